Context: an optimization exercise on an open-source flow, tuned for small area. The choices shown serve that exercise and are no tape-out recipe. Where RTL was checked, it was by simulation tests only, not by an equivalence proof against the original. Runs are listed by start time; runs that overlapped did not see each other's results, and the first one shown may already differ from the original design. Some runs may be left out. An edit can pass the tests and still lose a function that they never use. No functional check of the RTL was part of run 2. In runs 9 to 13 the design's own scripts or RTL, not TritonCTS, make the clock network. The flow treats the clock pin as an ideal source. Dropping or thinning the clock tree relies on that and would not hold on a real chip. Power and IR drop assume default switching activity.

**design/flow/design.v**
```verilog
module cache(reset, seletorVia, habilita, clock, endereco, entradaDeDados, saidaDeDados, hit, miss, lru1, lru2, dirty1, dirty2, valid1, valid2);
input seletorVia;
input habilita;
input clock;
input reset;
input [2:0] endereco;
input [7:0] entradaDeDados;
output reg [7:0] saidaDeDados;
output reg dirty1, dirty2, lru1, lru2, hit, miss;
output valid1, valid2;
reg [7:0] dado1 [0:7];   
reg [7:0] ff1;           
reg [7:0] ff2;           
assign valid1 = 1'b1;
assign valid2 = 1'b1;
wire acc  = seletorVia | habilita;           
wire wr1  = ~seletorVia & habilita;          
wire lru10 = ~reset & lru1 & ~lru2;          
wire wr2  = seletorVia & habilita & lru10;   
wire din_ff = &entradaDeDados;
wire ff1_a = reset | ff1[endereco];
wire ff2_a = reset | ff2[endereco];
wire eq1   = ~ff1[endereco] & (dado1[endereco] == entradaDeDados);
wire cmp_hit = ff1_a ? din_ff : eq1;
integer i;
always @(posedge clock) begin
  for (i = 0; i < 8; i = i + 1)
    if (acc && endereco == i)
      dado1[i] <= entradaDeDados;
  for (i = 0; i < 8; i = i + 1) begin
    if (acc && endereco == i)
      ff1[i] <= din_ff;
    else if (reset)
      ff1[i] <= 1'b1;
    if (wr2 && endereco == i)
      ff2[i] <= din_ff;
    else if (reset)
      ff2[i] <= 1'b1;
  end
  if (acc)
    saidaDeDados <= entradaDeDados;
  else if (reset)
    saidaDeDados <= 8'h00;
  if (wr1) begin
    hit  <= ~ff1_a;
    miss <= ff1_a;
  end else if (wr2) begin
    hit  <= ~ff2_a;
    miss <= ff2_a;
  end else if (seletorVia) begin
    hit  <= cmp_hit;
    miss <= ~cmp_hit;
  end else if (reset) begin
    hit  <= 1'b0;
    miss <= 1'b0;
  end
  if (wr1)
    dirty1 <= 1'b1;
  else if (reset)
    dirty1 <= 1'b0;
  if (wr2)
    dirty2 <= 1'b1;
  else if (reset)
    dirty2 <= 1'b0;
  if (wr2) begin
    lru1 <= 1'b0;
    lru2 <= 1'b1;
  end else if (acc) begin
    lru1 <= 1'b1;
    lru2 <= 1'b0;
  end else if (reset) begin
    lru1 <= 1'b0;
    lru2 <= 1'b0;
  end
end
endmodule
```
**design/flow/config.mk**
```make
export PLATFORM = sky130hd
export DESIGN_NAME = cache
export DESIGN_NICKNAME = cache
export VERILOG_FILES = /design/flow/design.v
export SDC_FILE = /design/flow/constraint.sdc
export NUM_CORES = 4
export LEC_CHECK = 0
export CAP_MARGIN = 20
export CORE_MARGIN = 2
export CORE_UTILIZATION = 40
export SLEW_MARGIN = 20
```
**design/flow/run.sh**
```bash
#!/bin/bash
# synth_recipe.tcl (not shown) runs the flow's synth.tcl, then flattens the netlist and writes it again
# the make line also repeats each setting of config.mk as NAME=value (left out here)
make -C /OpenROAD-flow-scripts/flow DESIGN_CONFIG=/design/flow/config.mk WORK_HOME=/design/flow/orfs CLKGATE_MAP_FILE= SYNTH_SCRIPT=/design/flow/synth_recipe.tcl finish
```
**design/flow/constraint.sdc**
```tcl
create_clock -name core_clock -period 5.0 [get_ports {clock}]
set_input_delay 1.0000 -clock core_clock [delete_from_list [all_inputs] [get_ports {clock}]]
set_output_delay 1.0000 -clock core_clock [all_outputs]
set_load 0.01 [all_outputs]
```
==> impl_metrics.csv, run 1 <==
group,metric,value,unit
global_route,track_usage,17.7,%
synthesis,yosysUniqueCellTypes,54,
timing,timing.final.crit_period,3.30,ns
pwr,p_sw_share,23.8,%
synthesis,yosys_most_used_dff,"edfxtp_1",
synthesis,synth.avg_cell_area,13.5,um^2
critical_path,end_kind,"flip-flop",
clock_tree,cts_num_sinks,94,
job,maxCapViolations,0,
worst_hold_path,hold_class,"reg -> reg",
critical_path,slowest_delay,0.64,ns
placement,place_area,4640,um^2
placement,post-dp-hpwl,6230,um
critical_path,critPathKind,"in -> reg",
finish,num-fill-cells,894,
finish,diodes,0,
finish,multi_input_area,1270,um^2
floorplan,die_area,11300,um^2
clock_tree,insertion_delay,0.36,ns
floorplan,core,10200,um^2
placement,post-place-cells,469,
pwr,seq_power_share,57.5,%
drt,drc_errors,0,
global_route,antenna_found_initial,0,
drt,routed_wl,9510,um
synthesis,async_reset_ff_share,0,%
floorplan,die_h,106,um
drt,antenna_left,0,
placement,gp_congestion,0.864,
finish,nets,359,
clock_tree,htree_levels,3,
timing,slew_viol_final,0,
clock_tree,ctsHoldBuffers,0,
clock_tree,clk_pin_slew,0.09,ns
drt,initialDrtViolationCount,224,
floorplan,core.rowCount,37,
clock_tree,root_buffer,"clkbuf_8",
global_route,gr-total-overflow,0,
timing,rsz0062_at_grt,"no",
pwr,finalPower,1590,uW
synthesis,synthCells,310,
pwr,vdd_drop_max,0.159,mV
clock_tree,cts_setup_buffers,0,
clock_tree,cts_made_buffers,9,
floorplan,ios,31,
timing,max_freq,303,MHz
synthesis,synth_top_area_cell,"edfxtp_1",
timing,hold_violations,0,
finish,stdcell_area,4830,um^2
global_route,grt_pass1_vias,2597,
clock_tree,cts_tree,"yes",
finish,register_area,2780,um^2
pwr,comb_power_share,11.2,%
synthesis,yosysMostFrequentCell,"edfxtp_1",
timing,timing.final.crit_share,66.1,%
pwr,internal_power,1220,uW
global_route,grt_pass1_wl,14600,um
synthesis,yosysWarningCount,2,
timing,setup_viol,0,
global_route,grt_max_degree,28,
clock_tree,clockBufferDepth,2,
pwr,p_switching,379,uW
pwr,leakage,0.00167,uW
drt,wl_per_cell,19.6,um
floorplan,start_util,40.9,%
critical_path,critical_path.cell_chain,"clkdlybuf4s50_1 -> mux2_1 -> mux4_2 -> or2_1 -> a2111o_1 -> nor4_2 -> a31oi_1",
pwr,cellPowerDensity,330,nW/um^2
clock_tree,cts_resized,0,
timing,tns,0,ns
drt,dr.pass1.iters,5,
pwr,p_clk_share,31.3,%
synthesis,ys_ff_latch,94,
synthesis,synth_top_area_share,64.5,%
finish,drive_above_1_share,12.6,%
finish,finalNonFillerCells,485,
critical_path,crit_required,5.12,ns
finish,syn_to_final_growth,15.4,%
drt,drt-vias-per-instance,5.47,
critical_path,crit_path_top_delay_cell,"clkdlybuf4s50_1",
timing,max_slew_margin,37.2,%
critical_path,cp.arrival,3.42,ns
synthesis,yosysSeqAreaShare,66.4,%
synthesis,synthTopCellsByArea,"edfxtp_1, mux2i_1, nor2_1",
status,outcome,"finished clean",
synthesis,synth_commonest_cells,"edfxtp_1, nor2_1, nand2_1",
drt,vias,2651,
critical_path,cp_max_fo,6,
placement,io_buffers,28,
floorplan,die_x,106,um
synthesis,syn-cell-area,4190,um^2
critical_path,cp-start-kind,"input port",
timing,tightest_slew,0.935,ns
synthesis,synth-edff-count,90,
timing,fin_skew,0.0131,ns
power groups by stage:
stage          Clock, uW  Combinational [uW]  Sequential, uW
2_1_floorplan          0                98.1             937
3_3_place_gp           0                 177             933
3_5_place_dp           0                 177             935
4_1_cts              504                 178             917
5_1_grt              541                 194             921
6_report             500                 178             917
stage by stage:
step	hold WS (ns)	setup WS (ns)	utilization [%]
6_report	0.462	1.70	47.2
3_5_place_dp	0.454	1.28	45.4
5_1_grt	0.502	1.53	47.2
3_3_place_gp	0.447	1.33	45.4
2_1_floorplan	0.474	1.99	-
4_1_cts	0.468	1.69	47.2
final timing paths:
kind,start,end,slack (ns),cells past startpoint
hold reg to reg,dirty1,dirty1,0.46,2
setup reg to reg,ff1[3],miss,2.64,6
hold / removal,dirty1,dirty1,0.46,2
setup / recovery,endereco[0],miss,1.70,7
cells by family (layout without fill, tap and decap cells):
group | count (synthesis) | in the layout | share of synthesized area (%)
and+or+nand+nor | 104 | 104 | 12.9
AOI/OAI and AO/OA | 52 | 52 | 9.44
DFF | 94 | 94 | 66.4
buffers and inverters | 30 | 68 | 3.23
muxes | 25 | 25 | 7.02
xor gates and xnor gates | 4 | 4 | 0.837
other | 1 | 2 | 0.0895
critical path: cells and delay by family:
family | cells | cell delay (ns)
compound gates | 2 | 0.43
buf+inv | 1 | 0.64
mux | 2 | 0.82
simple gates | 2 | 0.53
area by class of cell:
cell class | count | share of cell area [%]
Clock inverter | 5 | 1.22
Tap cell | 136 | 3.52
Clock buffer | 11 | 2.72
Inverter | 11 | 0.855
Multi-Input combinational cell | 187 | 26.4
Timing Repair Buffer | 41 | 7.72
Sequential cell | 94 | 57.6
placed cells by master (no fill, tap or decap), drive strengths merged, types with 6 or more instances in the layout:
master and instances:
buf 14, clkbuf 11, clkdlybuf4s50 27, edfxtp 90, inv 12, mux2 6
mux2i 17, nand2 20, nand2b 10, nand3 7, nor2 23, nor2b 13
or2 11
state kept, by name (all words and copies together) (netlist names):
name,cells
hit,1
dirty1,1
lru1,1
lru2,1
dado1,64
saidaDeDados,8
miss,1
ff1,8
ff2,8
dirty2,1
metal layers:
metal / track usage (%) / up-vias / part of all wire, %
li1: - / 1230 / -
met1: 24.6 / 1318 / 46
met2: 27.6 / 93 / 47
met3: 4.05 / 10 / 5.6
met4: 5.55 / 0 / 1.3
met5: 0 / - / 0
==> inputs of run 2 (changes only) <==
==> design/flow/design.v (replaced) <==
module cache(reset, seletorVia, habilita, clock, endereco, entradaDeDados, saidaDeDados, hit, miss, lru1, lru2, dirty1, dirty2, valid1, valid2);
input seletorVia;
input habilita;
input clock;
input reset;
input [2:0] endereco;
input [7:0] entradaDeDados;
output reg [7:0] saidaDeDados;
output reg dirty1, dirty2, lru1, lru2, hit, miss;
output valid1, valid2;
reg [7:0] dado1 [0:7];   
reg [7:0] e1;            
reg [7:0] ff2;           
assign valid1 = 1'b1;
assign valid2 = 1'b1;
wire acc  = seletorVia | habilita;           
wire wr1  = ~seletorVia & habilita;          
wire lru10 = ~reset & lru1 & ~lru2;          
wire wr2  = seletorVia & habilita & lru10;   
wire din_ff = &entradaDeDados;
wire hold = ~acc & ~reset;                   
wire [7:0] dec = 8'd1 << endereco;
wire [7:0] we1 = {8{acc}} & dec;
wire [7:0] we2 = {8{wr2}} & dec;
reg [7:0] rd;
integer j;
always @(*) begin
  rd = 8'd0;
  for (j = 0; j < 8; j = j + 1)
    rd = rd | ({8{dec[j]}} & dado1[j]);
end
wire e1_a  = reset | |(dec & e1);
wire ff2_a = |(dec & ff2);
wire ff1_a = e1_a | &rd;
wire cmp_hit = e1_a ? din_ff : (rd == entradaDeDados);
wire hit_n  = (wr1 & ~ff1_a) | (wr2 & ~ff2_a) | (seletorVia & ~wr2 & cmp_hit) | (hold & hit);
wire miss_n = (wr1 & ff1_a) | (wr2 & ff2_a) | (seletorVia & ~wr2 & ~cmp_hit) | (hold & miss);
integer i;
always @(posedge clock) begin
  for (i = 0; i < 8; i = i + 1)
    dado1[i] <= ({8{we1[i]}} & entradaDeDados) | ({8{~we1[i]}} & dado1[i]);
  e1  <= ~we1 & (e1 | {8{reset}});
  ff2 <= (we2 & {8{din_ff}}) | (~we2 & ff2) | {8{reset}};
  saidaDeDados <= ({8{acc}} & entradaDeDados) | ({8{hold}} & saidaDeDados);
  hit  <= hit_n;
  miss <= miss_n;
  dirty1 <= wr1 | (dirty1 & ~reset);
  dirty2 <= wr2 | (dirty2 & ~reset);
  lru1 <= (acc & ~wr2) | (hold & lru1);
  lru2 <= wr2 | (hold & lru2);
end
endmodule
==> design/flow/flow/run.sh (new file) <==
#!/bin/bash
# The standard layout (standard.sh) with area-oriented knobs:
#  - synthesis: synth_recipe.tcl with an area-oriented ABC mapping script (synth_area.tcl)
#  - port buffers of the smallest buffer cell
#  - no dummy loads in the clock tree
#  - after CTS, downsize cells on paths with slack to spare (post_cts.tcl)
set -euo pipefail
here=$(pwd)
bash standard.sh \
  "SYNTH_SCRIPT=$here/flow/synth_area.tcl" \
  "BUFFER_PORTS_ARGS=-buffer_cell sky130_fd_sc_hd__buf_1" \
  "CTS_ARGS=-sink_clustering_enable -repair_clock_nets -dont_use_dummy_load" \
  "POST_CTS_TCL=$here/flow/post_cts.tcl" \
  finish > make_finish.log 2>&1
==> design/flow/flow/area.abc (new file) <==
strash
&get -n
&dch -f
&nf -R 1000
&put
strash
&get -n
&dch -f
&nf -R 1000
&put
topo
==> design/flow/flow/post_cts.tcl (new file) <==
# Recover area: downsize cells on paths that have slack to spare, then re-legalise.
estimate_parasitics -placement
repair_timing -recover_power 100 -verbose
detailed_placement
check_placement -verbose
==> design/flow/flow/synth_area.tcl (new file) <==
# The standard synthesis (synth_recipe.tcl), with the final technology mapping done by an
# area-oriented ABC script instead of ORFS's delay-oriented one. Registers are untouched: abc
# maps only the combinational logic, so register names and cell types are the standard ones.
set area_abc_script [file join [file dirname [file normalize [info script]]] area.abc]
proc abc {args} {
  set i [lsearch -exact $args -script]
  if { $i >= 0 } { lset args [expr { $i + 1 }] $::area_abc_script }
  yosys abc {*}$args
}
source [file join [pwd] synth_recipe.tcl]
==> design/flow/standard.sh (new file) <==
#!/bin/bash
# synth_recipe.tcl (not shown) runs the flow's synth.tcl, then flattens the netlist and writes it again
# the make line also repeats each setting of config.mk as NAME=value (left out here)
make -C /OpenROAD-flow-scripts/flow DESIGN_CONFIG=/design/flow/config.mk WORK_HOME=/design/flow/orfs CLKGATE_MAP_FILE= SYNTH_SCRIPT=/design/flow/synth_recipe.tcl "${@:-finish}"
--- a/design/flow/config.mk
+++ b/design/flow/config.mk
@@ -10,2 +10,3 @@
 export CORE_UTILIZATION = 40
+export GPL_TIMING_DRIVEN = 0
 export SLEW_MARGIN = 20
removed: design/flow/run.sh
==> impl_metrics.csv, run 2 <==
group,metric,value,unit
status,outcome,"stopped before the end",
status,tool.error,"ERROR: TCL interpreter returned an error: couldn't read file \"/OpenROAD-flow-scripts/flow/synth_recipe.tcl\": no such file or directory",
status,lastStage,"synthesis",
synthesis,yosysWarningCount,2,
==> inputs of run 3 (changes only) <==
--- a/design/flow/design.v
+++ b/design/flow/design.v
@@ -40,3 +40,4 @@
   for (i = 0; i < 8; i = i + 1)
-    dado1[i] <= ({8{we1[i]}} & entradaDeDados) | ({8{~we1[i]}} & dado1[i]);
+    if (we1[i])
+      dado1[i] <= entradaDeDados;
   e1  <= ~we1 & (e1 | {8{reset}});
--- a/design/flow/flow/synth_area.tcl
+++ b/design/flow/flow/synth_area.tcl
@@ -3,3 +3,4 @@
 # maps only the combinational logic, so register names and cell types are the standard ones.
-set area_abc_script [file join [file dirname [file normalize [info script]]] area.abc]
+set area_flow_dir [file dirname [file normalize [info script]]]
+set area_abc_script [file join $area_flow_dir area.abc]
 proc abc {args} {
@@ -9,2 +10,2 @@
 }
-source [file join [pwd] synth_recipe.tcl]
+source [file join [file dirname $area_flow_dir] synth_recipe.tcl]
==> impl_metrics.csv, run 3 <==
group,metric,value,unit
status,outcome,"finished clean",
drt,wl_per_cell,20.1,um
drt,drc_errors,0,
floorplan,die_x,97.9,um
global_route,antenna_found_initial,0,
global_route,grt_pass1_vias,2267,
drt,dr.pass1.iters,4,
critical_path,crit_required,5.23,ns
synthesis,yosysWarningCount,2,
critical_path,rrSetupSlack,2.76,ns
synthesis,yosysSeqAreaShare,71.5,%
finish,nets,325,
synthesis,synth.avg_cell_area,13.1,um^2
synthesis,synth_top_area_share,54.4,%
synthesis,yosys_most_used_dff,"edfxtp_1",
synthesis,async_reset_ff_share,0,%
synthesis,synth_commonest_cells,"edfxtp_1, nor2_1, dfxtp_1",
synthesis,synthTopCellsByArea,"edfxtp_1, dfxtp_1, nor2_1",
finish,largest_reg_flops,64,
synthesis,yosysUniqueCellTypes,27,
placement,pre_cts_ws,1.03,ns
drt,vias,2338,
global_route,grt.busiest_layer,"met2",
global_route,grt_use_met2,28.7,%
pwr,finalPower,1390,uW
drt,drt-vias-per-instance,5.62,
timing,rsz0062_at_grt,"no",
placement,post-dp-hpwl,5230,um
finish,layout_common_cells,"edfxtp_1, nor2_1, dfxtp_1",
clock_tree,insertion_delay,0.36,ns
pwr,p_sw_share,22.9,%
global_route,gr-usage-met1,25.4,%
global_route,gr-total-overflow,0,
drt,antenna_left,0,
synthesis,synth_top_area_cell,"edfxtp_1",
clock_tree,clk_pin_slew,0.09,ns
critical_path,cp_max_fo,13,
pwr,internal_power,1070,uW
finish,diodes,0,
synthesis,yosysMostFrequentCell,"edfxtp_1",
global_route,grt_max_degree,22,
timing,setup_viol,0,
critical_path,cp-startpoint,"endereco[2]",
pwr,comb_power_share,8.6,%
finish,syn_to_final_growth,11.1,%
timing,tightest_slew,1.14,ns
synthesis,synthCells,269,
synthesis,syn-cell-area,3530,um^2
finish,final_common_cell,"edfxtp_1",
worst_hold_path,hold_depth,2,
critical_path,cp.arrival,3.84,ns
timing,fin_ws,1.39,ns
critical_path,worstReg2RegStart,"dado1[4][5]",
global_route,track_usage,18.3,%
timing,fin_skew,0.0242,ns
pwr,vdd_drop_max,0.201,mV
timing,max_slew_margin,24.0,%
timing,tns,0,ns
pwr,p_switching,317,uW
floorplan,die_area,9590,um^2
finish,final_util,45.4,%
finish,drive_above_1_share,5.19,%
job,maxCapViolations,0,
critical_path,critPathCapture,"miss",
worst_hold_path,hold_class,"reg -> reg",
global_route,gr-usage-met3,3.36,%
timing,slew_viol_final,0,
timing,hold_violations,0,
pwr,seq_power_share,63.7,%
critical_path,reg2reg_to,"miss",
floorplan,start_util,40.9,%
floorplan,die_h,97.9,um
pwr,cellPowerDensity,354,nW/um^2
drt,routed_wl,8360,um
floorplan,ios,31,
synthesis,ys_ff_latch,94,
placement,io_buffers,28,
timing,timing.final.crit_period,3.61,ns
finish,top_register,"dado1",
placement,place_area,3790,um^2
clock_tree,cts_num_sinks,94,
placement,gp_congestion,0.825,
drt,initialDrtViolationCount,261,
floorplan,core.rowCount,34,
critical_path,r2r_cells,8,
critical_path,cp-start-kind,"input port",
finish,stdcell_area,3920,um^2
global_route,grt_pass1_wl,13000,um
timing,max_freq,277,MHz
floorplan,core,8640,um^2
critical_path,end_kind,"flip-flop",
synthesis,synth-edff-count,64,
clock_tree,cts_tree,"yes",
pwr,leakage,0.00127,uW
critical_path,critPathKind,"in -> reg",
pwr,p_clk_share,27.7,%
timing,timing.final.crit_share,72.1,%
-- run 3: cells by family (layout without fill, tap and decap cells) --
group | count (synthesis) | in the layout | share of synthesized area, %
AND/OR/NAND/NOR | 97 | 97 | 12.4
flip-flops | 94 | 94 | 71.5
AO/OA/AOI/OAI | 68 | 68 | 14.1
XOR/XNOR | 5 | 5 | 1.24
buffers and inverters | 4 | 42 | 0.638
other | 1 | 2 | 0.106
-- run 3: layout make-up --
cell class | count | area [um^2]
inverter | 2 | 7.51
fill | 807 | 4720
tap | 108 | 135
timing repair buffer | 29 | 113
multi-input combinational | 172 | 1000
sequential | 94 | 2520
buffer | 2 | 15.0
clock buffer | 9 | 124
-- run 3: per-layer routing --
layer | share of wire (%) | vias up
met5 | 0 | -
met4 | 0.86 | 0
met3 | 8.4 | 7
met2 | 49 | 85
met1 | 42 | 1126
li1 | - | 1120
-- run 3: worst max-delay path: stages --
cell and delay (ns):
clkbuf_1 0.37, nor2_1 0.12, and2_0 0.45, a222oi_1 0.47
nand2_1 0.09, a221oi_1 0.42, nor2_1 0.08, nor3_1 0.18
nand4_1 0.12, o21ai_0 0.34, o221ai_1 0.18
-- run 3: through the flow --
step           std cells  hold slack (ns)
6_report             416            0.452
5_1_grt              416            0.496
3_5_place_dp         407            0.444
3_3_place_gp         406            0.441
2_1_floorplan        270            0.431
-- run 3: how the worst min path moves through the flow --
stage | slack (ns) | start | end
2_1_floorplan | 0.43 | ff2[3] | ff2[3]
5_1_grt | 0.50 | dirty2 | dirty2
3_5_place_dp | 0.44 | dirty2 | dirty2
3_3_place_gp | 0.44 | dirty2 | dirty2
6_report | 0.45 | dirty2 | dirty2
-- run 3: power groups by stage --
stage | sequential [uW] | clock, uW | combinational, uW
2_1_floorplan | 902 | 0 | 63.7
3_3_place_gp | 899 | 0 | 117
3_5_place_dp | 900 | 0 | 120
5_1_grt | 886 | 424 | 133
6_report | 883 | 384 | 119
==> inputs of run 4 (changes only) <==
--- a/design/flow/flow/run.sh
+++ b/design/flow/flow/run.sh
@@ -11,3 +11,3 @@
   "BUFFER_PORTS_ARGS=-buffer_cell sky130_fd_sc_hd__buf_1" \
-  "CTS_ARGS=-sink_clustering_enable -repair_clock_nets -dont_use_dummy_load" \
+  "CTS_ARGS=-sink_clustering_enable -repair_clock_nets -dont_use_dummy_load -root_buf sky130_fd_sc_hd__clkbuf_8 -buf_list sky130_fd_sc_hd__clkbuf_4" \
   "POST_CTS_TCL=$here/flow/post_cts.tcl" \
==> impl_metrics.csv, run 4 <==
group,metric,value,unit
drt,drt-vias-per-instance,5.62,
worst_hold_path,hold_class,"reg -> reg",
critical_path,end_kind,"flip-flop",
placement,post-dp-hpwl,5230,um
synthesis,synth.avg_cell_area,13.1,um^2
critical_path,cp-start-kind,"input port",
synthesis,synthCells,269,
clock_tree,cts_num_sinks,94,
synthesis,synth-edff-count,64,
timing,hold_violations,0,
drt,wl_per_cell,20.1,um
timing,setup_viol,0,
drt,initialDrtViolationCount,261,
clock_tree,clk_pin_slew,0.09,ns
finish,top_register,"dado1",
critical_path,cp-startpoint,"endereco[2]",
floorplan,die_h,97.9,um
synthesis,yosysWarningCount,2,
pwr,cellPowerDensity,354,nW/um^2
global_route,gr-total-overflow,0,
synthesis,ys_ff_latch,94,
timing,fin_skew,0.0242,ns
critical_path,worstReg2RegStart,"dado1[4][5]",
drt,drc_errors,0,
synthesis,yosysSeqAreaShare,71.5,%
timing,tns,0,ns
drt,vias,2338,
floorplan,die_x,97.9,um
synthesis,synth_top_area_cell,"edfxtp_1",
floorplan,die_area,9590,um^2
synthesis,syn-cell-area,3530,um^2
floorplan,start_util,40.9,%
pwr,vdd_drop_max,0.201,mV
global_route,grt_pass1_wl,13000,um
clock_tree,cts_tree,"yes",
drt,antenna_left,0,
finish,drive_above_1_share,5.19,%
synthesis,synth_commonest_cells,"edfxtp_1, nor2_1, dfxtp_1",
placement,post-place-cells,407,
timing,timing.final.crit_period,3.61,ns
timing,rsz0062_at_grt,"no",
finish,diodes,0,
floorplan,core,8640,um^2
synthesis,synthTopCellsByArea,"edfxtp_1, dfxtp_1, nor2_1",
worst_hold_path,hp-start,"dirty2",
global_route,grt_max_degree,22,
synthesis,yosysMostFrequentCell,"edfxtp_1",
timing,max_freq,277,MHz
critical_path,crit_required,5.23,ns
drt,routed_wl,8360,um
critical_path,cp.arrival,3.84,ns
pwr,leakage,0.00127,uW
synthesis,async_reset_ff_share,0,%
floorplan,core.rowCount,34,
finish,nets,325,
placement,gp_congestion,0.825,
synthesis,synth_top_area_share,54.4,%
critical_path,cp_max_fo,13,
finish,finalNonFillerCells,416,
timing,slew_viol_final,0,
synthesis,yosysUniqueCellTypes,27,
placement,io_buffers,28,
job,maxCapViolations,0,
finish,largest_reg_flops,64,
timing,tightest_slew,1.14,ns
status,outcome,"finished clean",
timing,max_slew_margin,24.0,%
global_route,track_usage,18.3,%
global_route,grt_pass1_vias,2267,
critical_path,critPathKind,"in -> reg",
timing,timing.final.crit_share,72.1,%
pwr,finalPower,1390,uW
floorplan,ios,31,
synthesis,yosys_most_used_dff,"edfxtp_1",
drt,dr.pass1.iters,4,
finish,syn_to_final_growth,11.1,%
clock_tree,insertion_delay,0.36,ns
finish,layout_common_cells,"edfxtp_1, nor2_1, dfxtp_1",
finish,final_common_cell,"edfxtp_1",
global_route,antenna_found_initial,0,
-- run 4: cell counts after synthesis --
No cell type changed its count.
-- run 4: cells by family after synthesis --
kind of cell,count (synthesis),share of synthesized area (%)
DFF,94,71.5
other,1,0.106
buffers and inverters,4,0.638
and+or+nand+nor,97,12.4
AOI/OAI and AO/OA,68,14.1
xor gates and xnor gates,5,1.24
-- run 4: worst max-delay path, stage by stage --
cell      delay (ns)
clkbuf_1        0.37
nor2_1          0.12
and2_0          0.45
a222oi_1        0.47
nand2_1         0.09
a221oi_1        0.42
nor2_1          0.08
nor3_1          0.18
nand4_1         0.12
o21ai_0         0.34
o221ai_1        0.18
-- run 4: path summary, 6_finish.rpt --
check,endpoint,slack [ns],cells after the start
hold reg to reg,dirty2,0.45,2
hold / removal,dirty2,0.45,2
setup / recovery,miss,1.39,11
setup reg to reg,miss,2.76,8
-- run 4: final cells by class --
| type | instances | area, um^2 |
|---|---|---|
| multi-input cells | 172 | 1000 |
| clock buffers | 9 | 124 |
| flip-flops and latches | 94 | 2520 |
| inverters | 2 | 7.51 |
| fillers | 807 | 4720 |
| plain buffers | 2 | 15.0 |
| repair buffers | 29 | 113 |
| well taps | 108 | 135 |
-- run 4: routing by layer --
metal | global-route usage [%] | up-vias | share of wire, %
li1 | - | 1120 | -
met1 | 25.4 | 1126 | 42
met2 | 28.7 | 85 | 49
met3 | 3.36 | 7 | 8.4
met4 | 7.16 | 0 | 0.86
met5 | 0 | - | 0
-- run 4: report_power, final --
group	total [uW]	switching [uW]	internal, uW
clock network	384	223	162
registers	883	13.3	869
logic	119	80.7	38.3
total	1390	317	1070
-- run 4: stage by stage --
step           utilization (%)  hold slack [ns]  cell area (um^2)  setup slack, ns
2_1_floorplan                -            0.431              3530             2.16
3_3_place_gp              43.7            0.441              3770            0.993
3_5_place_dp              43.9            0.444              3790             1.03
5_1_grt                   45.4            0.496              3920             1.09
6_report                  45.4            0.452              3920             1.39
==> inputs of run 5 (changes only) <==
--- a/design/flow/design.v
+++ b/design/flow/design.v
@@ -43,3 +43,7 @@
   e1  <= ~we1 & (e1 | {8{reset}});
-  ff2 <= (we2 & {8{din_ff}}) | (~we2 & ff2) | {8{reset}};
+  for (i = 0; i < 8; i = i + 1)
+    if (reset)
+      ff2[i] <= 1'b1;
+    else if (we2[i])
+      ff2[i] <= din_ff;
   saidaDeDados <= ({8{acc}} & entradaDeDados) | ({8{hold}} & saidaDeDados);
==> design/flow/flow/run.sh (replaced) <==
#!/bin/bash
# The standard layout (standard.sh) with area-oriented knobs:
#  - synthesis: synth_recipe.tcl with an area-oriented ABC mapping script (synth_area.tcl)
#  - port buffers (and synthesis pass-through buffers) of the smallest buffer cell
#  - no dummy loads in the clock tree
#  - after CTS, downsize cells on paths with slack to spare (post_cts.tcl)
set -euo pipefail
here=$(pwd)
bash standard.sh \
  "SYNTH_SCRIPT=$here/flow/synth_area.tcl" \
  "BUFFER_PORTS_ARGS=-buffer_cell sky130_fd_sc_hd__buf_1" \
  "CTS_ARGS=-sink_clustering_enable -repair_clock_nets -dont_use_dummy_load" \
  "POST_CTS_TCL=$here/flow/post_cts.tcl" \
  "MIN_BUF_CELL_AND_PORTS=sky130_fd_sc_hd__buf_1 A X" \
  finish > make_finish.log 2>&1
==> impl_metrics.csv, run 5 <==
group,metric,value,unit
status,outcome,"finished clean",
global_route,track_usage,17.6,%
timing,fin_ws,1.31,ns
global_route,grt_pass1_wl,12500,um
synthesis,synth-edff-count,64,
job,maxCapViolations,0,
synthesis,yosysSeqAreaShare,72.6,%
synthesis,synth-compound-area-share,14.7,%
timing,max_freq,271,MHz
finish,largest_reg_flops,64,
synthesis,synth-simple-area-share,10.8,%
synthesis,synth.avg_cell_area,14.1,um^2
synthesis,syn-cell-area,3480,um^2
pwr,internal_power,1070,uW
synthesis,yosys_most_used_dff,"edfxtp_1",
pwr,cellPowerDensity,355,nW/um^2
synthesis,synthAdderAreaFrac,0,%
floorplan,core.rowCount,34,
drt,routed_wl,8010,um
synthesis,synth_top_area_cell,"edfxtp_1",
pwr,finalPower,1390,uW
pwr,p_sw_share,22.9,%
timing,whs,0.464,ns
synthesis,synth_top_area_share,55.3,%
timing,max_slew_margin,30.6,%
drt,vias,2276,
floorplan,die_x,97.2,um
floorplan,ios,31,
critical_path,cp_max_fo,11,
synthesis,synth_xor_xnor_area_share,1.51,%
timing,timing.final.crit_share,73.7,%
drt,wl_per_cell,20.1,um
clock_tree,cts_num_sinks,94,
critical_path,slowest_delay,0.80,ns
pwr,p_clk_share,28.0,%
placement,post-place-cells,390,
timing,timing.final.crit_period,3.69,ns
floorplan,start_util,40.6,%
timing,slew_viol_final,0,
synthesis,yosysMostFrequentCell,"edfxtp_1",
pwr,comb_power_share,8.4,%
critical_path,critical_path.cell_chain,"clkbuf_1 -> nand2_1 -> nor2_1 -> a22oi_1 -> nand3_1 -> xor2_1 -> a2111oi_0 -> nand4_1 -> nor4_1 -> a21oi_1 -> a311o_1",
clock_tree,cts_tree,"yes",
synthesis,synthCells,247,
placement,post-dp-hpwl,5200,um
timing,tns,0,ns
finish,drive_above_1_share,6.19,%
placement,gp_congestion,0.771,
synthesis,async_reset_ff_share,0,%
drt,drc_errors,0,
critical_path,path_delay_family,"simple AND/OR/NAND/NOR gates",
synthesis,ys_ff_latch,94,
pwr,leakage,0.00127,uW
synthesis,yosysWarningCount,2,
placement,pre_cts_ws,0.919,ns
synthesis,synth_mux_area_share,0,%
worst_hold_path,hold_class,"reg -> reg",
critical_path,crit_required,5.25,ns
global_route,grt_pass1_vias,2207,
critical_path,cp.arrival,3.94,ns
global_route,antenna_found_initial,0,
finish,final_common_cell,"edfxtp_1",
drt,antenna_left,0,
synthesis,synthTopCellsByArea,"edfxtp_1, dfxtp_1, a222oi_1",
pwr,p_switching,317,uW
timing,tightest_slew,1.04,ns
drt,drt-vias-per-instance,5.70,
critical_path,crit_path_top_delay_cell,"nor2_1",
timing,rsz0062_at_grt,"no",
placement,io_buffers,28,
timing,fin_skew,0.0124,ns
finish,layout_common_cells,"edfxtp_1, dfxtp_1, nor2_1",
critical_path,end_kind,"flip-flop",
synthesis,yosysUniqueCellTypes,30,
finish,syn_to_final_growth,12.4,%
finish,finalNonFillerCells,399,
clock_tree,clk_pin_slew,0.08,ns
critical_path,cp_num_buf_inv,1,
synthesis,synth_top_family_by_area,"compound AO/OA/AOI/OAI gates",
floorplan,die_area,9450,um^2
finish,diodes,0,
critical_path,critPathKind,"in -> reg",
drt,initialDrtViolationCount,225,
finish,top_register,"dado1",
synthesis,synth_commonest_cells,"edfxtp_1, dfxtp_1, nor2_1",
finish,num-fill-cells,774,
pwr,seq_power_share,63.6,%
floorplan,die_h,97.2,um
clock_tree,insertion_delay,0.35,ns
timing,setup_viol,0,
global_route,grt_max_degree,20,
global_route,gr-total-overflow,0,
timing,hold_violations,0,
drt,dr.pass1.iters,7,
floorplan,core,8550,um^2
pwr,vdd_drop_max,0.189,mV
critical_path,cp-start-kind,"input port",
finish,nets,308,
-- run 5: changes by cell type in the layout (fill, tap and decap cells not counted), sizes merged, moves of 2 or more --
cell    delta
nor2      -15
nand2      -9
a222oi     +7
a22oi      -5
a221oi     -4
and2       +4
buf        +4
nor2b      +3
nor3b      +3
a21o       +2
nand2b     -2
nand4      -2
-- run 5: final cells by class --
type,count,area [um^2],area share [%]
Multi-Input combinational cell,151,968,24.8
Inverter,1,3.75,0.0961
Buffer,2,7.51,0.192
Timing Repair Buffer,34,146,3.75
Clock buffer,9,124,3.17
Tap cell,108,135,3.46
Sequential cell,94,2520,64.6
-- run 5: metrics by stage --
step	area, um^2	util (%)
final	3910	45.7
after global routing	3910	45.7
after detailed placement	3790	44.3
after global placement	3720	43.5
after floorplan	3480	-
-- run 5: path summary, 6_finish.rpt --
kind | startpoint | endpoint | slack [ns] | cells past startpoint
worst max-delay path | endereco[0] | miss | 1.31 | 11
worst min-delay path | dirty2 | dirty2 | 0.46 | 1
worst max register to register | dado1[6][4] | miss | 2.61 | 8
worst min register to register | dirty2 | dirty2 | 0.46 | 1
-- run 5: cell families (layout without fill, tap and decap cells) --
| family | after synthesis | in the layout |
|---|---|---|
| other cells | 1 | 2 |
| compound gates | 67 | 67 |
| buf+inv | 3 | 46 |
| flops | 94 | 94 |
| simple gates | 76 | 76 |
| xor+xnor | 6 | 6 |
-- run 5: power by group through the flow --
| stage | clock [uW] | combinational [uW] | sequential [uW] |
|---|---|---|---|
| final | 388 | 117 | 883 |
| after global routing | 421 | 129 | 887 |
| after detailed placement | 0 | 117 | 900 |
| after global placement | 0 | 111 | 899 |
| after floorplan | 0 | 60.9 | 902 |
-- run 5: layer usage --
layer / GRT usage (%) / part of all wire [%]
met1: 23.5 / 46
met2: 27.9 / 47
met3: 3.02 / 4.7
met4: 9.08 / 2.9
met5: 0 / 0
==> inputs of run 6 (changes only) <==
--- a/design/flow/config.mk
+++ b/design/flow/config.mk
@@ -7,3 +7,3 @@
 export LEC_CHECK = 0
-export CAP_MARGIN = 20
+export CAP_MARGIN = 0
 export CORE_MARGIN = 2
@@ -11,2 +11,2 @@
 export GPL_TIMING_DRIVEN = 0
-export SLEW_MARGIN = 20
+export SLEW_MARGIN = 0
==> impl_metrics.csv, run 6 <==
group,metric,value,unit
finish,diodes,0,
clock_tree,insertion_delay,0.35,ns
placement,pre_cts_ws,0.953,ns
timing,setup_viol,0,
finish,largest_reg_flops,64,
status,outcome,"finished clean",
drt,drc_errors,0,
synthesis,synth_top_area_cell,"edfxtp_1",
synthesis,ys_ff_latch,94,
timing,timing.final.crit_period,3.67,ns
synthesis,async_reset_ff_share,0,%
clock_tree,cts_tree,"yes",
placement,post-dp-hpwl,4960,um
synthesis,syn-cell-area,3480,um^2
pwr,cellPowerDensity,356,nW/um^2
timing,fin_ws,1.33,ns
critical_path,crit_required,5.24,ns
global_route,gr-total-overflow,0,
finish,top_register,"dado1",
synthesis,synth-edff-count,64,
global_route,grt_pass1_wl,12200,um
placement,gp_congestion,0.771,
finish,final_util,45.4,%
finish,drive_above_1_share,5.24,%
finish,num-fill-cells,790,
timing,slew_viol_final,0,
floorplan,die_h,97.2,um
pwr,vdd_drop_max,0.211,mV
synthesis,yosys_most_used_dff,"edfxtp_1",
drt,dr.pass1.iters,5,
drt,antenna_left,0,
floorplan,core.rowCount,34,
floorplan,start_util,40.6,%
drt,vias,2254,
placement,io_buffers,28,
finish,final_common_cell,"edfxtp_1",
critical_path,critPathKind,"in -> reg",
finish,nets,303,
synthesis,yosysUniqueCellTypes,30,
timing,max_freq,272,MHz
floorplan,core,8550,um^2
drt,routed_wl,7930,um
critical_path,cp.arrival,3.91,ns
critical_path,cp-start-kind,"input port",
synthesis,synth.avg_cell_area,14.1,um^2
worst_hold_path,hold_class,"reg -> reg",
critical_path,end_kind,"flip-flop",
finish,layout_common_cells,"edfxtp_1, dfxtp_1, nor2_1",
global_route,grt_pass1_vias,2156,
clock_tree,cts_num_sinks,94,
pwr,finalPower,1380,uW
finish,syn_to_final_growth,11.6,%
finish,finalNonFillerCells,394,
synthesis,synthCells,247,
synthesis,synthTopCellsByArea,"edfxtp_1, dfxtp_1, a222oi_1",
global_route,track_usage,17.2,%
timing,tightest_slew,1.16,ns
timing,hold_violations,0,
synthesis,synth_top_area_share,55.3,%
floorplan,ios,31,
timing,fin_skew,0.0224,ns
timing,rsz0062_at_grt,"no",
timing,max_slew_margin,22.0,%
global_route,antenna_found_initial,0,
synthesis,yosysWarningCount,2,
synthesis,yosysSeqAreaShare,72.6,%
global_route,grt_max_degree,20,
pwr,leakage,0.00126,uW
drt,initialDrtViolationCount,191,
synthesis,synth_commonest_cells,"edfxtp_1, dfxtp_1, nor2_1",
job,maxCapViolations,0,
drt,wl_per_cell,20.1,um
clock_tree,clk_pin_slew,0.08,ns
synthesis,yosysMostFrequentCell,"edfxtp_1",
timing,timing.final.crit_share,73.5,%
critical_path,cp_max_fo,11,
placement,post-place-cells,385,
floorplan,die_area,9450,um^2
timing,tns,0,ns
drt,drt-vias-per-instance,5.72,
floorplan,die_x,97.2,um
run 6: cell counts after synthesis:
No cell type changed its count.
run 6: worst max-delay path, stage by stage:
cell and delay (ns):
clkbuf_1 0.29, nand2_1 0.14, nor2_1 0.78, a22oi_1 0.23
nand3_1 0.18, xor2_1 0.08, a2111oi_0 0.36, nand4_1 0.14
nor4_1 0.28, a21oi_1 0.11, a311o_1 0.32
run 6: path summary, 6_finish.rpt:
check | endpoint | cells past startpoint | startpoint | slack, ns
min reg2reg | dirty2 | 1 | dirty2 | 0.47
max reg2reg | miss | 8 | dado1[2][0] | 2.56
max | miss | 11 | endereco[1] | 1.33
min | dirty2 | 1 | dirty2 | 0.47
run 6: power by group:
part | leakage [uW] | internal (uW) | total [uW] | switching, uW
logic | 0.000359 | 38.1 | 114 | 75.8
registers | 0.000833 | 869 | 883 | 13.9
clock network | 0.0000647 | 162 | 384 | 222
total | 0.00126 | 1070 | 1380 | 312
run 6: per-layer routing:
metal	GRT usage (%)	vias to the layer above	wire length, um
li1	-	1068	-
met1	23.5	1110	3670
met2	26.9	58	3680
met3	3.17	18	370
met4	7.69	0	206
met5	0	-	0
run 6: area by class of cell:
class	instances	area, um^2	share of cell area [%]
inverter	1	3.75	0.0967
sequential	94	2520	65.0
multi-input combinational	151	971	25.0
clock buffer	9	124	3.19
timing repair buffer	29	116	3.00
buffer	2	7.51	0.193
tap	108	135	3.48
run 6: cell families after synthesis:
kind of cell           after synthesis  share of synthesized area (%)
flip-flops                          94                           72.6
AND/OR/NAND/NOR                     76                           10.8
buffers and inverters                3                          0.324
AO/OA/AOI/OAI                       67                           14.7
XOR/XNOR                             6                           1.51
other                                1                          0.108
run 6: per-stage QoR:
stage	hold slack, ns	instance area [um^2]
after detailed placement	0.446	3760
after global placement	0.439	3720
after floorplan	0.431	3480
after global routing	0.486	3880
final	0.467	3880
==> inputs of run 7 (changes only) <==
--- a/design/flow/config.mk
+++ b/design/flow/config.mk
@@ -9,3 +9,3 @@
 export CORE_MARGIN = 2
-export CORE_UTILIZATION = 40
+export CORE_UTILIZATION = 60
 export GPL_TIMING_DRIVEN = 0
==> impl_metrics.csv, run 7 <==
group,metric,value,unit
synthesis,synth-edff-count,64,
pwr,cellPowerDensity,358,nW/um^2
critical_path,cp_max_fo,12,
synthesis,synth-simple-area-share,10.8,%
job,maxCapViolations,0,
floorplan,ios,31,
pwr,vdd_drop_max,0.251,mV
finish,syn_to_final_growth,10.3,%
synthesis,yosys_most_used_dff,"edfxtp_1",
timing,hold_violations,0,
timing,whs,0.468,ns
synthesis,synthAdderAreaFrac,0,%
floorplan,start_util,62.7,%
finish,nets,304,
global_route,antenna_found_initial,0,
floorplan,die_x,80.1,um
clock_tree,cts_tree,"yes",
clock_tree,insertion_delay,0.34,ns
placement,gp_congestion,0.729,
finish,top_register,"dado1",
floorplan,die_h,80.1,um
finish,largest_reg_flops,64,
finish,diodes,0,
synthesis,ys_ff_latch,94,
floorplan,core,5540,um^2
global_route,grt_pass1_vias,2106,
synthesis,synth-compound-area-share,14.7,%
worst_hold_path,hold_class,"reg -> reg",
timing,timing.final.crit_share,75.5,%
synthesis,syn-cell-area,3480,um^2
critical_path,crit_required,5.24,ns
critical_path,cp.arrival,4.01,ns
drt,routed_wl,7610,um
pwr,internal_power,1070,uW
timing,timing.final.crit_period,3.77,ns
floorplan,die_area,6420,um^2
timing,max_slew_margin,23.9,%
drt,drt-vias-per-instance,6.38,
finish,num-fill-cells,422,
drt,wl_per_cell,21.2,um
synthesis,yosysMostFrequentCell,"edfxtp_1",
clock_tree,clk_pin_slew,0.09,ns
status,outcome,"finished clean",
drt,initialDrtViolationCount,295,
synthesis,synth.avg_cell_area,14.1,um^2
finish,final_common_cell,"edfxtp_1",
pwr,leakage,0.00126,uW
critical_path,cp-start-kind,"input port",
clock_tree,cts_num_sinks,94,
synthesis,synth_top_area_share,55.3,%
timing,slew_viol_final,0,
placement,io_buffers,28,
placement,pre_cts_ws,0.933,ns
critical_path,critPathKind,"in -> reg",
finish,layout_common_cells,"edfxtp_1, dfxtp_1, nor2_1",
timing,rsz0062_at_grt,"no",
pwr,p_clk_share,27.3,%
timing,setup_viol,0,
synthesis,async_reset_ff_share,0,%
drt,antenna_left,0,
finish,drive_above_1_share,4.88,%
pwr,comb_power_share,8.3,%
timing,max_freq,265,MHz
global_route,track_usage,25.3,%
finish,finalNonFillerCells,359,
synthesis,yosysWarningCount,2,
timing,fin_ws,1.23,ns
synthesis,synth_top_family_by_area,"compound AO/OA/AOI/OAI gates",
drt,dr.pass1.iters,5,
global_route,grt_max_degree,20,
timing,fin_skew,0.0193,ns
synthesis,synthTopCellsByArea,"edfxtp_1, dfxtp_1, a222oi_1",
timing,tns,0,ns
synthesis,synth_top_area_cell,"edfxtp_1",
pwr,p_switching,302,uW
synthesis,synth_xor_xnor_area_share,1.51,%
global_route,grt_pass1_wl,11500,um
placement,post-dp-hpwl,4780,um
synthesis,yosysUniqueCellTypes,30,
drt,vias,2290,
pwr,finalPower,1370,uW
placement,post-place-cells,349,
critical_path,end_kind,"flip-flop",
pwr,seq_power_share,64.4,%
synthesis,synth_mux_area_share,0,%
pwr,p_sw_share,22.0,%
drt,drc_errors,0,
synthesis,synthCells,247,
floorplan,core.rowCount,27,
timing,tightest_slew,1.13,ns
global_route,gr-total-overflow,0,
synthesis,yosysSeqAreaShare,72.6,%
synthesis,synth_commonest_cells,"edfxtp_1, dfxtp_1, nor2_1",
-- run 7: cell counts after synthesis --
No cell type changed its count.
-- run 7: worst max-delay path, stage by stage --
cell	delay (ns)
buf_1	0.26
nor3b_2	0.91
a222oi_1	0.31
nand3_1	0.21
xor2_1	0.08
a2111oi_0	0.39
nand4_1	0.16
nor4_1	0.28
a21oi_1	0.10
a311o_1	0.32
-- run 7: worst paths after layout --
path	end	slack, ns	start	depth (start not counted)
worst max-delay path	miss	1.23	endereco[1]	10
worst min-delay path	dirty1	0.47	dirty1	1
worst max register to register	miss	2.54	dado1[1][4]	8
worst min register to register	dirty1	0.47	dirty1	1
-- run 7: metrics by stage --
step                      area (um^2)  util, %
final                            3830     69.2
after global routing             3830     69.2
after detailed placement         3710     67.0
after global placement           3670     66.3
after floorplan                  3480        -
-- run 7: layout make-up --
| type | count | area (um^2) | area share (%) |
|---|---|---|---|
| flip-flops and latches | 94 | 2520 | 65.8 |
| multi-input cells | 151 | 966 | 25.2 |
| clock buffers | 9 | 124 | 3.23 |
| repair buffers | 30 | 120 | 3.13 |
| well taps | 72 | 90.1 | 2.35 |
| plain buffers | 2 | 7.51 | 0.196 |
| inverters | 1 | 3.75 | 0.0979 |
-- run 7: logic make-up (layout without fill, tap and decap cells) --
| family | count (synthesis) | after routing |
|---|---|---|
| DFF | 94 | 94 |
| and+or+nand+nor | 76 | 76 |
| AOI/OAI and AO/OA | 67 | 67 |
| xor gates and xnor gates | 6 | 6 |
| buffers and inverters | 3 | 42 |
| other | 1 | 2 |
-- run 7: per-layer routing --
layer	global-route usage, %	share of wire, %	vias to the layer above
met3	3.71	5.5	8
met1	36.6	45	1140
met2	40.3	48	78
met4	7.46	0.87	0
met5	0	0	-
li1	-	-	1064
-- run 7: power by group through the flow --
| stage | Combinational (uW) | Sequential [uW] | Clock [uW] |
|---|---|---|---|
| 2_1_floorplan | 60.9 | 902 | 0 |
| 5_1_grt | 126 | 886 | 407 |
| 3_5_place_dp | 113 | 900 | 0 |
| 3_3_place_gp | 110 | 899 | 0 |
| 6_report | 114 | 883 | 374 |
==> inputs of run 8 (changes only) <==
--- a/design/flow/config.mk
+++ b/design/flow/config.mk
@@ -9,3 +9,3 @@
 export CORE_MARGIN = 2
-export CORE_UTILIZATION = 60
+export CORE_UTILIZATION = 75
 export GPL_TIMING_DRIVEN = 0
==> impl_metrics.csv, run 8 <==
group,metric,value,unit
synthesis,yosys_most_used_dff,"edfxtp_1",
finish,final_common_cell,"edfxtp_1",
synthesis,ys_ff_latch,94,
synthesis,yosysWarningCount,2,
job,maxCapViolations,0,
finish,drive_above_1_share,4.91,%
pwr,internal_power,1070,uW
pwr,vdd_drop_max,0.365,mV
pwr,finalPower,1380,uW
critical_path,cp.arrival,4.11,ns
timing,whs,0.473,ns
drt,wl_per_cell,23.3,um
pwr,p_sw_share,22.5,%
drt,antenna_left,0,
drt,initialDrtViolationCount,341,
critical_path,critPathKind,"in -> reg",
placement,post-dp-hpwl,4930,um
timing,fin_skew,0.0121,ns
floorplan,core,4410,um^2
status,outcome,"finished clean",
floorplan,ios,31,
clock_tree,cts_tree,"yes",
synthesis,yosysSeqAreaShare,72.6,%
synthesis,synth_top_area_share,55.3,%
synthesis,async_reset_ff_share,0,%
critical_path,rrSetupSlack,2.43,ns
placement,io_buffers,28,
critical_path,cp_max_fo,12,
critical_path,crit_path_top_delay_cell,"nor3b_2",
finish,top_register,"dado1",
global_route,grt_pass1_wl,12000,um
timing,setup_viol,0,
critical_path,cpMostUsedCell,"a21oi_1",
pwr,p_clk_share,27.4,%
floorplan,die_h,72.1,um
floorplan,die_x,72.1,um
critical_path,path_delay_family,"simple AND/OR/NAND/NOR gates",
critical_path,cp-start-kind,"input port",
floorplan,core.rowCount,24,
timing,max_slew_margin,22.9,%
pwr,p_switching,310,uW
critical_path,end_kind,"flip-flop",
synthesis,synth_commonest_cells,"edfxtp_1, dfxtp_1, nor2_1",
critical_path,slowest_delay,0.93,ns
synthesis,synth-edff-count,64,
finish,largest_reg_flops,64,
clock_tree,cts_num_sinks,94,
critical_path,cp_num_buf_inv,1,
timing,max_freq,258,MHz
pwr,cellPowerDensity,363,nW/um^2
placement,gp_congestion,0.812,
timing,slew_viol_final,0,
pwr,comb_power_share,8.4,%
drt,vias,2396,
timing,tightest_slew,1.15,ns
clock_tree,insertion_delay,0.35,ns
drt,routed_wl,7850,um
synthesis,synth.avg_cell_area,14.1,um^2
drt,drc_errors,0,
timing,rsz0062_at_grt,"no",
finish,num-fill-cells,212,
pwr,seq_power_share,64.2,%
timing,timing.final.crit_share,77.5,%
critical_path,crit_required,5.24,ns
global_route,gr-total-overflow,0,
synthesis,synth_top_area_cell,"edfxtp_1",
worst_hold_path,hold_class,"reg -> reg",
global_route,track_usage,32.7,%
drt,dr.pass1.iters,6,
clock_tree,clk_pin_slew,0.08,ns
finish,diodes,0,
finish,layout_common_cells,"edfxtp_1, dfxtp_1, nor2_1",
synthesis,synthCells,247,
synthesis,synthTopCellsByArea,"edfxtp_1, dfxtp_1, a222oi_1",
synthesis,syn-cell-area,3480,um^2
timing,tns,0,ns
timing,timing.final.crit_period,3.87,ns
global_route,grt_max_degree,20,
synthesis,yosysMostFrequentCell,"edfxtp_1",
finish,syn_to_final_growth,9.29,%
global_route,grt_pass1_vias,2329,
floorplan,die_area,5190,um^2
drt,drt-vias-per-instance,7.11,
timing,hold_violations,0,
synthesis,yosysUniqueCellTypes,30,
critical_path,critical_path.cell_chain,"clkbuf_1 -> nor3b_2 -> a22oi_1 -> nand3_1 -> a21oi_1 -> a2111oi_0 -> nand4_1 -> nor4_1 -> a21oi_1 -> a311o_1",
global_route,antenna_found_initial,0,
floorplan,start_util,78.7,%
finish,nets,302,
pwr,leakage,0.00125,uW
## run 8: cell counts after synthesis
No cell type changed its count.
## run 8: metrics by stage
stage	instances	utilization, %	area (um^2)	setup WS (ns)
2_1_floorplan	248	-	3480	1.63
3_3_place_gp	328	82.7	3650	0.453
3_5_place_dp	328	83.2	3670	0.817
5_1_grt	337	86.1	3800	1.01
6_report	337	86.1	3800	1.13
## run 8: path summary, 6_finish.rpt
kind,start,endpoint,cells after the start
worst max-delay path,endereco[2],miss,10
worst min-delay path,dirty1,dirty1,1
worst max register to register,dado1[6][4],miss,8
worst min register to register,dirty1,dirty1,1
## run 8: cell families after synthesis
kind of cell,share of synthesized area (%)
AO/OA/AOI/OAI,14.7
buffers and inverters,0.324
AND/OR/NAND/NOR,10.8
flip-flops,72.6
other,0.108
XOR/XNOR,1.51
## run 8: power groups by stage
stage,clock [uW],combinational [uW],sequential (uW)
2_1_floorplan,0,60.9,902
3_3_place_gp,0,108,899
3_5_place_dp,0,114,902
5_1_grt,406,125,888
6_report,378,116,885
## run 8: layout make-up
type                    count  area [um^2]  share of cell area [%]
clock buffers               9          124                    3.26
multi-input cells         151          971                    25.6
well taps                  52         65.1                    1.71
flip-flops and latches     94         2520                    66.4
inverters                   1         3.75                  0.0988
repair buffers             28          105                    2.77
plain buffers               2         7.51                   0.198
## run 8: metal layers
layer / vias up / GRT usage (%) / wire length, um
met2: 161 / 51.2 / 3950
met3: 21 / 9.03 / 806
li1: 1063 / - / -
met4: 0 / 15.3 / 161
met5: - / 0 / 0
met1: 1151 / 43.2 / 2930
==> inputs of run 9 (changes only) <==
--- a/design/flow/flow/run.sh
+++ b/design/flow/flow/run.sh
@@ -4,3 +4,3 @@
 #  - port buffers (and synthesis pass-through buffers) of the smallest buffer cell
-#  - no dummy loads in the clock tree
+#  - clock tree: a single level of clock buffers built by manual_cts.tcl
 #  - after CTS, downsize cells on paths with slack to spare (post_cts.tcl)
@@ -11,3 +11,3 @@
   "BUFFER_PORTS_ARGS=-buffer_cell sky130_fd_sc_hd__buf_1" \
-  "CTS_ARGS=-sink_clustering_enable -repair_clock_nets -dont_use_dummy_load" \
+  "PRE_CTS_TCL=$here/flow/manual_cts.tcl" \
   "POST_CTS_TCL=$here/flow/post_cts.tcl" \
==> design/flow/flow/manual_cts.tcl (new file) <==
set mcts_cell sky130_fd_sc_hd__buf_8
set mcts_groups 4

set block [ord::get_db_block]
set db [ord::get_db]
set master [$db findMaster $mcts_cell]
set clk_net [$block findNet clock]

set sinks {}
foreach it [$clk_net getITerms] {
  if { [$it isInputSignal] || [[$it getMTerm] getSigType] eq "CLOCK" || 1 } {
    set inst [$it getInst]
    set bb [$inst getBBox]
    lappend sinks [list $it [expr { ([$bb xMin] + [$bb xMax]) / 2 }] [expr { ([$bb yMin] + [$bb yMax]) / 2 }]]
  }
}
puts "manual CTS: [llength $sinks] clock sinks, $mcts_groups x $mcts_cell"

proc mcts_split { items n } {
  # split items into n groups of near-equal size: by x first, then by y
  if { $n <= 1 } { return [list $items] }
  set half [expr { $n / 2 }]
  set byx [lsort -integer -index 1 $items]
  set cut [expr { [llength $items] * $half / $n }]
  set a [lrange $byx 0 [expr { $cut - 1 }]]
  set b [lrange $byx $cut end]
  set out {}
  foreach g [list $a $b] k [list $half [expr { $n - $half }]] {
    if { $k <= 1 } { lappend out $g; continue }
    set byy [lsort -integer -index 2 $g]
    set c2 [expr { [llength $g] * ($k / 2) / $k }]
    lappend out [lrange $byy 0 [expr { $c2 - 1 }]] [lrange $byy $c2 end]
  }
  return $out
}

set groups [mcts_split $sinks $mcts_groups]
set k 0
foreach g $groups {
  set inst [odb::dbInst_create $block $master "clkbuf_manual_$k"]
  set net [odb::dbNet_create $block "clknet_manual_$k"]
  $net setSigType CLOCK
  [$inst findITerm A] connect $clk_net
  [$inst findITerm X] connect $net
  set sx 0
  set sy 0
  foreach s $g {
    set it [lindex $s 0]
    $it disconnect
    $it connect $net
    incr sx [lindex $s 1]
    incr sy [lindex $s 2]
  }
  set cx [expr { $sx / [llength $g] }]
  set cy [expr { $sy / [llength $g] }]
  $inst setLocation $cx $cy
  $inst setPlacementStatus PLACED
  puts "manual CTS: clkbuf_manual_$k drives [llength $g] sinks at ($cx, $cy)"
  incr k
}
$clk_net setSigType CLOCK
global_connect

# TritonCTS is not run: the tree above is the clock tree.
proc clock_tree_synthesis { args } {
  puts "manual CTS: clock_tree_synthesis skipped ($args)"
}
set_propagated_clock [all_clocks]
==> impl_metrics.csv, run 9 <==
group,metric,value,unit
critical_path,end_kind,"flip-flop",
timing,rsz0062_at_grt,"no",
floorplan,die_x,72.1,um
global_route,grt_max_degree,25,
synthesis,async_reset_ff_share,0,%
clock_tree,insertion_delay,0.14,ns
synthesis,yosysWarningCount,2,
finish,drive_above_1_share,3.21,%
synthesis,yosysUniqueCellTypes,30,
floorplan,core.rowCount,24,
timing,setup_viol,0,
synthesis,ys_ff_latch,94,
drt,dr.pass1.iters,5,
finish,top_register,"dado1",
critical_path,cp_max_fo,12,
drt,vias,2322,
finish,layout_common_cells,"edfxtp_1, dfxtp_1, nor2_1",
critical_path,reg2reg_to,"miss",
finish,syn_to_final_growth,7.45,%
critical_path,rrSetupSlack,2.36,ns
timing,hold_violations,0,
drt,wl_per_cell,22.9,um
global_route,grt_pass1_wl,11800,um
timing,fin_skew,0.0127,ns
job,maxCapViolations,0,
finish,nets,297,
pwr,leakage,0.00122,uW
drt,antenna_left,0,
pwr,finalPower,1260,uW
drt,drc_errors,0,
synthesis,synth-edff-count,64,
synthesis,synth_top_area_cell,"edfxtp_1",
critical_path,cp-start-kind,"input port",
drt,initialDrtViolationCount,336,
placement,io_buffers,28,
floorplan,core,4410,um^2
timing,tightest_slew,1.11,ns
synthesis,synthTopCellsByArea,"edfxtp_1, dfxtp_1, a222oi_1",
critical_path,r2r_cells,8,
synthesis,yosys_most_used_dff,"edfxtp_1",
critical_path,cp-startpoint,"endereco[2]",
global_route,gr-total-overflow,0,
critical_path,worstReg2RegStart,"dado1[6][4]",
finish,diodes,0,
timing,fin_ws,0.871,ns
finish,final_common_cell,"edfxtp_1",
pwr,vdd_drop_max,0.280,mV
placement,gp_congestion,0.812,
drt,drt-vias-per-instance,6.99,
global_route,track_usage,30.2,%
pwr,cellPowerDensity,338,nW/um^2
synthesis,syn-cell-area,3480,um^2
global_route,grt_pass1_vias,2266,
synthesis,yosysMostFrequentCell,"edfxtp_1",
floorplan,start_util,78.7,%
floorplan,ios,31,
status,outcome,"finished clean",
floorplan,die_area,5190,um^2
drt,routed_wl,7590,um
synthesis,yosysSeqAreaShare,72.6,%
synthesis,synth_commonest_cells,"edfxtp_1, dfxtp_1, nor2_1",
timing,max_slew_margin,25.7,%
critical_path,cp.arrival,4.17,ns
timing,timing.final.crit_period,4.13,ns
clock_tree,clk_pin_slew,0.12,ns
critical_path,critPathCapture,"miss",
critical_path,critPathKind,"in -> reg",
critical_path,crit_required,5.04,ns
finish,largest_reg_flops,64,
worst_hold_path,hold_class,"reg -> reg",
timing,max_freq,242,MHz
placement,post-dp-hpwl,4930,um
synthesis,synth_top_area_share,55.3,%
global_route,antenna_found_initial,0,
synthesis,synthCells,247,
placement,pre_cts_ws,0.817,ns
floorplan,die_h,72.1,um
timing,timing.final.crit_share,82.6,%
timing,slew_viol_final,0,
timing,tns,0,ns
synthesis,synth.avg_cell_area,14.1,um^2
## run 9: cell counts after synthesis
Identical to the previous run, type by type.
## run 9: critical path, stage by stage
cell	delay (ns)
clkbuf_1	0.34
nor3b_2	0.94
a22oi_1	0.21
nand3_1	0.17
a21oi_1	0.09
a2111oi_0	0.54
nand4_1	0.16
nor4_1	0.29
a21oi_1	0.10
a311o_1	0.33
## run 9: kinds of logic after synthesis
| group | after synthesis | share of synthesized area (%) |
|---|---|---|
| other | 1 | 0.108 |
| and+or+nand+nor | 76 | 10.8 |
| buffers and inverters | 3 | 0.324 |
| DFF | 94 | 72.6 |
| xor gates and xnor gates | 6 | 1.51 |
| AOI/OAI and AO/OA | 67 | 14.7 |
## run 9: how the worst min path moves through the flow
stage / from / endpoint / depth (start not counted)
floorplan: ff2[2] / ff2[2] / 2
global placement: dirty2 / dirty2 / 1
detailed placement: dirty1 / dirty1 / 1
global route: dirty1 / dirty1 / 1
finish: dirty1 / dirty1 / 1
## run 9: routing by layer
metal	part of all wire [%]	track usage [%]	vias up
li1	-	-	1059
met1	38	42.4	1107
met2	50	51.4	150
met3	11	6.53	6
met4	0.70	3.35	0
met5	0	0	-
## run 9: stage by stage
step                      hold slack [ns]  util [%]  instances  cell area [um^2]
final                               0.484      84.6        332              3730
after detailed placement            0.451      83.2        328              3670
after global routing                0.497      84.6        332              3730
after global placement              0.438      82.7        328              3650
after floorplan                     0.431         -        248              3480
## run 9: report_power, final
group / total (uW) / switching, uW / internal (uW)
registers: 884 / 15.3 / 869
logic: 115 / 77.5 / 37.6
clock network: 263 / 171 / 91.9
total: 1260 / 264 / 999
## run 9: area by class of cell
type	instances	area, um^2
plain buffers	6	67.6
fillers	223	679
inverters	1	3.75
multi-input cells	151	971
flip-flops and latches	94	2520
well taps	52	65.1
repair buffers	28	105
==> inputs of run 10 (changes only) <==
--- a/design/flow/flow/manual_cts.tcl
+++ b/design/flow/flow/manual_cts.tcl
@@ -1,2 +1,2 @@
-set mcts_cell sky130_fd_sc_hd__buf_8
+set mcts_cell sky130_fd_sc_hd__clkbuf_16
 set mcts_groups 4
==> impl_metrics.csv, run 10 <==
group,metric,value,unit
global_route,grt_max_degree,25,
synthesis,yosysMostFrequentCell,"edfxtp_1",
timing,setup_viol,0,
synthesis,synth_top_area_cell,"edfxtp_1",
floorplan,die_x,72.1,um
critical_path,cp_max_fo,12,
synthesis,synth_commonest_cells,"edfxtp_1, dfxtp_1, nor2_1",
synthesis,synth_top_area_share,55.3,%
synthesis,synth-edff-count,64,
floorplan,core.rowCount,24,
pwr,p_switching,262,uW
critical_path,cp_num_buf_inv,1,
critical_path,reg2reg_to,"miss",
synthesis,synthCells,247,
floorplan,ios,31,
critical_path,r2r_cells,8,
critical_path,rrSetupSlack,2.37,ns
timing,max_freq,245,MHz
status,outcome,"finished clean",
synthesis,yosys_most_used_dff,"edfxtp_1",
worst_hold_path,hold_end,"dirty1",
floorplan,die_h,72.1,um
timing,slew_viol_final,0,
drt,drc_errors,0,
pwr,internal_power,1050,uW
finish,layout_common_cells,"edfxtp_1, dfxtp_1, nor2_1",
finish,final_util,85.5,%
drt,wl_per_cell,22.8,um
timing,max_slew_margin,22.1,%
drt,routed_wl,7580,um
critical_path,crit_required,5.04,ns
finish,top_register,"dado1",
critical_path,slowest_delay,0.91,ns
drt,initialDrtViolationCount,343,
global_route,antenna_found_initial,0,
finish,final_common_cell,"edfxtp_1",
worst_hold_path,hold_class,"reg -> reg",
finish,largest_reg_flops,64,
timing,fin_skew,0.0105,ns
pwr,comb_power_share,8.7,%
synthesis,syn-cell-area,3480,um^2
synthesis,synth.avg_cell_area,14.1,um^2
placement,gp_congestion,0.812,
timing,tightest_slew,1.16,ns
synthesis,synthTopCellsByArea,"edfxtp_1, dfxtp_1, a222oi_1",
critical_path,worstReg2RegStart,"dado1[6][4]",
clock_tree,clk_pin_slew,0.09,ns
finish,diodes,0,
critical_path,cp-startpoint,"endereco[2]",
floorplan,start_util,78.7,%
pwr,seq_power_share,67.3,%
timing,timing.final.crit_share,81.6,%
floorplan,die_area,5190,um^2
clock_tree,insertion_delay,0.15,ns
synthesis,async_reset_ff_share,0,%
global_route,grt_pass1_wl,11800,um
drt,antenna_left,0,
pwr,p_sw_share,19.9,%
timing,rsz0062_at_grt,"no",
critical_path,critical_path.cell_chain,"clkbuf_1 -> nor3b_2 -> a22oi_1 -> nand3_1 -> a21oi_1 -> a2111oi_0 -> nand4_1 -> nor4_1 -> a21oi_1 -> a311o_1",
pwr,p_clk_share,24.0,%
global_route,track_usage,30.3,%
critical_path,path_delay_family,"simple AND/OR/NAND/NOR gates",
timing,timing.final.crit_period,4.08,ns
synthesis,ys_ff_latch,94,
pwr,vdd_drop_max,0.272,mV
placement,post-dp-hpwl,4930,um
critical_path,crit_path_top_delay_cell,"nor3b_2",
drt,drt-vias-per-instance,7.08,
placement,io_buffers,28,
critical_path,cp-start-kind,"input port",
pwr,cellPowerDensity,348,nW/um^2
timing,tns,0,ns
critical_path,critPathKind,"in -> reg",
synthesis,yosysSeqAreaShare,72.6,%
synthesis,yosysWarningCount,2,
job,maxCapViolations,0,
global_route,gr-total-overflow,0,
critical_path,end_kind,"flip-flop",
timing,hold_violations,0,
global_route,grt_pass1_vias,2278,
worst_hold_path,hp-start,"dirty1",
finish,nets,297,
floorplan,core,4410,um^2
worst_hold_path,hold_depth,1,
finish,drive_above_1_share,3.21,%
pwr,leakage,0.00124,uW
critical_path,cp.arrival,4.12,ns
synthesis,yosysUniqueCellTypes,30,
drt,dr.pass1.iters,7,
finish,syn_to_final_growth,8.60,%
critical_path,cpMostUsedCell,"a21oi_1",
drt,vias,2349,
## run 10: cell types whose count changed in the layout (fill, tap and decap cells not counted)
cell,previous run,this run
buf_8,4,0
clkbuf_16,0,4
## run 10: per-layer routing
layer,up-vias,GRT usage (%),part of all wire (%)
met4,0,3.77,0.92
met2,135,51.6,50
met1,1153,43.3,39
met5,-,0,0
li1,1052,-,-
met3,9,5.14,10
## run 10: worst max-delay path by stage
stage / end / slack, ns / depth (start not counted)
finish: miss / 0.92 / 10
global route: miss / 0.74 / 10
detailed placement: miss / 0.82 / 10
global placement: miss / 0.45 / 10
floorplan: miss / 1.63 / 9
## run 10: power by group through the flow
stage	clock network, uW	registers [uW]	logic [uW]
after floorplan	0	902	60.9
after global placement	0	899	108
after detailed placement	0	902	114
after global routing	343	888	125
final	315	885	115
## run 10: kinds of logic (layout without fill, tap and decap cells)
kind of cell | after synthesis | after routing | share of synthesized area, %
AO/OA/AOI/OAI | 67 | 67 | 14.7
XOR/XNOR | 6 | 6 | 1.51
buffers and inverters | 3 | 35 | 0.324
flip-flops | 94 | 94 | 72.6
other | 1 | 2 | 0.108
AND/OR/NAND/NOR | 76 | 76 | 10.8
## run 10: final cells by class
type	instances	area, um^2
buffer	6	108
fill	214	639
inverter	1	3.75
multi-input combinational	151	971
sequential	94	2520
tap	52	65.1
timing repair buffer	28	105
## run 10: worst reg2reg max path: stages (launching register included)
cell and delay [ns]:
edfxtp_1 0.39, a222oi_1 0.42, nand3_1 0.20, xor2_1 0.18, a2111oi_0 0.43, nand4_1 0.16, nor4_1 0.30, a21oi_1 0.10
a311o_1 0.33
## run 10: through the flow
stage / worst slack [ns] / cell area (um^2) / hold slack (ns) / power, uW / std cells
floorplan: 1.63 / 3480 / 0.431 / 963 / 248
finish: 0.921 / 3770 / 0.476 / 1310 / 332
global placement: 0.453 / 3650 / 0.438 / 1010 / 328
detailed placement: 0.817 / 3670 / 0.451 / 1020 / 328
global route: 0.738 / 3770 / 0.489 / 1360 / 332
==> inputs of run 11 (changes only) <==
--- a/design/flow/flow/manual_cts.tcl
+++ b/design/flow/flow/manual_cts.tcl
@@ -1,2 +1,2 @@
-set mcts_cell sky130_fd_sc_hd__clkbuf_16
+set mcts_cell sky130_fd_sc_hd__buf_12
 set mcts_groups 4
==> impl_metrics.csv, run 11 <==
group,metric,value,unit
status,outcome,"finished clean",
synthesis,yosysWarningCount,2,
drt,dr.pass1.iters,6,
timing,tightest_slew,1.09,ns
finish,diodes,0,
synthesis,yosys_most_used_dff,"edfxtp_1",
pwr,p_clk_share,23.0,%
floorplan,die_h,72.1,um
timing,max_slew_margin,26.8,%
critical_path,cp.arrival,4.12,ns
finish,syn_to_final_growth,8.03,%
critical_path,cp-start-kind,"input port",
critical_path,worstReg2RegStart,"dado1[6][4]",
pwr,finalPower,1300,uW
synthesis,async_reset_ff_share,0,%
global_route,grt_pass1_vias,2261,
floorplan,die_area,5190,um^2
drt,vias,2332,
global_route,track_usage,30.2,%
drt,initialDrtViolationCount,369,
timing,hold_violations,0,
synthesis,synth_commonest_cells,"edfxtp_1, dfxtp_1, nor2_1",
synthesis,yosysUniqueCellTypes,30,
synthesis,yosysMostFrequentCell,"edfxtp_1",
pwr,comb_power_share,8.8,%
floorplan,start_util,78.7,%
critical_path,r2r_cells,8,
timing,fin_skew,0.0104,ns
critical_path,slowest_delay,0.94,ns
synthesis,syn-cell-area,3480,um^2
clock_tree,insertion_delay,0.13,ns
timing,whs,0.475,ns
critical_path,reg2reg_to,"miss",
finish,layout_common_cells,"edfxtp_1, dfxtp_1, nor2_1",
finish,nets,297,
finish,final_util,85.1,%
global_route,gr-total-overflow,0,
pwr,seq_power_share,68.1,%
timing,max_freq,243,MHz
timing,timing.final.crit_share,82.2,%
synthesis,synth_top_area_share,55.3,%
critical_path,critPathKind,"in -> reg",
worst_hold_path,hold_depth,2,
placement,post-dp-hpwl,4930,um
synthesis,synthTopCellsByArea,"edfxtp_1, dfxtp_1, a222oi_1",
finish,largest_reg_flops,64,
global_route,grt_max_degree,25,
timing,rsz0062_at_grt,"no",
pwr,cellPowerDensity,346,nW/um^2
critical_path,end_kind,"flip-flop",
synthesis,ys_ff_latch,94,
placement,io_buffers,28,
synthesis,synth_top_area_cell,"edfxtp_1",
placement,post-place-cells,328,
worst_hold_path,hp-start,"e1[1]",
finish,drive_above_1_share,3.21,%
pwr,leakage,0.00122,uW
floorplan,ios,31,
drt,routed_wl,7550,um
worst_hold_path,hold_class,"reg -> reg",
global_route,antenna_found_initial,0,
critical_path,cpMostUsedCell,"a21oi_1",
critical_path,rrSetupSlack,2.43,ns
floorplan,core,4410,um^2
pwr,p_sw_share,20.1,%
floorplan,core.rowCount,24,
clock_tree,clk_pin_slew,0.09,ns
worst_hold_path,hold_end,"e1[1]",
pwr,internal_power,1040,uW
critical_path,crit_required,5.01,ns
critical_path,cp_num_buf_inv,1,
drt,antenna_left,0,
job,maxCapViolations,0,
floorplan,die_x,72.1,um
critical_path,critical_path.cell_chain,"clkbuf_1 -> nor3b_2 -> a22oi_1 -> nand3_1 -> a21oi_1 -> a2111oi_0 -> nand4_1 -> nor4_1 -> a21oi_1 -> a311o_1",
timing,tns,0,ns
critical_path,crit_path_top_delay_cell,"nor3b_2",
critical_path,cp.depth,10,
timing,timing.final.crit_period,4.11,ns
drt,drc_errors,0,
critical_path,cp_max_fo,12,
placement,gp_congestion,0.812,
finish,final_common_cell,"edfxtp_1",
synthesis,synthCells,247,
global_route,grt_pass1_wl,11800,um
synthesis,synth-edff-count,64,
timing,slew_viol_final,0,
critical_path,path_delay_family,"simple AND/OR/NAND/NOR gates",
finish,finalNonFillerCells,332,
synthesis,yosysSeqAreaShare,72.6,%
pwr,vdd_drop_max,0.269,mV
timing,setup_viol,0,
synthesis,synth.avg_cell_area,14.1,um^2
finish,top_register,"dado1",
drt,drt-vias-per-instance,7.02,
pwr,p_switching,262,uW
drt,wl_per_cell,22.8,um
==> run 11: cell counts after synthesis <==
Identical to the previous run, type by type.
==> run 11: cell families (layout without fill, tap and decap cells) <==
kind of cell           Yosys count  count (layout)  synth area share [%]
other                            1               2                 0.108
AND/OR/NAND/NOR                 76              76                  10.8
flip-flops                      94              94                  72.6
buffers and inverters            3              35                 0.324
XOR/XNOR                         6               6                  1.51
AO/OA/AOI/OAI                   67              67                  14.7
==> run 11: how the worst max path moves through the flow <==
stage	to	start
after detailed placement	miss	endereco[2]
after global routing	miss	endereco[2]
after global placement	miss	endereco[1]
after floorplan	miss	endereco[0]
final	miss	endereco[2]
==> run 11: tightest hold or removal path, delay by kind of cell (launching register included) <==
family | cells | cell delay, ns
flip-flops | 1 | 0.32
AND/OR/NAND/NOR | 2 | 0.12
==> run 11: per-stage QoR <==
| step | area [um^2] | setup WS [ns] |
|---|---|---|
| global placement | 3650 | 0.453 |
| global route | 3750 | 0.735 |
| detailed placement | 3670 | 0.817 |
| floorplan | 3480 | 1.63 |
| finish | 3750 | 0.889 |
==> run 11: final cells by class <==
class,count,area [um^2]
sequential,94,2520
multi-input combinational,151,971
fill,220,659
timing repair buffer,28,105
buffer,6,87.6
tap,52,65.1
inverter,1,3.75
==> run 11: layer usage <==
metal / share of wire, % / up-vias / global-route usage (%)
met1: 38 / 1116 / 42.6
met3: 10 / 10 / 6.11
met2: 51 / 149 / 51.5
met4: 1.4 / 0 / 3.35
li1: - / 1057 / -
met5: 0 / - / 0
==> run 11: power groups by stage <==
stage | Sequential [uW] | Combinational (uW) | Clock [uW]
2_1_floorplan | 902 | 60.9 | 0
3_3_place_gp | 899 | 108 | 0
3_5_place_dp | 902 | 114 | 0
5_1_grt | 888 | 126 | 327
6_report | 885 | 115 | 299
==> inputs of run 12 (changes only) <==
--- a/design/flow/flow/run.sh
+++ b/design/flow/flow/run.sh
@@ -5,3 +5,3 @@
 #  - clock tree: a single level of clock buffers built by manual_cts.tcl
-#  - after CTS, downsize cells on paths with slack to spare (post_cts.tcl)
+#  - after the clock tree, downsize cells on paths with slack to spare (post_cts.tcl)
 set -euo pipefail
==> impl_metrics.csv, run 12 <==
group,metric,value,unit
finish,drive_above_1_share,3.21,%
timing,setup_viol,0,
finish,final_common_cell,"edfxtp_1",
synthesis,syn-cell-area,3480,um^2
placement,gp_congestion,0.812,
timing,whs,0.475,ns
synthesis,ys_ff_latch,94,
synthesis,async_reset_ff_share,0,%
global_route,grt_max_degree,25,
floorplan,start_util,78.7,%
finish,stdcell_area,3750,um^2
synthesis,yosysWarningCount,2,
drt,dr.pass1.iters,6,
floorplan,ios,31,
pwr,vdd_drop_max,0.269,mV
finish,syn_to_final_growth,8.03,%
finish,num-fill-cells,220,
clock_tree,clk_pin_slew,0.09,ns
finish,nets,297,
critical_path,end_kind,"flip-flop",
timing,timing.final.crit_share,82.2,%
global_route,gr-total-overflow,0,
global_route,grt_pass1_vias,2261,
pwr,cellPowerDensity,346,nW/um^2
synthesis,synth-edff-count,64,
critical_path,cp_max_fo,12,
synthesis,synth_top_area_share,55.3,%
critical_path,crit_path_top_delay_cell,"nor3b_2",
worst_hold_path,hold_class,"reg -> reg",
status,outcome,"finished clean",
clock_tree,insertion_delay,0.13,ns
global_route,grt_pass1_wl,11800,um
global_route,track_usage,30.2,%
finish,diodes,0,
finish,largest_reg_flops,64,
timing,hold_violations,0,
synthesis,yosys_most_used_dff,"edfxtp_1",
finish,layout_common_cells,"edfxtp_1, dfxtp_1, nor2_1",
critical_path,path_delay_family,"simple AND/OR/NAND/NOR gates",
timing,tightest_slew,1.09,ns
timing,slew_viol_final,0,
critical_path,crit_required,5.01,ns
synthesis,synth_top_area_cell,"edfxtp_1",
timing,tns,0,ns
synthesis,synthCells,247,
placement,io_buffers,28,
drt,initialDrtViolationCount,369,
drt,routed_wl,7550,um
timing,fin_skew,0.0104,ns
placement,post-dp-hpwl,4930,um
timing,fin_ws,0.889,ns
placement,place_area,3670,um^2
job,maxCapViolations,0,
global_route,antenna_found_initial,0,
critical_path,critPathKind,"in -> reg",
drt,wl_per_cell,22.8,um
timing,max_slew_margin,26.8,%
pwr,leakage,0.00122,uW
pwr,finalPower,1300,uW
finish,top_register,"dado1",
floorplan,die_h,72.1,um
timing,max_freq,243,MHz
critical_path,cp_num_buf_inv,1,
critical_path,critical_path.cell_chain,"clkbuf_1 -> nor3b_2 -> a22oi_1 -> nand3_1 -> a21oi_1 -> a2111oi_0 -> nand4_1 -> nor4_1 -> a21oi_1 -> a311o_1",
timing,rsz0062_at_grt,"no",
drt,vias,2332,
synthesis,synthTopCellsByArea,"edfxtp_1, dfxtp_1, a222oi_1",
synthesis,yosysMostFrequentCell,"edfxtp_1",
synthesis,yosysUniqueCellTypes,30,
synthesis,synth.avg_cell_area,14.1,um^2
timing,timing.final.crit_period,4.11,ns
floorplan,die_x,72.1,um
critical_path,cp-start-kind,"input port",
floorplan,core.rowCount,24,
critical_path,cpMostUsedCell,"a21oi_1",
drt,drc_errors,0,
drt,antenna_left,0,
synthesis,synth_commonest_cells,"edfxtp_1, dfxtp_1, nor2_1",
floorplan,die_area,5190,um^2
synthesis,yosysSeqAreaShare,72.6,%
critical_path,cp.arrival,4.12,ns
placement,pre_cts_ws,0.817,ns
drt,drt-vias-per-instance,7.02,
critical_path,slowest_delay,0.94,ns
floorplan,core,4410,um^2
==> run 12: worst paths after layout <==
check | start | to | slack (ns) | depth (start not counted)
setup / recovery | endereco[2] | miss | 0.89 | 10
hold / removal | e1[1] | e1[1] | 0.48 | 2
setup reg to reg | dado1[6][4] | miss | 2.43 | 8
hold reg to reg | e1[1] | e1[1] | 0.48 | 2
==> run 12: logic make-up (layout without fill, tap and decap cells) <==
family	after synthesis	after routing	share of synthesized area [%]
AO/OA/AOI/OAI	67	67	14.7
XOR/XNOR	6	6	1.51
buffers and inverters	3	35	0.324
flip-flops	94	94	72.6
other	1	2	0.108
AND/OR/NAND/NOR	76	76	10.8
==> run 12: power by group <==
group	switching (uW)	internal, uW
Combinational	77.3	37.6
Sequential	15.3	870
Clock	169	130
Total	262	1040
==> run 12: metrics by stage <==
step / utilization, % / instances
finish: 85.1 / 332
global route: 85.1 / 332
detailed placement: 83.2 / 328
global placement: 82.7 / 328
floorplan: - / 248
==> run 12: final cells by class <==
type	instances	area (um^2)	share of cell area [%]
flip-flops and latches	94	2520	67.2
multi-input cells	151	971	25.9
repair buffers	28	105	2.80
plain buffers	6	87.6	2.33
well taps	52	65.1	1.73
inverters	1	3.75	0.100
==> run 12: routing by layer <==
metal / up-vias / track usage, % / share of wire [%]
met4: 0 / 3.35 / 1.4
li1: 1057 / - / -
met1: 1116 / 42.6 / 38
met3: 10 / 6.11 / 10
met5: - / 0 / 0
met2: 149 / 51.5 / 51
==> run 12: tightest hold or removal path: cells and delay by family, from the launching register on <==
family           cells  cell delay [ns]
AND/OR/NAND/NOR      2             0.12
flip-flops           1             0.32
==> inputs of run 13 (changes only) <==
--- a/design/flow/flow/manual_cts.tcl
+++ b/design/flow/flow/manual_cts.tcl
@@ -10,7 +10,5 @@
 foreach it [$clk_net getITerms] {
-  if { [$it isInputSignal] || [[$it getMTerm] getSigType] eq "CLOCK" || 1 } {
-    set inst [$it getInst]
-    set bb [$inst getBBox]
-    lappend sinks [list $it [expr { ([$bb xMin] + [$bb xMax]) / 2 }] [expr { ([$bb yMin] + [$bb yMax]) / 2 }]]
-  }
+  set inst [$it getInst]
+  set bb [$inst getBBox]
+  lappend sinks [list $it [expr { ([$bb xMin] + [$bb xMax]) / 2 }] [expr { ([$bb yMin] + [$bb yMax]) / 2 }]]
 }
--- a/design/flow/config.mk
+++ b/design/flow/config.mk
@@ -9,3 +9,3 @@
 export CORE_MARGIN = 2
-export CORE_UTILIZATION = 75
+export CORE_UTILIZATION = 85
 export GPL_TIMING_DRIVEN = 0
==> impl_metrics.csv, run 13 <==
group,metric,value,unit
status,outcome,"failed layout checks",
status,so.violations,"capacitance limit, slew limit",
synthesis,synth.avg_cell_area,14.1,um^2
finish,syn_to_final_growth,7.96,%
placement,gp_congestion,0.822,
placement,post-dp-hpwl,5770,um
pwr,comb_power_share,10.0,%
drt,vias,2780,
timing,tightest_slew,1.51,ns
synthesis,yosysSeqAreaShare,72.6,%
floorplan,ios,31,
pwr,internal_power,1040,uW
timing,whs,0.500,ns
drt,antenna_left,0,
pwr,p_switching,295,uW
synthesis,yosys_most_used_dff,"edfxtp_1",
synthesis,synthCells,247,
synthesis,syn-cell-area,3480,um^2
critical_path,crit_required,5.03,ns
critical_path,cp_num_buf_inv,1,
timing,setup_viol,0,
finish,stdcell_area,3750,um^2
pwr,cellPowerDensity,355,nW/um^2
floorplan,die_x,67.9,um
finish,nets,297,
pwr,p_clk_share,23.2,%
drt,wl_per_cell,32.5,um
drt,dr.pass1.iters,7,
global_route,track_usage,48.3,%
critical_path,slowest_delay,0.94,ns
critical_path,cp.arrival,4.69,ns
drt,drc_errors,0,
critical_path,crit_path_top_delay_cell,"nor2_1",
timing,rsz0062_at_grt,"no",
clock_tree,clk_pin_slew,0.10,ns
floorplan,core.rowCount,23,
clock_tree,insertion_delay,0.13,ns
pwr,seq_power_share,66.9,%
synthesis,synth_top_area_share,55.3,%
timing,tns,0,ns
critical_path,end_kind,"flip-flop",
timing,timing.final.crit_period,4.67,ns
timing,slew_viol_final,12,
synthesis,synth_top_area_cell,"edfxtp_1",
global_route,grt_pass1_vias,2702,
floorplan,start_util,87.5,%
synthesis,yosysWarningCount,2,
global_route,grt_pass1_wl,15300,um
critical_path,cp_max_fo,11,
pwr,p_sw_share,22.1,%
worst_hold_path,hold_class,"reg -> reg",
global_route,grt_max_degree,25,
finish,final_common_cell,"edfxtp_1",
global_route,antenna_found_initial,0,
critical_path,critPathKind,"in -> reg",
finish,top_register,"dado1",
timing,max_slew_margin,-1.32,%
critical_path,path_delay_family,"simple AND/OR/NAND/NOR gates",
synthesis,yosysMostFrequentCell,"edfxtp_1",
drt,initialDrtViolationCount,769,
floorplan,die_area,4620,um^2
timing,timing.final.crit_share,93.4,%
job,maxCapViolations,1,
finish,largest_reg_flops,64,
finish,layout_common_cells,"edfxtp_1, dfxtp_1, nor2_1",
synthesis,synthTopCellsByArea,"edfxtp_1, dfxtp_1, a222oi_1",
finish,num-fill-cells,103,
pwr,vdd_drop_max,0.307,mV
placement,place_area,3670,um^2
synthesis,yosysUniqueCellTypes,30,
global_route,gr-total-overflow,0,
floorplan,die_h,67.9,um
timing,max_freq,214,MHz
synthesis,ys_ff_latch,94,
pwr,leakage,0.00122,uW
critical_path,critical_path.cell_chain,"clkbuf_1 -> nand2_1 -> nor2_1 -> a22oi_1 -> nand3_1 -> xor2_1 -> a2111oi_0 -> nand4_1 -> nor4_1 -> a21oi_1 -> a311o_1",
drt,drt-vias-per-instance,8.42,
synthesis,synth-edff-count,64,
synthesis,async_reset_ff_share,0,%
timing,fin_skew,0.0103,ns
synthesis,synth_commonest_cells,"edfxtp_1, dfxtp_1, nor2_1",
finish,drive_above_1_share,3.21,%
timing,hold_violations,0,
finish,diodes,0,
floorplan,core,3970,um^2
drt,routed_wl,10700,um
critical_path,cp-start-kind,"input port",
placement,io_buffers,28,
-- run 13: kinds of logic after synthesis --
kind of cell / after synthesis / synth area share [%]
other: 1 / 0.108
xor gates and xnor gates: 6 / 1.51
and+or+nand+nor: 76 / 10.8
AOI/OAI and AO/OA: 67 / 14.7
buffers and inverters: 3 / 0.324
DFF: 94 / 72.6
-- run 13: cell type report --
class | count | area (um^2) | share of cell area, %
flip-flops and latches | 94 | 2520 | 67.2
inverters | 1 | 3.75 | 0.100
well taps | 50 | 62.6 | 1.67
plain buffers | 6 | 87.6 | 2.33
multi-input cells | 151 | 971 | 25.9
repair buffers | 28 | 105 | 2.80
-- run 13: final timing paths --
path / startpoint / cells past startpoint / endpoint / slack, ns
setup / recovery: endereco[0] / 11 / miss / 0.33
hold / removal: saidaDeDados[4] / 1 / saidaDeDados[4] / 0.50
setup reg to reg: dado1[6][4] / 8 / miss / 2.03
hold reg to reg: saidaDeDados[4] / 1 / saidaDeDados[4] / 0.50
-- run 13: power groups by stage --
stage                     combinational (uW)  sequential (uW)  clock (uW)
after floorplan                         60.9              902           0
after global placement                   106              898           0
after detailed placement                 116              903           0
after global routing                     137              892         327
final                                    133              892         309
-- run 13: layer usage --
layer,GRT usage (%),up-vias,wire length [um]
met5,3.75,-,0
met2,70.8,378,4930
met1,59.7,1246,3200
met4,31.8,0,738
met3,18.8,99,1860
li1,-,1057,-
-- run 13: metrics by stage --
step                      total power [uW]  instances  setup slack, ns  utilization, %
after floorplan                        963        248             1.63               -
after global placement                1000        326            0.499            91.8
after detailed placement              1020        326            0.814            92.5
after global routing                  1360        330            0.326            94.5
final                                 1330        330            0.332            94.5

## afterwards: timing with drivers on the ports
How much do the figures lean on ideal ports? The routed layouts below were timed once more, with nothing changed but the port constraints.
Step 1: set_driving_cell puts a clkbuf_16 on clock and a buf_2 on each other input, an assumption about the parent block.
Step 2 times the ports against the registers' clock, not the clock port: input delays grow and output delays shrink by t, the midpoint of the rising clock arrivals with the driver on.
Three values: ideal, step 1, step 2; two values: the first two.
| run | t (ns) | setup WS [ns] | hold slack, ns |
|---|---|---|---|
| run 1 | 0.390 | 1.697 / 1.705 / 1.315 | 0.462 / 0.462 / 0.462 |
| run 3 | 0.375 | 1.395 / 1.401 / 1.026 | 0.452 / 0.452 / 0.452 |
| run 4 | 0.375 | 1.395 / 1.401 / 1.026 | 0.452 / 0.452 / 0.452 |
| run 5 | 0.382 | 1.314 / 1.321 / 0.940 | 0.464 / 0.464 / 0.464 |
| run 6 | 0.368 | 1.326 / 1.331 / 0.963 | 0.467 / 0.467 / 0.467 |
| run 7 | 0.361 | 1.226 / 1.229 / 0.868 | 0.468 / 0.468 / 0.468 |
| run 8 | 0.369 | 1.125 / 1.132 / 0.762 | 0.473 / 0.473 / 0.473 |
| run 9 | 0.210 | 0.871 / 0.920 / 0.710 | 0.484 / 0.484 / 0.484 |
| run 10 | 0.223 | 0.921 / 0.974 / 0.752 | 0.476 / 0.476 / 0.476 |
| run 11 | 0.205 | 0.889 / 0.949 / 0.744 | 0.475 / 0.475 / 0.475 |
| run 12 | 0.205 | 0.889 / 0.949 / 0.744 | 0.475 / 0.475 / 0.475 |
| run 13 | 0.207 | 0.332 / 0.389 / 0.182 | 0.500 / 0.500 / 0.500 |
For run 1, which loses most, drivers alone change the setup slack by +0.008 ns; drivers and shift together by -0.382 ns.
